Background: an optimization exercise with open tools, aiming at small area and a short achievable clock period. Do not read the settings as production practice. The RTL was checked by simulation tests, not by an equivalence proof against the original design. The runs stand in the order in which they began. Some may have run side by side, so a run need not build on the results above it, and the first need not be the original design. Not every run is shown, and edits may drop behaviour that the tests do not exercise. Power figures rest on the tool's default switching activity, not on a simulated workload.

===== flow/flow/run.sh =====
#!/bin/bash
# Standard layout, with plain buffers (buf_1) on the ports instead of the
# delay-cell buffers buffer_ports picks by default, and timing repair aimed
# at a 5.5 ns setup margin.
set -euo pipefail
bash standard.sh BUFFER_PORTS_ARGS="-buffer_cell sky130_fd_sc_hd__buf_1" SETUP_SLACK_MARGIN=5.5 finish > flow_make.log 2>&1

===== flow/standard.sh =====
#!/bin/bash
# synth_recipe.tcl (not shown) runs the flow's synth.tcl, then flattens the netlist and writes it again
# the make line also repeats each setting of config.mk as NAME=value (left out here)
make -C /OpenROAD-flow-scripts/flow DESIGN_CONFIG=/design/flow/config.mk WORK_HOME=/design/flow/orfs CLKGATE_MAP_FILE= SYNTH_SCRIPT=/design/flow/synth_recipe.tcl "${@:-finish}"

===== flow/config.mk =====
export PLATFORM = sky130hd
export DESIGN_NAME = MIPS_CPU
export DESIGN_NICKNAME = MIPS_CPU
export VERILOG_FILES = /design/flow/design.v
export SDC_FILE = /design/flow/constraint.sdc
export NUM_CORES = 4
export LEC_CHECK = 0
export CAP_MARGIN = 20
export CELL_PAD_IN_SITES_DETAIL_PLACEMENT = 1
export CORE_MARGIN = 2
export CORE_UTILIZATION = 50
export CTS_CLUSTER_DIAMETER = 100
export CTS_CLUSTER_SIZE = 20
export PLACE_DENSITY = 0.65
export SETUP_SLACK_MARGIN = 5
export SLEW_MARGIN = 20
export SYNTH_HIERARCHICAL = 1

===== flow/constraint.sdc =====
create_clock -name core_clock -period 14.0 [get_ports {clk}]
set_input_delay 2.8000 -clock core_clock [delete_from_list [all_inputs] [get_ports {clk}]]
set_output_delay 2.8000 -clock core_clock [all_outputs]
set_load 0.01 [all_outputs]

===== flow/design.v =====
`timescale 1ns / 1ps
module AddrAdd(input [11:0] a, input [11:0] b, output [11:0] s);
    wire g1, t2, p3, g7, t8, p9, g13, t14, p15, g19, t20, p21, g25, t26, p27, g31, t32, p33, g37, t38, p39, g43, t44, p45, g49, t50, p51, g55, t56, p57, g61, t62, p63, g67, t68, p69, G73, G75, T77, G79, T81, G83, T85, G87, T89, G91, T93, n95, n97, G99, G101, n103, n105, G107, T109, G111, T113, n115, n117, G119, T121, G123, T125, G127, n129, n131, G133, G135, G137, n139, n141, G143, G145, n147, n149, G151, n153, n155, G157;
    g_nand2 u4 (.a(a[0]), .b(b[0]), .y(g1));
    g_nor2 u5 (.a(a[0]), .b(b[0]), .y(t2));
    g_xor2 u6 (.a(a[0]), .b(b[0]), .y(p3));
    g_nand2 u10 (.a(a[1]), .b(b[1]), .y(g7));
    g_nor2 u11 (.a(a[1]), .b(b[1]), .y(t8));
    g_xor2 u12 (.a(a[1]), .b(b[1]), .y(p9));
    g_nand2 u16 (.a(a[2]), .b(b[2]), .y(g13));
    g_nor2 u17 (.a(a[2]), .b(b[2]), .y(t14));
    g_xor2 u18 (.a(a[2]), .b(b[2]), .y(p15));
    g_nand2 u22 (.a(a[3]), .b(b[3]), .y(g19));
    g_nor2 u23 (.a(a[3]), .b(b[3]), .y(t20));
    g_xor2 u24 (.a(a[3]), .b(b[3]), .y(p21));
    g_nand2 u28 (.a(a[4]), .b(b[4]), .y(g25));
    g_nor2 u29 (.a(a[4]), .b(b[4]), .y(t26));
    g_xor2 u30 (.a(a[4]), .b(b[4]), .y(p27));
    g_nand2 u34 (.a(a[5]), .b(b[5]), .y(g31));
    g_nor2 u35 (.a(a[5]), .b(b[5]), .y(t32));
    g_xor2 u36 (.a(a[5]), .b(b[5]), .y(p33));
    g_nand2 u40 (.a(a[6]), .b(b[6]), .y(g37));
    g_nor2 u41 (.a(a[6]), .b(b[6]), .y(t38));
    g_xor2 u42 (.a(a[6]), .b(b[6]), .y(p39));
    g_nand2 u46 (.a(a[7]), .b(b[7]), .y(g43));
    g_nor2 u47 (.a(a[7]), .b(b[7]), .y(t44));
    g_xor2 u48 (.a(a[7]), .b(b[7]), .y(p45));
    g_nand2 u52 (.a(a[8]), .b(b[8]), .y(g49));
    g_nor2 u53 (.a(a[8]), .b(b[8]), .y(t50));
    g_xor2 u54 (.a(a[8]), .b(b[8]), .y(p51));
    g_nand2 u58 (.a(a[9]), .b(b[9]), .y(g55));
    g_nor2 u59 (.a(a[9]), .b(b[9]), .y(t56));
    g_xor2 u60 (.a(a[9]), .b(b[9]), .y(p57));
    g_nand2 u64 (.a(a[10]), .b(b[10]), .y(g61));
    g_nor2 u65 (.a(a[10]), .b(b[10]), .y(t62));
    g_xor2 u66 (.a(a[10]), .b(b[10]), .y(p63));
    g_nand2 u70 (.a(a[11]), .b(b[11]), .y(g67));
    g_nor2 u71 (.a(a[11]), .b(b[11]), .y(t68));
    g_xor2 u72 (.a(a[11]), .b(b[11]), .y(p69));
    g_oai21 u74 (.a1(t8), .a2(g1), .b1(g7), .y(G73));
    g_oai21 u76 (.a1(t20), .a2(g13), .b1(g19), .y(G75));
    g_nor2 u78 (.a(t20), .b(t14), .y(T77));
    g_oai21 u80 (.a1(t32), .a2(g25), .b1(g31), .y(G79));
    g_nor2 u82 (.a(t32), .b(t26), .y(T81));
    g_oai21 u84 (.a1(t44), .a2(g37), .b1(g43), .y(G83));
    g_nor2 u86 (.a(t44), .b(t38), .y(T85));
    g_oai21 u88 (.a1(t56), .a2(g49), .b1(g55), .y(G87));
    g_nor2 u90 (.a(t56), .b(t50), .y(T89));
    g_oai21 u92 (.a1(t68), .a2(g61), .b1(g67), .y(G91));
    g_nor2 u94 (.a(t68), .b(t62), .y(T93));
    g_inv u96 (.a(g13), .y(n95));
    g_inv u98 (.a(t14), .y(n97));
    g_aoi21 u100 (.a1(n97), .a2(G73), .b1(n95), .y(G99));
    g_aoi21 u102 (.a1(T77), .a2(G73), .b1(G75), .y(G101));
    g_inv u104 (.a(g37), .y(n103));
    g_inv u106 (.a(t38), .y(n105));
    g_aoi21 u108 (.a1(n105), .a2(G79), .b1(n103), .y(G107));
    g_nand2 u110 (.a(n105), .b(T81), .y(T109));
    g_aoi21 u112 (.a1(T85), .a2(G79), .b1(G83), .y(G111));
    g_nand2 u114 (.a(T85), .b(T81), .y(T113));
    g_inv u116 (.a(g61), .y(n115));
    g_inv u118 (.a(t62), .y(n117));
    g_aoi21 u120 (.a1(n117), .a2(G87), .b1(n115), .y(G119));
    g_nand2 u122 (.a(n117), .b(T89), .y(T121));
    g_aoi21 u124 (.a1(T93), .a2(G87), .b1(G91), .y(G123));
    g_nand2 u126 (.a(T93), .b(T89), .y(T125));
    g_oai21 u128 (.a1(t26), .a2(G101), .b1(g25), .y(G127));
    g_inv u130 (.a(G79), .y(n129));
    g_inv u132 (.a(T81), .y(n131));
    g_oai21 u134 (.a1(n131), .a2(G101), .b1(n129), .y(G133));
    g_oai21 u136 (.a1(T109), .a2(G101), .b1(G107), .y(G135));
    g_oai21 u138 (.a1(T113), .a2(G101), .b1(G111), .y(G137));
    g_inv u140 (.a(g49), .y(n139));
    g_inv u142 (.a(t50), .y(n141));
    g_aoi21 u144 (.a1(n141), .a2(G137), .b1(n139), .y(G143));
    g_aoi21 u146 (.a1(T89), .a2(G137), .b1(G87), .y(G145));
    g_inv u148 (.a(G119), .y(n147));
    g_inv u150 (.a(T121), .y(n149));
    g_aoi21 u152 (.a1(n149), .a2(G137), .b1(n147), .y(G151));
    g_inv u154 (.a(G123), .y(n153));
    g_inv u156 (.a(T125), .y(n155));
    g_aoi21 u158 (.a1(n155), .a2(G137), .b1(n153), .y(G157));
    g_xnor2 u159 (.a(p9), .b(g1), .y(s[1]));
    g_xor2 u160 (.a(p15), .b(G73), .y(s[2]));
    g_xnor2 u161 (.a(p21), .b(G99), .y(s[3]));
    g_xnor2 u162 (.a(p27), .b(G101), .y(s[4]));
    g_xor2 u163 (.a(p33), .b(G127), .y(s[5]));
    g_xor2 u164 (.a(p39), .b(G133), .y(s[6]));
    g_xor2 u165 (.a(p45), .b(G135), .y(s[7]));
    g_xor2 u166 (.a(p51), .b(G137), .y(s[8]));
    g_xnor2 u167 (.a(p57), .b(G143), .y(s[9]));
    g_xnor2 u168 (.a(p63), .b(G145), .y(s[10]));
    g_xnor2 u169 (.a(p69), .b(G151), .y(s[11]));
    assign s[0] = p3;
endmodule
module AluAdd(input [31:0] a, input [31:0] b, input cin, output [31:0] s, output co, output [31:0] pp, output [31:0] gn, output [31:0] tn);
    wire n1, g3, t4, p5, g9, t10, p11, g15, t16, p17, g21, t22, p23, g27, t28, p29, g33, t34, p35, g39, t40, p41, g45, t46, p47, g51, t52, p53, g57, t58, p59, g63, t64, p65, g69, t70, p71, g75, t76, p77, g81, t82, p83, g87, t88, p89, g93, t94, p95, g99, t100, p101, g105, t106, p107, g111, t112, p113, g117, t118, p119, g123, t124, p125, g129, t130, p131, g135, t136, p137, g141, t142, p143, g147, t148, p149, g153, t154, p155, g159, t160, p161, g165, t166, p167, g171, t172, p173, g177, t178, p179, g183, t184, p185, g189, t190, p191, G195, G197, T199, G201, T203, G205, T207, G209, T211, G213, T215, G217, T219, G221, T223, G225, T227, G229, T231, G233, T235, G237, T239, G241, T243, G245, T247, G249, T251, G253, T255, n257, n259, G261, G263, n265, n267, G269, T271, G273, T275, n277, n279, G281, T283, G285, T287, n289, n291, G293, T295, G297, T299, n301, n303, G305, T307, G309, T311, n313, n315, G317, T319, G321, T323, n325, n327, G329, T331, G333, T335, n337, n339, G341, T343, G345, T347, G349, n351, n353, G355, G357, G359, G361, T363, n365, n367, G369, T371, G373, T375, G377, T379, G381, T383, n385, n387, G389, T391, G393, T395, G397, T399, G401, T403, n405, n407, G409, T411, G413, T415, G417, T419, n421, n423, G425, G427, n429, n431, G433, n435, n437, G439, G441, G443, G445, G447, n449, n451, G453, T455, G457, T459, n461, n463, G465, T467, n469, n471, G473, T475, G477, T479, G481, T483, G485, T487, G489, T491, G493, n495, n497, G499, G501, G503, n505, n507, G509, n511, n513, G515, n517, n519, G521, n523, n525, G527, G529, G531, G533, G535, G537, G539, G541, G543, n545, n547, G549;
    g_inv u2 (.a(cin), .y(n1));
    g_nand2 u6 (.a(a[0]), .b(b[0]), .y(g3));
    g_nor2 u7 (.a(a[0]), .b(b[0]), .y(t4));
    g_xor2 u8 (.a(a[0]), .b(b[0]), .y(p5));
    assign pp[0] = p5; assign gn[0] = g3; assign tn[0] = t4;
    g_nand2 u12 (.a(a[1]), .b(b[1]), .y(g9));
    g_nor2 u13 (.a(a[1]), .b(b[1]), .y(t10));
    g_xor2 u14 (.a(a[1]), .b(b[1]), .y(p11));
    assign pp[1] = p11; assign gn[1] = g9; assign tn[1] = t10;
    g_nand2 u18 (.a(a[2]), .b(b[2]), .y(g15));
    g_nor2 u19 (.a(a[2]), .b(b[2]), .y(t16));
    g_xor2 u20 (.a(a[2]), .b(b[2]), .y(p17));
    assign pp[2] = p17; assign gn[2] = g15; assign tn[2] = t16;
    g_nand2 u24 (.a(a[3]), .b(b[3]), .y(g21));
    g_nor2 u25 (.a(a[3]), .b(b[3]), .y(t22));
    g_xor2 u26 (.a(a[3]), .b(b[3]), .y(p23));
    assign pp[3] = p23; assign gn[3] = g21; assign tn[3] = t22;
    g_nand2 u30 (.a(a[4]), .b(b[4]), .y(g27));
    g_nor2 u31 (.a(a[4]), .b(b[4]), .y(t28));
    g_xor2 u32 (.a(a[4]), .b(b[4]), .y(p29));
    assign pp[4] = p29; assign gn[4] = g27; assign tn[4] = t28;
    g_nand2 u36 (.a(a[5]), .b(b[5]), .y(g33));
    g_nor2 u37 (.a(a[5]), .b(b[5]), .y(t34));
    g_xor2 u38 (.a(a[5]), .b(b[5]), .y(p35));
    assign pp[5] = p35; assign gn[5] = g33; assign tn[5] = t34;
    g_nand2 u42 (.a(a[6]), .b(b[6]), .y(g39));
    g_nor2 u43 (.a(a[6]), .b(b[6]), .y(t40));
    g_xor2 u44 (.a(a[6]), .b(b[6]), .y(p41));
    assign pp[6] = p41; assign gn[6] = g39; assign tn[6] = t40;
    g_nand2 u48 (.a(a[7]), .b(b[7]), .y(g45));
    g_nor2 u49 (.a(a[7]), .b(b[7]), .y(t46));
    g_xor2 u50 (.a(a[7]), .b(b[7]), .y(p47));
    assign pp[7] = p47; assign gn[7] = g45; assign tn[7] = t46;
    g_nand2 u54 (.a(a[8]), .b(b[8]), .y(g51));
    g_nor2 u55 (.a(a[8]), .b(b[8]), .y(t52));
    g_xor2 u56 (.a(a[8]), .b(b[8]), .y(p53));
    assign pp[8] = p53; assign gn[8] = g51; assign tn[8] = t52;
    g_nand2 u60 (.a(a[9]), .b(b[9]), .y(g57));
    g_nor2 u61 (.a(a[9]), .b(b[9]), .y(t58));
    g_xor2 u62 (.a(a[9]), .b(b[9]), .y(p59));
    assign pp[9] = p59; assign gn[9] = g57; assign tn[9] = t58;
    g_nand2 u66 (.a(a[10]), .b(b[10]), .y(g63));
    g_nor2 u67 (.a(a[10]), .b(b[10]), .y(t64));
    g_xor2 u68 (.a(a[10]), .b(b[10]), .y(p65));
    assign pp[10] = p65; assign gn[10] = g63; assign tn[10] = t64;
    g_nand2 u72 (.a(a[11]), .b(b[11]), .y(g69));
    g_nor2 u73 (.a(a[11]), .b(b[11]), .y(t70));
    g_xor2 u74 (.a(a[11]), .b(b[11]), .y(p71));
    assign pp[11] = p71; assign gn[11] = g69; assign tn[11] = t70;
    g_nand2 u78 (.a(a[12]), .b(b[12]), .y(g75));
    g_nor2 u79 (.a(a[12]), .b(b[12]), .y(t76));
    g_xor2 u80 (.a(a[12]), .b(b[12]), .y(p77));
    assign pp[12] = p77; assign gn[12] = g75; assign tn[12] = t76;
    g_nand2 u84 (.a(a[13]), .b(b[13]), .y(g81));
    g_nor2 u85 (.a(a[13]), .b(b[13]), .y(t82));
    g_xor2 u86 (.a(a[13]), .b(b[13]), .y(p83));
    assign pp[13] = p83; assign gn[13] = g81; assign tn[13] = t82;
    g_nand2 u90 (.a(a[14]), .b(b[14]), .y(g87));
    g_nor2 u91 (.a(a[14]), .b(b[14]), .y(t88));
    g_xor2 u92 (.a(a[14]), .b(b[14]), .y(p89));
    assign pp[14] = p89; assign gn[14] = g87; assign tn[14] = t88;
    g_nand2 u96 (.a(a[15]), .b(b[15]), .y(g93));
    g_nor2 u97 (.a(a[15]), .b(b[15]), .y(t94));
    g_xor2 u98 (.a(a[15]), .b(b[15]), .y(p95));
    assign pp[15] = p95; assign gn[15] = g93; assign tn[15] = t94;
    g_nand2 u102 (.a(a[16]), .b(b[16]), .y(g99));
    g_nor2 u103 (.a(a[16]), .b(b[16]), .y(t100));
    g_xor2 u104 (.a(a[16]), .b(b[16]), .y(p101));
    assign pp[16] = p101; assign gn[16] = g99; assign tn[16] = t100;
    g_nand2 u108 (.a(a[17]), .b(b[17]), .y(g105));
    g_nor2 u109 (.a(a[17]), .b(b[17]), .y(t106));
    g_xor2 u110 (.a(a[17]), .b(b[17]), .y(p107));
    assign pp[17] = p107; assign gn[17] = g105; assign tn[17] = t106;
    g_nand2 u114 (.a(a[18]), .b(b[18]), .y(g111));
    g_nor2 u115 (.a(a[18]), .b(b[18]), .y(t112));
    g_xor2 u116 (.a(a[18]), .b(b[18]), .y(p113));
    assign pp[18] = p113; assign gn[18] = g111; assign tn[18] = t112;
    g_nand2 u120 (.a(a[19]), .b(b[19]), .y(g117));
    g_nor2 u121 (.a(a[19]), .b(b[19]), .y(t118));
    g_xor2 u122 (.a(a[19]), .b(b[19]), .y(p119));
    assign pp[19] = p119; assign gn[19] = g117; assign tn[19] = t118;
    g_nand2 u126 (.a(a[20]), .b(b[20]), .y(g123));
    g_nor2 u127 (.a(a[20]), .b(b[20]), .y(t124));
    g_xor2 u128 (.a(a[20]), .b(b[20]), .y(p125));
    assign pp[20] = p125; assign gn[20] = g123; assign tn[20] = t124;
    g_nand2 u132 (.a(a[21]), .b(b[21]), .y(g129));
    g_nor2 u133 (.a(a[21]), .b(b[21]), .y(t130));
    g_xor2 u134 (.a(a[21]), .b(b[21]), .y(p131));
    assign pp[21] = p131; assign gn[21] = g129; assign tn[21] = t130;
    g_nand2 u138 (.a(a[22]), .b(b[22]), .y(g135));
    g_nor2 u139 (.a(a[22]), .b(b[22]), .y(t136));
    g_xor2 u140 (.a(a[22]), .b(b[22]), .y(p137));
    assign pp[22] = p137; assign gn[22] = g135; assign tn[22] = t136;
    g_nand2 u144 (.a(a[23]), .b(b[23]), .y(g141));
    g_nor2 u145 (.a(a[23]), .b(b[23]), .y(t142));
    g_xor2 u146 (.a(a[23]), .b(b[23]), .y(p143));
    assign pp[23] = p143; assign gn[23] = g141; assign tn[23] = t142;
    g_nand2 u150 (.a(a[24]), .b(b[24]), .y(g147));
    g_nor2 u151 (.a(a[24]), .b(b[24]), .y(t148));
    g_xor2 u152 (.a(a[24]), .b(b[24]), .y(p149));
    assign pp[24] = p149; assign gn[24] = g147; assign tn[24] = t148;
    g_nand2 u156 (.a(a[25]), .b(b[25]), .y(g153));
    g_nor2 u157 (.a(a[25]), .b(b[25]), .y(t154));
    g_xor2 u158 (.a(a[25]), .b(b[25]), .y(p155));
    assign pp[25] = p155; assign gn[25] = g153; assign tn[25] = t154;
    g_nand2 u162 (.a(a[26]), .b(b[26]), .y(g159));
    g_nor2 u163 (.a(a[26]), .b(b[26]), .y(t160));
    g_xor2 u164 (.a(a[26]), .b(b[26]), .y(p161));
    assign pp[26] = p161; assign gn[26] = g159; assign tn[26] = t160;
    g_nand2 u168 (.a(a[27]), .b(b[27]), .y(g165));
    g_nor2 u169 (.a(a[27]), .b(b[27]), .y(t166));
    g_xor2 u170 (.a(a[27]), .b(b[27]), .y(p167));
    assign pp[27] = p167; assign gn[27] = g165; assign tn[27] = t166;
    g_nand2 u174 (.a(a[28]), .b(b[28]), .y(g171));
    g_nor2 u175 (.a(a[28]), .b(b[28]), .y(t172));
    g_xor2 u176 (.a(a[28]), .b(b[28]), .y(p173));
    assign pp[28] = p173; assign gn[28] = g171; assign tn[28] = t172;
    g_nand2 u180 (.a(a[29]), .b(b[29]), .y(g177));
    g_nor2 u181 (.a(a[29]), .b(b[29]), .y(t178));
    g_xor2 u182 (.a(a[29]), .b(b[29]), .y(p179));
    assign pp[29] = p179; assign gn[29] = g177; assign tn[29] = t178;
    g_nand2 u186 (.a(a[30]), .b(b[30]), .y(g183));
    g_nor2 u187 (.a(a[30]), .b(b[30]), .y(t184));
    g_xor2 u188 (.a(a[30]), .b(b[30]), .y(p185));
    assign pp[30] = p185; assign gn[30] = g183; assign tn[30] = t184;
    g_nand2 u192 (.a(a[31]), .b(b[31]), .y(g189));
    g_nor2 u193 (.a(a[31]), .b(b[31]), .y(t190));
    g_xor2 u194 (.a(a[31]), .b(b[31]), .y(p191));
    assign pp[31] = p191; assign gn[31] = g189; assign tn[31] = t190;
    g_oai21 u196 (.a1(t4), .a2(n1), .b1(g3), .y(G195));
    g_oai21 u198 (.a1(t16), .a2(g9), .b1(g15), .y(G197));
    g_nor2 u200 (.a(t16), .b(t10), .y(T199));
    g_oai21 u202 (.a1(t28), .a2(g21), .b1(g27), .y(G201));
    g_nor2 u204 (.a(t28), .b(t22), .y(T203));
    g_oai21 u206 (.a1(t40), .a2(g33), .b1(g39), .y(G205));
    g_nor2 u208 (.a(t40), .b(t34), .y(T207));
    g_oai21 u210 (.a1(t52), .a2(g45), .b1(g51), .y(G209));
    g_nor2 u212 (.a(t52), .b(t46), .y(T211));
    g_oai21 u214 (.a1(t64), .a2(g57), .b1(g63), .y(G213));
    g_nor2 u216 (.a(t64), .b(t58), .y(T215));
    g_oai21 u218 (.a1(t76), .a2(g69), .b1(g75), .y(G217));
    g_nor2 u220 (.a(t76), .b(t70), .y(T219));
    g_oai21 u222 (.a1(t88), .a2(g81), .b1(g87), .y(G221));
    g_nor2 u224 (.a(t88), .b(t82), .y(T223));
    g_oai21 u226 (.a1(t100), .a2(g93), .b1(g99), .y(G225));
    g_nor2 u228 (.a(t100), .b(t94), .y(T227));
    g_oai21 u230 (.a1(t112), .a2(g105), .b1(g111), .y(G229));
    g_nor2 u232 (.a(t112), .b(t106), .y(T231));
    g_oai21 u234 (.a1(t124), .a2(g117), .b1(g123), .y(G233));
    g_nor2 u236 (.a(t124), .b(t118), .y(T235));
    g_oai21 u238 (.a1(t136), .a2(g129), .b1(g135), .y(G237));
    g_nor2 u240 (.a(t136), .b(t130), .y(T239));
    g_oai21 u242 (.a1(t148), .a2(g141), .b1(g147), .y(G241));
    g_nor2 u244 (.a(t148), .b(t142), .y(T243));
    g_oai21 u246 (.a1(t160), .a2(g153), .b1(g159), .y(G245));
    g_nor2 u248 (.a(t160), .b(t154), .y(T247));
    g_oai21 u250 (.a1(t172), .a2(g165), .b1(g171), .y(G249));
    g_nor2 u252 (.a(t172), .b(t166), .y(T251));
    g_oai21 u254 (.a1(t184), .a2(g177), .b1(g183), .y(G253));
    g_nor2 u256 (.a(t184), .b(t178), .y(T255));
    g_inv u258 (.a(g9), .y(n257));
    g_inv u260 (.a(t10), .y(n259));
    g_aoi21 u262 (.a1(n259), .a2(G195), .b1(n257), .y(G261));
    g_aoi21 u264 (.a1(T199), .a2(G195), .b1(G197), .y(G263));
    g_inv u266 (.a(g33), .y(n265));
    g_inv u268 (.a(t34), .y(n267));
    g_aoi21 u270 (.a1(n267), .a2(G201), .b1(n265), .y(G269));
    g_nand2 u272 (.a(n267), .b(T203), .y(T271));
    g_aoi21 u274 (.a1(T207), .a2(G201), .b1(G205), .y(G273));
    g_nand2 u276 (.a(T207), .b(T203), .y(T275));
    g_inv u278 (.a(g57), .y(n277));
    g_inv u280 (.a(t58), .y(n279));
    g_aoi21 u282 (.a1(n279), .a2(G209), .b1(n277), .y(G281));
    g_nand2 u284 (.a(n279), .b(T211), .y(T283));
    g_aoi21 u286 (.a1(T215), .a2(G209), .b1(G213), .y(G285));
    g_nand2 u288 (.a(T215), .b(T211), .y(T287));
    g_inv u290 (.a(g81), .y(n289));
    g_inv u292 (.a(t82), .y(n291));
    g_aoi21 u294 (.a1(n291), .a2(G217), .b1(n289), .y(G293));
    g_nand2 u296 (.a(n291), .b(T219), .y(T295));
    g_aoi21 u298 (.a1(T223), .a2(G217), .b1(G221), .y(G297));
    g_nand2 u300 (.a(T223), .b(T219), .y(T299));
    g_inv u302 (.a(g105), .y(n301));
    g_inv u304 (.a(t106), .y(n303));
    g_aoi21 u306 (.a1(n303), .a2(G225), .b1(n301), .y(G305));
    g_nand2 u308 (.a(n303), .b(T227), .y(T307));
    g_aoi21 u310 (.a1(T231), .a2(G225), .b1(G229), .y(G309));
    g_nand2 u312 (.a(T231), .b(T227), .y(T311));
    g_inv u314 (.a(g129), .y(n313));
    g_inv u316 (.a(t130), .y(n315));
    g_aoi21 u318 (.a1(n315), .a2(G233), .b1(n313), .y(G317));
    g_nand2 u320 (.a(n315), .b(T235), .y(T319));
    g_aoi21 u322 (.a1(T239), .a2(G233), .b1(G237), .y(G321));
    g_nand2 u324 (.a(T239), .b(T235), .y(T323));
    g_inv u326 (.a(g153), .y(n325));
    g_inv u328 (.a(t154), .y(n327));
    g_aoi21 u330 (.a1(n327), .a2(G241), .b1(n325), .y(G329));
    g_nand2 u332 (.a(n327), .b(T243), .y(T331));
    g_aoi21 u334 (.a1(T247), .a2(G241), .b1(G245), .y(G333));
    g_nand2 u336 (.a(T247), .b(T243), .y(T335));
    g_inv u338 (.a(g177), .y(n337));
    g_inv u340 (.a(t178), .y(n339));
    g_aoi21 u342 (.a1(n339), .a2(G249), .b1(n337), .y(G341));
    g_nand2 u344 (.a(n339), .b(T251), .y(T343));
    g_aoi21 u346 (.a1(T255), .a2(G249), .b1(G253), .y(G345));
    g_nand2 u348 (.a(T255), .b(T251), .y(T347));
    g_oai21 u350 (.a1(t22), .a2(G263), .b1(g21), .y(G349));
    g_inv u352 (.a(G201), .y(n351));
    g_inv u354 (.a(T203), .y(n353));
    g_oai21 u356 (.a1(n353), .a2(G263), .b1(n351), .y(G355));
    g_oai21 u358 (.a1(T271), .a2(G263), .b1(G269), .y(G357));
    g_oai21 u360 (.a1(T275), .a2(G263), .b1(G273), .y(G359));
    g_oai21 u362 (.a1(t70), .a2(G285), .b1(g69), .y(G361));
    g_nor2 u364 (.a(t70), .b(T287), .y(T363));
    g_inv u366 (.a(G217), .y(n365));
    g_inv u368 (.a(T219), .y(n367));
    g_oai21 u370 (.a1(n367), .a2(G285), .b1(n365), .y(G369));
    g_nor2 u372 (.a(n367), .b(T287), .y(T371));
    g_oai21 u374 (.a1(T295), .a2(G285), .b1(G293), .y(G373));
    g_nor2 u376 (.a(T295), .b(T287), .y(T375));
    g_oai21 u378 (.a1(T299), .a2(G285), .b1(G297), .y(G377));
    g_nor2 u380 (.a(T299), .b(T287), .y(T379));
    g_oai21 u382 (.a1(t118), .a2(G309), .b1(g117), .y(G381));
    g_nor2 u384 (.a(t118), .b(T311), .y(T383));
    g_inv u386 (.a(G233), .y(n385));
    g_inv u388 (.a(T235), .y(n387));
    g_oai21 u390 (.a1(n387), .a2(G309), .b1(n385), .y(G389));
    g_nor2 u392 (.a(n387), .b(T311), .y(T391));
    g_oai21 u394 (.a1(T319), .a2(G309), .b1(G317), .y(G393));
    g_nor2 u396 (.a(T319), .b(T311), .y(T395));
    g_oai21 u398 (.a1(T323), .a2(G309), .b1(G321), .y(G397));
    g_nor2 u400 (.a(T323), .b(T311), .y(T399));
    g_oai21 u402 (.a1(t166), .a2(G333), .b1(g165), .y(G401));
    g_nor2 u404 (.a(t166), .b(T335), .y(T403));
    g_inv u406 (.a(G249), .y(n405));
    g_inv u408 (.a(T251), .y(n407));
    g_oai21 u410 (.a1(n407), .a2(G333), .b1(n405), .y(G409));
    g_nor2 u412 (.a(n407), .b(T335), .y(T411));
    g_oai21 u414 (.a1(T343), .a2(G333), .b1(G341), .y(G413));
    g_nor2 u416 (.a(T343), .b(T335), .y(T415));
    g_oai21 u418 (.a1(T347), .a2(G333), .b1(G345), .y(G417));
    g_nor2 u420 (.a(T347), .b(T335), .y(T419));
    g_inv u422 (.a(g45), .y(n421));
    g_inv u424 (.a(t46), .y(n423));
    g_aoi21 u426 (.a1(n423), .a2(G359), .b1(n421), .y(G425));
    g_aoi21 u428 (.a1(T211), .a2(G359), .b1(G209), .y(G427));
    g_inv u430 (.a(G281), .y(n429));
    g_inv u432 (.a(T283), .y(n431));
    g_aoi21 u434 (.a1(n431), .a2(G359), .b1(n429), .y(G433));
    g_inv u436 (.a(G285), .y(n435));
    g_inv u438 (.a(T287), .y(n437));
    g_aoi21 u440 (.a1(n437), .a2(G359), .b1(n435), .y(G439));
    g_aoi21 u442 (.a1(T363), .a2(G359), .b1(G361), .y(G441));
    g_aoi21 u444 (.a1(T371), .a2(G359), .b1(G369), .y(G443));
    g_aoi21 u446 (.a1(T375), .a2(G359), .b1(G373), .y(G445));
    g_aoi21 u448 (.a1(T379), .a2(G359), .b1(G377), .y(G447));
    g_inv u450 (.a(g141), .y(n449));
    g_inv u452 (.a(t142), .y(n451));
    g_aoi21 u454 (.a1(n451), .a2(G397), .b1(n449), .y(G453));
    g_nand2 u456 (.a(n451), .b(T399), .y(T455));
    g_aoi21 u458 (.a1(T243), .a2(G397), .b1(G241), .y(G457));
    g_nand2 u460 (.a(T243), .b(T399), .y(T459));
    g_inv u462 (.a(G329), .y(n461));
    g_inv u464 (.a(T331), .y(n463));
    g_aoi21 u466 (.a1(n463), .a2(G397), .b1(n461), .y(G465));
    g_nand2 u468 (.a(n463), .b(T399), .y(T467));
    g_inv u470 (.a(G333), .y(n469));
    g_inv u472 (.a(T335), .y(n471));
    g_aoi21 u474 (.a1(n471), .a2(G397), .b1(n469), .y(G473));
    g_nand2 u476 (.a(n471), .b(T399), .y(T475));
    g_aoi21 u478 (.a1(T403), .a2(G397), .b1(G401), .y(G477));
    g_nand2 u480 (.a(T403), .b(T399), .y(T479));
    g_aoi21 u482 (.a1(T411), .a2(G397), .b1(G409), .y(G481));
    g_nand2 u484 (.a(T411), .b(T399), .y(T483));
    g_aoi21 u486 (.a1(T415), .a2(G397), .b1(G413), .y(G485));
    g_nand2 u488 (.a(T415), .b(T399), .y(T487));
    g_aoi21 u490 (.a1(T419), .a2(G397), .b1(G417), .y(G489));
    g_nand2 u492 (.a(T419), .b(T399), .y(T491));
    g_oai21 u494 (.a1(t94), .a2(G447), .b1(g93), .y(G493));
    g_inv u496 (.a(G225), .y(n495));
    g_inv u498 (.a(T227), .y(n497));
    g_oai21 u500 (.a1(n497), .a2(G447), .b1(n495), .y(G499));
    g_oai21 u502 (.a1(T307), .a2(G447), .b1(G305), .y(G501));
    g_oai21 u504 (.a1(T311), .a2(G447), .b1(G309), .y(G503));
    g_inv u506 (.a(G381), .y(n505));
    g_inv u508 (.a(T383), .y(n507));
    g_oai21 u510 (.a1(n507), .a2(G447), .b1(n505), .y(G509));
    g_inv u512 (.a(G389), .y(n511));
    g_inv u514 (.a(T391), .y(n513));
    g_oai21 u516 (.a1(n513), .a2(G447), .b1(n511), .y(G515));
    g_inv u518 (.a(G393), .y(n517));
    g_inv u520 (.a(T395), .y(n519));
    g_oai21 u522 (.a1(n519), .a2(G447), .b1(n517), .y(G521));
    g_inv u524 (.a(G397), .y(n523));
    g_inv u526 (.a(T399), .y(n525));
    g_oai21 u528 (.a1(n525), .a2(G447), .b1(n523), .y(G527));
    g_oai21 u530 (.a1(T455), .a2(G447), .b1(G453), .y(G529));
    g_oai21 u532 (.a1(T459), .a2(G447), .b1(G457), .y(G531));
    g_oai21 u534 (.a1(T467), .a2(G447), .b1(G465), .y(G533));
    g_oai21 u536 (.a1(T475), .a2(G447), .b1(G473), .y(G535));
    g_oai21 u538 (.a1(T479), .a2(G447), .b1(G477), .y(G537));
    g_oai21 u540 (.a1(T483), .a2(G447), .b1(G481), .y(G539));
    g_oai21 u542 (.a1(T487), .a2(G447), .b1(G485), .y(G541));
    g_oai21 u544 (.a1(T491), .a2(G447), .b1(G489), .y(G543));
    g_inv u546 (.a(g189), .y(n545));
    g_inv u548 (.a(t190), .y(n547));
    g_aoi21 u550 (.a1(n547), .a2(G543), .b1(n545), .y(G549));
    g_xnor2 u551 (.a(p5), .b(n1), .y(s[0]));
    g_xor2 u552 (.a(p11), .b(G195), .y(s[1]));
    g_xnor2 u553 (.a(p17), .b(G261), .y(s[2]));
    g_xnor2 u554 (.a(p23), .b(G263), .y(s[3]));
    g_xor2 u555 (.a(p29), .b(G349), .y(s[4]));
    g_xor2 u556 (.a(p35), .b(G355), .y(s[5]));
    g_xor2 u557 (.a(p41), .b(G357), .y(s[6]));
    g_xor2 u558 (.a(p47), .b(G359), .y(s[7]));
    g_xnor2 u559 (.a(p53), .b(G425), .y(s[8]));
    g_xnor2 u560 (.a(p59), .b(G427), .y(s[9]));
    g_xnor2 u561 (.a(p65), .b(G433), .y(s[10]));
    g_xnor2 u562 (.a(p71), .b(G439), .y(s[11]));
    g_xnor2 u563 (.a(p77), .b(G441), .y(s[12]));
    g_xnor2 u564 (.a(p83), .b(G443), .y(s[13]));
    g_xnor2 u565 (.a(p89), .b(G445), .y(s[14]));
    g_xnor2 u566 (.a(p95), .b(G447), .y(s[15]));
    g_xor2 u567 (.a(p101), .b(G493), .y(s[16]));
    g_xor2 u568 (.a(p107), .b(G499), .y(s[17]));
    g_xor2 u569 (.a(p113), .b(G501), .y(s[18]));
    g_xor2 u570 (.a(p119), .b(G503), .y(s[19]));
    g_xor2 u571 (.a(p125), .b(G509), .y(s[20]));
    g_xor2 u572 (.a(p131), .b(G515), .y(s[21]));
    g_xor2 u573 (.a(p137), .b(G521), .y(s[22]));
    g_xor2 u574 (.a(p143), .b(G527), .y(s[23]));
    g_xor2 u575 (.a(p149), .b(G529), .y(s[24]));
    g_xor2 u576 (.a(p155), .b(G531), .y(s[25]));
    g_xor2 u577 (.a(p161), .b(G533), .y(s[26]));
    g_xor2 u578 (.a(p167), .b(G535), .y(s[27]));
    g_xor2 u579 (.a(p173), .b(G537), .y(s[28]));
    g_xor2 u580 (.a(p179), .b(G539), .y(s[29]));
    g_xor2 u581 (.a(p185), .b(G541), .y(s[30]));
    g_xor2 u582 (.a(p191), .b(G543), .y(s[31]));
    g_inv u583 (.a(G549), .y(co));
endmodule
module g_inv(input a, output y);  assign y = ~a; endmodule
module g_nand2(input a, b, output y);  assign y = ~(a & b); endmodule
module g_nor2(input a, b, output y);  assign y = ~(a | b); endmodule
module g_xor2(input a, b, output y);  assign y = a ^ b; endmodule
module g_xnor2(input a, b, output y);  assign y = ~(a ^ b); endmodule
module g_aoi21(input a1, a2, b1, output y);  assign y = ~((a1 & a2) | b1); endmodule
module g_oai21(input a1, a2, b1, output y);  assign y = ~((a1 | a2) & b1); endmodule
`timescale 1ns / 1ps
module RegRead(
    input  [31:0]   sel,
    input  [1023:0] q,
    output [31:0]   r
    );
    genvar b, k;
    generate
        for (b = 0; b < 32; b = b + 1) begin : bt
            wire [10:0] p;
            for (k = 0; k < 10; k = k + 1) begin : t
                aoi222 u (.a1(sel[3*k]),   .a2(q[(3*k)*32 + b]),
                          .b1(sel[3*k+1]), .b2(q[(3*k+1)*32 + b]),
                          .c1(sel[3*k+2]), .c2(q[(3*k+2)*32 + b]),
                          .y(p[k]));
            end
            aoi222 u10 (.a1(sel[30]), .a2(q[30*32 + b]),
                        .b1(sel[31]), .b2(q[31*32 + b]),
                        .c1(sel[31]), .c2(q[31*32 + b]), .y(p[10]));
            nand11 un (.p(p), .y(r[b]));
        end
    endgenerate
endmodule
module aoi222(input a1, a2, b1, b2, c1, c2, output y);
    assign y = ~((a1 & a2) | (b1 & b2) | (c1 & c2));
endmodule
module aoi22(input a1, a2, b1, b2, output y);
    assign y = ~((a1 & a2) | (b1 & b2));
endmodule
module nand11(input [10:0] p, output y);
    wire [2:0] a;
    and4g u0 (.a(p[0]), .b(p[1]), .c(p[2]), .d(p[3]), .y(a[0]));
    and4g u1 (.a(p[4]), .b(p[5]), .c(p[6]), .d(p[7]), .y(a[1]));
    and3g u2 (.a(p[8]), .b(p[9]), .c(p[10]), .y(a[2]));
    nand3g u3 (.a(a[0]), .b(a[1]), .c(a[2]), .y(y));
endmodule
module and4g(input a, b, c, d, output y);
    assign y = a & b & c & d;
endmodule
module and3g(input a, b, c, output y);
    assign y = a & b & c;
endmodule
module nand3g(input a, b, c, output y);
    assign y = ~(a & b & c);
endmodule
`timescale 1ns / 1ps
module CountNext(
    input  [31:0] q,
    input  inc,
    output [31:0] d
    );
    wire [31:0] all1;
    assign all1[0] = 1'b1;
    genvar i;
    generate
        for (i = 1; i < 32; i = i + 1) begin : c
            assign all1[i] = all1[i-1] & q[i-1];
        end
    endgenerate
    assign d = q ^ ({32{inc}} & all1);
endmodule
`timescale 1ns / 1ps
module MIPS_CPU(clr, Go, clk, Leddata, Count_cycle, Count_branch, Count_jmp,
    imem_addr, imem_data, dmem_addr, dmem_we, dmem_be, dmem_wdata, dmem_rdata);
    input clr, clk, Go;
    output reg [31:0] Leddata;
    output reg [31:0] Count_cycle, Count_branch, Count_jmp;
    output [31:0] imem_addr;
    input  [31:0] imem_data;
    output [9:0]  dmem_addr;
    output        dmem_we;
    output [3:0]  dmem_be;
    output [31:0] dmem_wdata;
    input  [31:0] dmem_rdata;
    reg [31:0] PC;
    wire [31:0] instr = imem_data;
    wire [5:0] op = instr[31:26];
    wire [5:0] fn = instr[5:0];
    wire [4:0] rs = instr[25:21];
    wire [4:0] rt = instr[20:16];
    wire [4:0] rd = instr[15:11];
    wire [4:0] sa = instr[10:6];
    wire [15:0] imm16 = instr[15:0];
    wire opR    = (op == 6'd0);
    wire SYSCALL = opR & (fn == 6'd12);
    wire R_type = opR & ~(fn == 6'd12);
    wire JR     = opR & (fn == 6'd8);
    wire J      = (op == 6'd2);
    wire JAL    = (op == 6'd3);
    wire BEQ    = (op == 6'd4);
    wire BNE    = (op == 6'd5);
    wire BGTZ   = (op == 6'd7);
    wire ADDI   = (op == 6'd8);
    wire ADDIU  = (op == 6'd9);
    wire SLTI   = (op == 6'd10);
    wire SLTIU  = (op == 6'd11);
    wire ANDI   = (op == 6'd12);
    wire ORI    = (op == 6'd13);
    wire LW     = (op == 6'd35);
    wire SH     = (op == 6'd41);
    wire SW     = (op == 6'd43);
    wire sel_add  = opR & (fn == 6'd32 | fn == 6'd33) | ADDI | ADDIU;
    wire sel_sub  = opR & (fn == 6'd34);
    wire sel_and  = opR & (fn == 6'd36) | ANDI;
    wire sel_or   = opR & (fn == 6'd37) | ORI;
    wire sel_nor  = opR & (fn == 6'd39);
    wire sel_slt  = opR & (fn == 6'd42) | SLTI;
    wire sel_sltu = opR & (fn == 6'd43) | SLTIU;
    wire sel_sll  = opR & (fn == 6'd0 | fn == 6'd4);
    wire sel_srl  = opR & (fn == 6'd2);
    wire sel_sra  = opR & (fn == 6'd3);
    wire SLLV     = opR & (fn == 6'd4);
    wire alu_imm  = op[3];                       
    wire imm_zext = ANDI | ORI | SLTIU;
    wire [31:0] immx = {{16{imm16[15] & ~imm_zext}}, imm16};
    wire regwrite = R_type | JAL | ADDI | ADDIU | SLTI | SLTIU | ANDI | ORI | LW;
    wire [4:0] W = R_type ? rd : (JAL ? 5'd31 : rt);
    reg  [1023:0] q;
    wire [31:0]   dec_rs = 32'd1 << rs;
    wire [31:0]   dec_rt = 32'd1 << rt;
    wire [31:0]   dec_w  = {32{clr}} | ({32{regwrite}} & (32'd1 << W));
    wire [31:0]   r1, r2;
    integer i;
    RegRead rd1 (.sel(dec_rs), .q(q), .r(r1));
    RegRead rd2 (.sel(dec_rt), .q(q), .r(r2));
    wire [31:0] din;
    genvar g;
    generate
        for (g = 0; g < 32; g = g + 1) begin : rf
            always @(posedge clk)
                if (dec_w[g]) q[g*32 +: 32] <= din;
        end
    endgenerate
    wire [31:0] v2 = q[2*32 +: 32];
    wire [31:0] v4 = q[4*32 +: 32];
    wire is34 = (v2 == 32'd34);
    wire show = SYSCALL & is34;
    wire run  = ~SYSCALL | is34;
    wire [31:0] X = r1;
    wire [31:0] Y = alu_imm ? immx : r2;
    wire subop = sel_sub | sel_slt | sel_sltu;
    wire [32:0] sum;
    wire [31:0] pp, gn, tn;
    AluAdd add (.a(X), .b(Y ^ {32{subop}}), .cin(subop), .s(sum[31:0]), .co(sum[32]),
        .pp(pp), .gn(gn), .tn(tn));
    wire lt_u = ~sum[32];
    wire lt_s = (X[31] ^ Y[31]) ? X[31] : sum[31];
    wire [4:0] shamt = SLLV ? X[4:0] : sa;
    reg  [31:0] y_rev, sh_rev;
    always @(*)
        for (i = 0; i < 32; i = i + 1) y_rev[i] = r2[31 - i];
    wire [31:0] sh_in = sel_sll ? y_rev : r2;
    wire fill = sel_sra & r2[31];
    wire [63:0] sh_wide = {{32{fill}}, sh_in} >> shamt;
    wire [31:0] sh_out = sh_wide[31:0];
    always @(*)
        for (i = 0; i < 32; i = i + 1) sh_rev[i] = sh_out[31 - i];
    wire [31:0] alu =
          ({32{sel_add | sel_sub}} & sum[31:0])
        | ({32{sel_and}} & ~gn)
        | ({32{sel_or}}  & ~tn)
        | ({32{sel_nor}} & tn)
        | {31'd0, (sel_slt & lt_s) | (sel_sltu & lt_u)}
        | ({32{sel_sll}} & sh_rev)
        | ({32{sel_srl | sel_sra}} & sh_out);
    wire [29:0] pc4_hi = PC[31:2] + 30'd1;
    wire [31:0] pc4 = {pc4_hi, PC[1:0]};
    wire [29:0] br_hi = pc4_hi + {{14{imm16[15]}}, imm16};
    wire eq = ~|pp;
    wire taken = (BEQ & eq) | (BNE & ~eq) | (BGTZ & ~r1[31] & (r1 != 32'd0));
    wire jump = J | JAL | JR;
    wire [31:0] pc_next = JR ? r1 :
                          (J | JAL) ? {PC[31:28], instr[25:0], 2'b00} :
                          taken ? {br_hi, PC[1:0]} : pc4;
    always @(posedge clk or posedge clr)
        if (clr) PC <= 32'd0;
        else if (run | Go) PC <= pc_next;
    wire din_lw  = LW & ~clr;
    wire din_jal = JAL & ~clr;
    wire din_alu = ~LW & ~JAL & ~clr;
    assign din = ({32{din_lw}} & dmem_rdata) | ({32{din_jal}} & pc4) | ({32{din_alu}} & alu);
    wire [11:0] maddr;
    AddrAdd aadd (.a(r1[11:0]), .b(imm16[11:0]), .s(maddr));
    assign dmem_addr = maddr[11:2];
    assign dmem_we = SW | SH;
    assign dmem_be = {SW | maddr[1], SW | maddr[1], SW | ~maddr[1], SW | ~maddr[1]};
    assign dmem_wdata = {SH ? r2[15:0] : r2[31:16], r2[15:0]};
    assign imem_addr = PC;
    always @(posedge clk or posedge clr)
        if (clr) Leddata <= 32'd0;
        else if (show) Leddata <= v4;
    wire [31:0] cc_next, cb_next, cj_next;
    CountNext c_cyc (.q(Count_cycle),  .inc(run),   .d(cc_next));
    CountNext c_br  (.q(Count_branch), .inc(taken), .d(cb_next));
    CountNext c_jmp (.q(Count_jmp),    .inc(jump),  .d(cj_next));
    always @(posedge clk or posedge clr)
        if (clr) begin
            Count_cycle <= 32'd0;
            Count_branch <= 32'd0;
            Count_jmp <= 32'd0;
        end else begin
            Count_cycle <= cc_next;
            Count_branch <= cb_next;
            Count_jmp <= cj_next;
        end
endmodule

==> results by group, run 1 <==
Status
  – Status: no timing/DRC/antenna violations

Setup path
  – Worst Path Arrival: ~6000 ps
  – Crit end category: primary output
  – Crit-path cells: buf_6 -> clkinvlp_4 -> nand2_2 -> nor2_2 -> buf_4 -> a222oi_1 -> and4_1 -> nand3_2 -> mux2_2 -> buf_1
  – Crit path buf inv count: 4
  – CP top delay family: simple AND/OR/NAND/NOR gates
  – Worst setup SP type: primary input
  – Crit Path Category: in -> out
  – Crit-path max FO: 32
  – CP Data Required Time: ~11000 ps
  – Worst path slowest cell: a222oi_1
  – CP peak stage delay: 510 ps

Drt
  – DRC: 0
  – DR iter-0 viols: ~13000
  – Routed Antenna Nets: 0
  – Via/cell ratio: about 8
  – DR pass1 iterations: 15
  – Post-DR wirelength/cell: around 43 um
  – Via count: 51400
  – Total wire length: 278000 um

Global route
  – First-pass GRT wire length: between 300000 and 400000 um
  – Largest net degree at the start of global routing: between 60 and 70
  – Initial antenna violation count: 15
  – Global-route usage over all layers: between 40% and 50%
  – Vias in the first global route: between 40000 and 50000
  – GRT overflow: 0

Synth
  – Syn. warnings: 7
  – Syn Nets: roughly 4500
  – Synth Cell Area: 58300 um2
  – Gate Count Post-Synth: around 4400
  – Mean Syn Cell Area: ~13 um2

Placed design
  – Worst Setup Slack post-DPL: ~3500 ps
  – Placed Cells: roughly 6200
  – Placer Congestion: roughly 1.0
  – Detail Placement HPWL: around 180000 um
  – PortBufs: roughly 270

Clocking
  – Clk root buf: clkbuf_16
  – Clock slew at reported path FFs: ~90 ps
  – CTS sink cnt: about 1200
  – Total CTS buffers: a little over 70
  – CTS max path bufs: 3
  – # hold bufs at CTS: 0
  – Htree depth: 3
  – Clk latency of the worst-skew pair: about 700 ps
  – CTS tree: yes

Floorplan
  – Die Ht: roughly 350 um
  – I/O pin count: 274
  – Area of the die: ~120000 um2
  – Placeable Area: approximately 120000 um2
  – Die W: around 350 um
  – Initial Util: 50.3%
  – Std cell rows: between 100 and 150

Finish
  – Most frequent cells in the layout: edfxtp_1, a222oi_1, nand2_1
  – Most common cell after layout, fill and taps aside: edfxtp_1
  – Syn-to-layout area delta: 15.0%
  – Final nets: ~5000
  – Final core occ: between 50 and 60%
  – Fillers: roughly 11000
  – Non-Filler Instances: ~6400
  – Layout cell share with drive strength beyond 1: 17.1%

Min path
  – Hold WC Path Type: reg -> reg

Power
  – Leakage power: between 20 and 25 nW
  – PD cells: between 100 and 150 nW/um2
  – Max IR drop VDD: approximately 120 uV

STA
  – Final Slew Violations: 0
  – Fin. Hold Viols: 0
  – Slew @ Worst Pin: roughly 1300 ps
  – WHS: 483 ps
  – Worst relative slew slack: 15.6%
  – Fmax: 115 MHz
  – Final min period: 8670 ps
  – Final worst slack: about 5300 ps
  – Worst Skew: 60.2 ps
  – Final setup viols: 0
  – Final setup TNS: 0 ps
  – Period utilization: 61.9%
  – RSZ-0062 raised after global routing: yes

Flow run
  – Max Cap Viol: 0
routing by layer:
layer	vias up	global-route usage (%)	part of all wire [%]
met3	1184	14.4	15
met5	-	0	0.083
met4	10	34.0	9.9
met2	5008	66.5	43
li1	19800	-	-
met1	25400	53.9	32
registers in the layout, summed over array words and instances, names as in the netlist:
signal        flops
Count_cycle      32
PC               32
Leddata          32
Count_jmp        32
Count_branch     32
q              1024
power breakdown:
| part | internal [mW] | switching (mW) |
|---|---|---|
| Sequential | 4.35 | 0.331 |
| Clock | 0.993 | 1.22 |
| Combinational | 0.753 | 1.75 |
metrics by stage:
stage | cell area, um2 | power (mW)
after global routing | 67000 | 9.60
after CTS | 66000 | 9.18
final | 67100 | 9.39
after global placement | 62300 | 6.89
after floorplan | 58600 | 6.01
after detailed placement | 62300 | 6.97
final cells by class:
class                      instances  area [um2]  area share (%)
clock buffer                     103        1920            2.86
tap                             1524        1910            2.84
multi-input combinational       2933       23600            35.2
timing repair buffer             581        4290            6.40
antenna                            9        22.5          0.0336
clock inverter                    12         173           0.257
sequential                      1184       34800            51.8
inverter                          98         379           0.565
final timing paths:
check                         startpoint                to  slack [ps]  cells past startpoint
max reg2reg                       q[129]            q[605]        7960                     14
min reg2reg                Count_jmp[31]     Count_jmp[31]         480                      1
min                        Count_jmp[31]     Count_jmp[31]         480                      1
max                        imem_data[16]    dmem_wdata[28]        5330                     10
min in group asynchronous            clr  Count_branch[31]        2530                      3
max in group asynchronous            clr        Leddata[4]       10030                      4
timing repair:
item,4_1_cts,5_1_grt
pin swaps,53,62
cloned,16,7
endpoints found under the setup margin,932,341
endpoints found under the hold margin,0,0
setup buffers,64,43
gates resized for setup,223,132
==> run 2: changes to the inputs <==
--- a/flow/config.mk
+++ b/flow/config.mk
@@ -15,3 +15,4 @@
 export SETUP_SLACK_MARGIN = 5
 export SLEW_MARGIN = 20
 export SYNTH_HIERARCHICAL = 1
+export TNS_END_PERCENT = 5
==> run 2 against run 1 <==
Setup slack worse by 160 ps. Highest routed layer unchanged. Design area down 1.4%. Via count is 2.6% lower. Wire length is 5.8% lower. First-iteration DRC count is 10% lower. Clock-buffer cell count is the same. Maximum frequency fell by 1.8%. Largest cell class unchanged. Final cell count decreased by 0.73%. Still clean on timing, DRC and antenna. Hold slack worse by 9.9 ps. Clock power about the same.
==> results by group, run 2 <==
Floorplan
  – Die W: approximately 350 um
  – Die Ht: ~350 um
  – Initial Util: ~50%
  – Area of the die: about 120000 um2
  – Placeable Area: 116000 um2
  – I/O pin count: around 270
  – Std cell rows: approximately 130

Finish
  – Max FFs per register: just over 1000
  – Most frequent cells in the layout: edfxtp_1, a222oi_1, nand2_1
  – Reg with most FFs: q
  – Fillers: 11500
  – Final core occ: between 50% and 60%
  – Syn-to-layout area delta: 13.3%
  – Layout cell share with drive strength beyond 1: between 10% and 20%
  – Most common cell after layout, fill and taps aside: edfxtp_1
  – Multi-input gate area: ~23000 um2
  – Final nets: 4932
  – Fin area: 66100 um2
  – FF/Latch Area: about 35000 um2

STA
  – Worst Skew: roughly 42 ps
  – Final setup TNS: 0 ps
  – Worst relative slew slack: 17.7%
  – Final min period: 8830 ps
  – Fin. Hold Viols: 0
  – Final setup viols: 0
  – Slew @ Worst Pin: 1240 ps
  – RSZ-0062 raised after global routing: yes
  – Period utilization: 63.1%
  – Final Slew Violations: 0
  – Fmax: 113 MHz

Drt
  – Via count: 50100
  – Via/cell ratio: ~7.8
  – Post-DR wirelength/cell: ~41 um
  – Total wire length: between 200000 and 300000 um
  – DR pass1 iterations: 13
  – Routed Antenna Nets: 0
  – DR iter-0 viols: roughly 11000
  – DRC: 0

Global route
  – Global-route usage over all layers: a little over two fifths
  – GRT overflow: 0
  – Vias in the first global route: between 40000 and 50000
  – Initial antenna violation count: 13
  – First-pass GRT wire length: roughly 370000 um
  – Largest net degree at the start of global routing: 76

Power
  – Power Total: just over 9 mW
  – Max IR drop VDD: ~110 uV
  – Leakage power: roughly 23 nW
  – PD cells: around 140 nW/um2

Setup path
  – CP peak stage delay: around 770 ps
  – Crit-path cells: buf_2 -> nor2b_1 -> nand2_2 -> nor2_4 -> buf_4 -> a222oi_1 -> and4_4 -> nand3_2 -> mux2_2 -> buf_1
  – Worst Path Arrival: approximately 6000 ps
  – Crit-path max FO: 32
  – Worst setup SP type: primary input
  – CP top delay family: simple AND/OR/NAND/NOR gates
  – Crit path buf inv count: 3
  – Worst path slowest cell: a222oi_1
  – Crit Path Category: in -> out
  – CP Data Required Time: ~11000 ps
  – Crit end category: primary output

Clocking
  – Total CTS buffers: slightly above 70
  – CTS max path bufs: 3
  – CTS tree: yes
  – # hold bufs at CTS: 0
  – Clock slew at reported path FFs: about 80 ps
  – Clk root buf: clkbuf_16
  – Clk latency of the worst-skew pair: about 700 ps
  – Htree depth: 3
  – CTS sink cnt: approximately 1200

Status
  – Status: no timing/DRC/antenna violations

Flow run
  – Max Cap Viol: 0

Synth
  – Gate Count Post-Synth: approximately 4400
  – Synth Cell Area: between 50000 and 60000 um2
  – Syn Nets: 4537
  – Mean Syn Cell Area: 13.2 um2
  – Syn. warnings: 7

Placed design
  – Detail Placement HPWL: 169000 um
  – Placer Congestion: approximately 1.1
  – PortBufs: 273
  – DP Area: 62300 um2

Min path
  – Hold WC Path Type: reg -> reg
==> run 2: what timing repair did <==
action	CTS	global route
gates cloned	9	1
pin swaps	38	32
gates resized for setup	212	40
endpoints found under the setup margin	1032	548
setup buffers	70	8
==> run 2: final timing paths <==
| path | from | endpoint | slack, ps | cells past startpoint |
|---|---|---|---|---|
| setup / recovery | imem_data[18] | dmem_wdata[29] | 5170 | 10 |
| hold / removal | Count_jmp[31] | Count_jmp[31] | 470 | 1 |
| setup reg to reg | q[289] | q[797] | 8050 | 13 |
| hold reg to reg | Count_jmp[31] | Count_jmp[31] | 470 | 1 |
| max in group asynchronous | clr | Leddata[14] | 10040 | 4 |
| min in group asynchronous | clr | PC[28] | 2510 | 3 |
==> run 2: cell type report <==
class / count / share of cell area (%)
antenna: 8 / 0.0303
clock buffer: 103 / 2.92
clock inverter: 11 / 0.299
inverter: 98 / 0.568
multi-input combinational: 2932 / 35.5
sequential: 1184 / 52.6
tap: 1524 / 2.89
timing repair buffer: 537 / 5.25
==> run 2: stage by stage <==
step | cells | worst slack, ps | hold slack, ps
after floorplan | 4429 | 5460 | 507
after global placement | 6186 | 3660 | 460
after detailed placement | 6187 | 3530 | 462
after CTS | 6380 | 5440 | 477
after global routing | 6390 | 5250 | 491
final | 6397 | 5170 | 474
==> run 2: per-layer routing <==
metal	share of wire, %	wire length (um)	GRT usage [%]
met5	0.017	44	0
met4	8.9	23300	29.9
met3	14	37000	11.9
met2	43	113000	63.7
met1	34	88100	53.2
==> run 2: power breakdown <==
part | internal [mW] | switching [mW]
clock network | 1.02 | 1.19
registers | 4.35 | 0.318
logic | 0.728 | 1.70
total | 6.09 | 3.22
==> run 3: changes to the inputs <==
==> flow/design.v (replaced) <==
`timescale 1ns / 1ps
module AddrAdd(input [11:0] a, input [11:0] b, output [11:0] s);
    wire g1, t2, g6, t7, p8, g12, t13, p14, g18, t19, p20, g24, t25, p26, g30, t31, p32, g36, t37, p38, g42, t43, p44, g48, t49, p50, g54, t55, p56, g60, t61, p62, g66, t67, p68, G72, G74, T76, G78, T80, G82, T84, G86, T88, G90, T92, n94, n96, G98, G100, n102, n104, G106, T108, G110, T112, n114, n116, G118, T120, G122, T124, G126, n128, n130, G132, G134, G136, n138, n140, G142, G144, n146, n148, G150, n152, n154, G156;
    g_nand2 u3 (.a(a[0]), .b(b[0]), .y(g1));
    g_nor2 u4 (.a(a[0]), .b(b[0]), .y(t2));
    g_xor2 u5 (.a(a[0]), .b(b[0]), .y(s[0]));
    g_nand2 u9 (.a(a[1]), .b(b[1]), .y(g6));
    g_nor2 u10 (.a(a[1]), .b(b[1]), .y(t7));
    g_xor2 u11 (.a(a[1]), .b(b[1]), .y(p8));
    g_nand2 u15 (.a(a[2]), .b(b[2]), .y(g12));
    g_nor2 u16 (.a(a[2]), .b(b[2]), .y(t13));
    g_xor2 u17 (.a(a[2]), .b(b[2]), .y(p14));
    g_nand2 u21 (.a(a[3]), .b(b[3]), .y(g18));
    g_nor2 u22 (.a(a[3]), .b(b[3]), .y(t19));
    g_xor2 u23 (.a(a[3]), .b(b[3]), .y(p20));
    g_nand2 u27 (.a(a[4]), .b(b[4]), .y(g24));
    g_nor2 u28 (.a(a[4]), .b(b[4]), .y(t25));
    g_xor2 u29 (.a(a[4]), .b(b[4]), .y(p26));
    g_nand2 u33 (.a(a[5]), .b(b[5]), .y(g30));
    g_nor2 u34 (.a(a[5]), .b(b[5]), .y(t31));
    g_xor2 u35 (.a(a[5]), .b(b[5]), .y(p32));
    g_nand2 u39 (.a(a[6]), .b(b[6]), .y(g36));
    g_nor2 u40 (.a(a[6]), .b(b[6]), .y(t37));
    g_xor2 u41 (.a(a[6]), .b(b[6]), .y(p38));
    g_nand2 u45 (.a(a[7]), .b(b[7]), .y(g42));
    g_nor2 u46 (.a(a[7]), .b(b[7]), .y(t43));
    g_xor2 u47 (.a(a[7]), .b(b[7]), .y(p44));
    g_nand2 u51 (.a(a[8]), .b(b[8]), .y(g48));
    g_nor2 u52 (.a(a[8]), .b(b[8]), .y(t49));
    g_xor2 u53 (.a(a[8]), .b(b[8]), .y(p50));
    g_nand2 u57 (.a(a[9]), .b(b[9]), .y(g54));
    g_nor2 u58 (.a(a[9]), .b(b[9]), .y(t55));
    g_xor2 u59 (.a(a[9]), .b(b[9]), .y(p56));
    g_nand2 u63 (.a(a[10]), .b(b[10]), .y(g60));
    g_nor2 u64 (.a(a[10]), .b(b[10]), .y(t61));
    g_xor2 u65 (.a(a[10]), .b(b[10]), .y(p62));
    g_nand2 u69 (.a(a[11]), .b(b[11]), .y(g66));
    g_nor2 u70 (.a(a[11]), .b(b[11]), .y(t67));
    g_xor2 u71 (.a(a[11]), .b(b[11]), .y(p68));
    g_oai21 u73 (.a1(t7), .a2(g1), .b1(g6), .y(G72));
    g_oai21 u75 (.a1(t19), .a2(g12), .b1(g18), .y(G74));
    g_nor2 u77 (.a(t19), .b(t13), .y(T76));
    g_oai21 u79 (.a1(t31), .a2(g24), .b1(g30), .y(G78));
    g_nor2 u81 (.a(t31), .b(t25), .y(T80));
    g_oai21 u83 (.a1(t43), .a2(g36), .b1(g42), .y(G82));
    g_nor2 u85 (.a(t43), .b(t37), .y(T84));
    g_oai21 u87 (.a1(t55), .a2(g48), .b1(g54), .y(G86));
    g_nor2 u89 (.a(t55), .b(t49), .y(T88));
    g_oai21 u91 (.a1(t67), .a2(g60), .b1(g66), .y(G90));
    g_nor2 u93 (.a(t67), .b(t61), .y(T92));
    g_inv u95 (.a(g12), .y(n94));
    g_inv u97 (.a(t13), .y(n96));
    g_aoi21 u99 (.a1(n96), .a2(G72), .b1(n94), .y(G98));
    g_aoi21 u101 (.a1(T76), .a2(G72), .b1(G74), .y(G100));
    g_inv u103 (.a(g36), .y(n102));
    g_inv u105 (.a(t37), .y(n104));
    g_aoi21 u107 (.a1(n104), .a2(G78), .b1(n102), .y(G106));
    g_nand2 u109 (.a(n104), .b(T80), .y(T108));
    g_aoi21 u111 (.a1(T84), .a2(G78), .b1(G82), .y(G110));
    g_nand2 u113 (.a(T84), .b(T80), .y(T112));
    g_inv u115 (.a(g60), .y(n114));
    g_inv u117 (.a(t61), .y(n116));
    g_aoi21 u119 (.a1(n116), .a2(G86), .b1(n114), .y(G118));
    g_nand2 u121 (.a(n116), .b(T88), .y(T120));
    g_aoi21 u123 (.a1(T92), .a2(G86), .b1(G90), .y(G122));
    g_nand2 u125 (.a(T92), .b(T88), .y(T124));
    g_oai21 u127 (.a1(t25), .a2(G100), .b1(g24), .y(G126));
    g_inv u129 (.a(G78), .y(n128));
    g_inv u131 (.a(T80), .y(n130));
    g_oai21 u133 (.a1(n130), .a2(G100), .b1(n128), .y(G132));
    g_oai21 u135 (.a1(T108), .a2(G100), .b1(G106), .y(G134));
    g_oai21 u137 (.a1(T112), .a2(G100), .b1(G110), .y(G136));
    g_inv u139 (.a(g48), .y(n138));
    g_inv u141 (.a(t49), .y(n140));
    g_aoi21 u143 (.a1(n140), .a2(G136), .b1(n138), .y(G142));
    g_aoi21 u145 (.a1(T88), .a2(G136), .b1(G86), .y(G144));
    g_inv u147 (.a(G118), .y(n146));
    g_inv u149 (.a(T120), .y(n148));
    g_aoi21 u151 (.a1(n148), .a2(G136), .b1(n146), .y(G150));
    g_inv u153 (.a(G122), .y(n152));
    g_inv u155 (.a(T124), .y(n154));
    g_aoi21 u157 (.a1(n154), .a2(G136), .b1(n152), .y(G156));
    g_xnor2 u158 (.a(p8), .b(g1), .y(s[1]));
    g_xor2 u159 (.a(p14), .b(G72), .y(s[2]));
    g_xnor2 u160 (.a(p20), .b(G98), .y(s[3]));
    g_xnor2 u161 (.a(p26), .b(G100), .y(s[4]));
    g_xor2 u162 (.a(p32), .b(G126), .y(s[5]));
    g_xor2 u163 (.a(p38), .b(G132), .y(s[6]));
    g_xor2 u164 (.a(p44), .b(G134), .y(s[7]));
    g_xor2 u165 (.a(p50), .b(G136), .y(s[8]));
    g_xnor2 u166 (.a(p56), .b(G142), .y(s[9]));
    g_xnor2 u167 (.a(p62), .b(G144), .y(s[10]));
    g_xnor2 u168 (.a(p68), .b(G150), .y(s[11]));
endmodule
module AluAdd(input [31:0] a, input [31:0] b, input cin, output [31:0] s, output co, output [31:0] pp, output [31:0] gn, output [31:0] tn);
    wire n1, G99, G101, T103, G105, T107, G109, T111, G113, T115, G117, T119, G121, T123, G125, T127, G129, T131, G133, T135, G137, T139, G141, T143, G145, T147, G149, T151, G153, T155, G157, T159, n161, n163, G165, G167, n169, n171, G173, T175, G177, T179, n181, n183, G185, T187, G189, T191, n193, n195, G197, T199, G201, T203, n205, n207, G209, T211, G213, T215, n217, n219, G221, T223, G225, T227, n229, n231, G233, T235, G237, T239, n241, n243, G245, T247, G249, T251, G253, n255, n257, G259, G261, G263, G265, T267, n269, n271, G273, T275, G277, T279, G281, T283, G285, T287, n289, n291, G293, T295, G297, T299, G301, T303, G305, T307, n309, n311, G313, T315, G317, T319, G321, T323, n325, n327, G329, G331, n333, n335, G337, n339, n341, G343, G345, G347, G349, G351, n353, n355, G357, T359, G361, T363, n365, n367, G369, T371, n373, n375, G377, T379, G381, T383, G385, T387, G389, T391, G393, T395, G397, n399, n401, G403, G405, G407, n409, n411, G413, n415, n417, G419, n421, n423, G425, n427, n429, G431, G433, G435, G437, G439, G441, G443, G445, G447, n449, n451, G453;
    g_inv u2 (.a(cin), .y(n1));
    g_nand2 u3 (.a(a[0]), .b(b[0]), .y(gn[0]));
    g_nor2 u4 (.a(a[0]), .b(b[0]), .y(tn[0]));
    g_xor2 u5 (.a(a[0]), .b(b[0]), .y(pp[0]));
    g_nand2 u6 (.a(a[1]), .b(b[1]), .y(gn[1]));
    g_nor2 u7 (.a(a[1]), .b(b[1]), .y(tn[1]));
    g_xor2 u8 (.a(a[1]), .b(b[1]), .y(pp[1]));
    g_nand2 u9 (.a(a[2]), .b(b[2]), .y(gn[2]));
    g_nor2 u10 (.a(a[2]), .b(b[2]), .y(tn[2]));
    g_xor2 u11 (.a(a[2]), .b(b[2]), .y(pp[2]));
    g_nand2 u12 (.a(a[3]), .b(b[3]), .y(gn[3]));
    g_nor2 u13 (.a(a[3]), .b(b[3]), .y(tn[3]));
    g_xor2 u14 (.a(a[3]), .b(b[3]), .y(pp[3]));
    g_nand2 u15 (.a(a[4]), .b(b[4]), .y(gn[4]));
    g_nor2 u16 (.a(a[4]), .b(b[4]), .y(tn[4]));
    g_xor2 u17 (.a(a[4]), .b(b[4]), .y(pp[4]));
    g_nand2 u18 (.a(a[5]), .b(b[5]), .y(gn[5]));
    g_nor2 u19 (.a(a[5]), .b(b[5]), .y(tn[5]));
    g_xor2 u20 (.a(a[5]), .b(b[5]), .y(pp[5]));
    g_nand2 u21 (.a(a[6]), .b(b[6]), .y(gn[6]));
    g_nor2 u22 (.a(a[6]), .b(b[6]), .y(tn[6]));
    g_xor2 u23 (.a(a[6]), .b(b[6]), .y(pp[6]));
    g_nand2 u24 (.a(a[7]), .b(b[7]), .y(gn[7]));
    g_nor2 u25 (.a(a[7]), .b(b[7]), .y(tn[7]));
    g_xor2 u26 (.a(a[7]), .b(b[7]), .y(pp[7]));
    g_nand2 u27 (.a(a[8]), .b(b[8]), .y(gn[8]));
    g_nor2 u28 (.a(a[8]), .b(b[8]), .y(tn[8]));
    g_xor2 u29 (.a(a[8]), .b(b[8]), .y(pp[8]));
    g_nand2 u30 (.a(a[9]), .b(b[9]), .y(gn[9]));
    g_nor2 u31 (.a(a[9]), .b(b[9]), .y(tn[9]));
    g_xor2 u32 (.a(a[9]), .b(b[9]), .y(pp[9]));
    g_nand2 u33 (.a(a[10]), .b(b[10]), .y(gn[10]));
    g_nor2 u34 (.a(a[10]), .b(b[10]), .y(tn[10]));
    g_xor2 u35 (.a(a[10]), .b(b[10]), .y(pp[10]));
    g_nand2 u36 (.a(a[11]), .b(b[11]), .y(gn[11]));
    g_nor2 u37 (.a(a[11]), .b(b[11]), .y(tn[11]));
    g_xor2 u38 (.a(a[11]), .b(b[11]), .y(pp[11]));
    g_nand2 u39 (.a(a[12]), .b(b[12]), .y(gn[12]));
    g_nor2 u40 (.a(a[12]), .b(b[12]), .y(tn[12]));
    g_xor2 u41 (.a(a[12]), .b(b[12]), .y(pp[12]));
    g_nand2 u42 (.a(a[13]), .b(b[13]), .y(gn[13]));
    g_nor2 u43 (.a(a[13]), .b(b[13]), .y(tn[13]));
    g_xor2 u44 (.a(a[13]), .b(b[13]), .y(pp[13]));
    g_nand2 u45 (.a(a[14]), .b(b[14]), .y(gn[14]));
    g_nor2 u46 (.a(a[14]), .b(b[14]), .y(tn[14]));
    g_xor2 u47 (.a(a[14]), .b(b[14]), .y(pp[14]));
    g_nand2 u48 (.a(a[15]), .b(b[15]), .y(gn[15]));
    g_nor2 u49 (.a(a[15]), .b(b[15]), .y(tn[15]));
    g_xor2 u50 (.a(a[15]), .b(b[15]), .y(pp[15]));
    g_nand2 u51 (.a(a[16]), .b(b[16]), .y(gn[16]));
    g_nor2 u52 (.a(a[16]), .b(b[16]), .y(tn[16]));
    g_xor2 u53 (.a(a[16]), .b(b[16]), .y(pp[16]));
    g_nand2 u54 (.a(a[17]), .b(b[17]), .y(gn[17]));
    g_nor2 u55 (.a(a[17]), .b(b[17]), .y(tn[17]));
    g_xor2 u56 (.a(a[17]), .b(b[17]), .y(pp[17]));
    g_nand2 u57 (.a(a[18]), .b(b[18]), .y(gn[18]));
    g_nor2 u58 (.a(a[18]), .b(b[18]), .y(tn[18]));
    g_xor2 u59 (.a(a[18]), .b(b[18]), .y(pp[18]));
    g_nand2 u60 (.a(a[19]), .b(b[19]), .y(gn[19]));
    g_nor2 u61 (.a(a[19]), .b(b[19]), .y(tn[19]));
    g_xor2 u62 (.a(a[19]), .b(b[19]), .y(pp[19]));
    g_nand2 u63 (.a(a[20]), .b(b[20]), .y(gn[20]));
    g_nor2 u64 (.a(a[20]), .b(b[20]), .y(tn[20]));
    g_xor2 u65 (.a(a[20]), .b(b[20]), .y(pp[20]));
    g_nand2 u66 (.a(a[21]), .b(b[21]), .y(gn[21]));
    g_nor2 u67 (.a(a[21]), .b(b[21]), .y(tn[21]));
    g_xor2 u68 (.a(a[21]), .b(b[21]), .y(pp[21]));
    g_nand2 u69 (.a(a[22]), .b(b[22]), .y(gn[22]));
    g_nor2 u70 (.a(a[22]), .b(b[22]), .y(tn[22]));
    g_xor2 u71 (.a(a[22]), .b(b[22]), .y(pp[22]));
    g_nand2 u72 (.a(a[23]), .b(b[23]), .y(gn[23]));
    g_nor2 u73 (.a(a[23]), .b(b[23]), .y(tn[23]));
    g_xor2 u74 (.a(a[23]), .b(b[23]), .y(pp[23]));
    g_nand2 u75 (.a(a[24]), .b(b[24]), .y(gn[24]));
    g_nor2 u76 (.a(a[24]), .b(b[24]), .y(tn[24]));
    g_xor2 u77 (.a(a[24]), .b(b[24]), .y(pp[24]));
    g_nand2 u78 (.a(a[25]), .b(b[25]), .y(gn[25]));
    g_nor2 u79 (.a(a[25]), .b(b[25]), .y(tn[25]));
    g_xor2 u80 (.a(a[25]), .b(b[25]), .y(pp[25]));
    g_nand2 u81 (.a(a[26]), .b(b[26]), .y(gn[26]));
    g_nor2 u82 (.a(a[26]), .b(b[26]), .y(tn[26]));
    g_xor2 u83 (.a(a[26]), .b(b[26]), .y(pp[26]));
    g_nand2 u84 (.a(a[27]), .b(b[27]), .y(gn[27]));
    g_nor2 u85 (.a(a[27]), .b(b[27]), .y(tn[27]));
    g_xor2 u86 (.a(a[27]), .b(b[27]), .y(pp[27]));
    g_nand2 u87 (.a(a[28]), .b(b[28]), .y(gn[28]));
    g_nor2 u88 (.a(a[28]), .b(b[28]), .y(tn[28]));
    g_xor2 u89 (.a(a[28]), .b(b[28]), .y(pp[28]));
    g_nand2 u90 (.a(a[29]), .b(b[29]), .y(gn[29]));
    g_nor2 u91 (.a(a[29]), .b(b[29]), .y(tn[29]));
    g_xor2 u92 (.a(a[29]), .b(b[29]), .y(pp[29]));
    g_nand2 u93 (.a(a[30]), .b(b[30]), .y(gn[30]));
    g_nor2 u94 (.a(a[30]), .b(b[30]), .y(tn[30]));
    g_xor2 u95 (.a(a[30]), .b(b[30]), .y(pp[30]));
    g_nand2 u96 (.a(a[31]), .b(b[31]), .y(gn[31]));
    g_nor2 u97 (.a(a[31]), .b(b[31]), .y(tn[31]));
    g_xor2 u98 (.a(a[31]), .b(b[31]), .y(pp[31]));
    g_oai21 u100 (.a1(tn[0]), .a2(n1), .b1(gn[0]), .y(G99));
    g_oai21 u102 (.a1(tn[2]), .a2(gn[1]), .b1(gn[2]), .y(G101));
    g_nor2 u104 (.a(tn[2]), .b(tn[1]), .y(T103));
    g_oai21 u106 (.a1(tn[4]), .a2(gn[3]), .b1(gn[4]), .y(G105));
    g_nor2 u108 (.a(tn[4]), .b(tn[3]), .y(T107));
    g_oai21 u110 (.a1(tn[6]), .a2(gn[5]), .b1(gn[6]), .y(G109));
    g_nor2 u112 (.a(tn[6]), .b(tn[5]), .y(T111));
    g_oai21 u114 (.a1(tn[8]), .a2(gn[7]), .b1(gn[8]), .y(G113));
    g_nor2 u116 (.a(tn[8]), .b(tn[7]), .y(T115));
    g_oai21 u118 (.a1(tn[10]), .a2(gn[9]), .b1(gn[10]), .y(G117));
    g_nor2 u120 (.a(tn[10]), .b(tn[9]), .y(T119));
    g_oai21 u122 (.a1(tn[12]), .a2(gn[11]), .b1(gn[12]), .y(G121));
    g_nor2 u124 (.a(tn[12]), .b(tn[11]), .y(T123));
    g_oai21 u126 (.a1(tn[14]), .a2(gn[13]), .b1(gn[14]), .y(G125));
    g_nor2 u128 (.a(tn[14]), .b(tn[13]), .y(T127));
    g_oai21 u130 (.a1(tn[16]), .a2(gn[15]), .b1(gn[16]), .y(G129));
    g_nor2 u132 (.a(tn[16]), .b(tn[15]), .y(T131));
    g_oai21 u134 (.a1(tn[18]), .a2(gn[17]), .b1(gn[18]), .y(G133));
    g_nor2 u136 (.a(tn[18]), .b(tn[17]), .y(T135));
    g_oai21 u138 (.a1(tn[20]), .a2(gn[19]), .b1(gn[20]), .y(G137));
    g_nor2 u140 (.a(tn[20]), .b(tn[19]), .y(T139));
    g_oai21 u142 (.a1(tn[22]), .a2(gn[21]), .b1(gn[22]), .y(G141));
    g_nor2 u144 (.a(tn[22]), .b(tn[21]), .y(T143));
    g_oai21 u146 (.a1(tn[24]), .a2(gn[23]), .b1(gn[24]), .y(G145));
    g_nor2 u148 (.a(tn[24]), .b(tn[23]), .y(T147));
    g_oai21 u150 (.a1(tn[26]), .a2(gn[25]), .b1(gn[26]), .y(G149));
    g_nor2 u152 (.a(tn[26]), .b(tn[25]), .y(T151));
    g_oai21 u154 (.a1(tn[28]), .a2(gn[27]), .b1(gn[28]), .y(G153));
    g_nor2 u156 (.a(tn[28]), .b(tn[27]), .y(T155));
    g_oai21 u158 (.a1(tn[30]), .a2(gn[29]), .b1(gn[30]), .y(G157));
    g_nor2 u160 (.a(tn[30]), .b(tn[29]), .y(T159));
    g_inv u162 (.a(gn[1]), .y(n161));
    g_inv u164 (.a(tn[1]), .y(n163));
    g_aoi21 u166 (.a1(n163), .a2(G99), .b1(n161), .y(G165));
    g_aoi21 u168 (.a1(T103), .a2(G99), .b1(G101), .y(G167));
    g_inv u170 (.a(gn[5]), .y(n169));
    g_inv u172 (.a(tn[5]), .y(n171));
    g_aoi21 u174 (.a1(n171), .a2(G105), .b1(n169), .y(G173));
    g_nand2 u176 (.a(n171), .b(T107), .y(T175));
    g_aoi21 u178 (.a1(T111), .a2(G105), .b1(G109), .y(G177));
    g_nand2 u180 (.a(T111), .b(T107), .y(T179));
    g_inv u182 (.a(gn[9]), .y(n181));
    g_inv u184 (.a(tn[9]), .y(n183));
    g_aoi21 u186 (.a1(n183), .a2(G113), .b1(n181), .y(G185));
    g_nand2 u188 (.a(n183), .b(T115), .y(T187));
    g_aoi21 u190 (.a1(T119), .a2(G113), .b1(G117), .y(G189));
    g_nand2 u192 (.a(T119), .b(T115), .y(T191));
    g_inv u194 (.a(gn[13]), .y(n193));
    g_inv u196 (.a(tn[13]), .y(n195));
    g_aoi21 u198 (.a1(n195), .a2(G121), .b1(n193), .y(G197));
    g_nand2 u200 (.a(n195), .b(T123), .y(T199));
    g_aoi21 u202 (.a1(T127), .a2(G121), .b1(G125), .y(G201));
    g_nand2 u204 (.a(T127), .b(T123), .y(T203));
    g_inv u206 (.a(gn[17]), .y(n205));
    g_inv u208 (.a(tn[17]), .y(n207));
    g_aoi21 u210 (.a1(n207), .a2(G129), .b1(n205), .y(G209));
    g_nand2 u212 (.a(n207), .b(T131), .y(T211));
    g_aoi21 u214 (.a1(T135), .a2(G129), .b1(G133), .y(G213));
    g_nand2 u216 (.a(T135), .b(T131), .y(T215));
    g_inv u218 (.a(gn[21]), .y(n217));
    g_inv u220 (.a(tn[21]), .y(n219));
    g_aoi21 u222 (.a1(n219), .a2(G137), .b1(n217), .y(G221));
    g_nand2 u224 (.a(n219), .b(T139), .y(T223));
    g_aoi21 u226 (.a1(T143), .a2(G137), .b1(G141), .y(G225));
    g_nand2 u228 (.a(T143), .b(T139), .y(T227));
    g_inv u230 (.a(gn[25]), .y(n229));
    g_inv u232 (.a(tn[25]), .y(n231));
    g_aoi21 u234 (.a1(n231), .a2(G145), .b1(n229), .y(G233));
    g_nand2 u236 (.a(n231), .b(T147), .y(T235));
    g_aoi21 u238 (.a1(T151), .a2(G145), .b1(G149), .y(G237));
    g_nand2 u240 (.a(T151), .b(T147), .y(T239));
    g_inv u242 (.a(gn[29]), .y(n241));
    g_inv u244 (.a(tn[29]), .y(n243));
    g_aoi21 u246 (.a1(n243), .a2(G153), .b1(n241), .y(G245));
    g_nand2 u248 (.a(n243), .b(T155), .y(T247));
    g_aoi21 u250 (.a1(T159), .a2(G153), .b1(G157), .y(G249));
    g_nand2 u252 (.a(T159), .b(T155), .y(T251));
    g_oai21 u254 (.a1(tn[3]), .a2(G167), .b1(gn[3]), .y(G253));
    g_inv u256 (.a(G105), .y(n255));
    g_inv u258 (.a(T107), .y(n257));
    g_oai21 u260 (.a1(n257), .a2(G167), .b1(n255), .y(G259));
    g_oai21 u262 (.a1(T175), .a2(G167), .b1(G173), .y(G261));
    g_oai21 u264 (.a1(T179), .a2(G167), .b1(G177), .y(G263));
    g_oai21 u266 (.a1(tn[11]), .a2(G189), .b1(gn[11]), .y(G265));
    g_nor2 u268 (.a(tn[11]), .b(T191), .y(T267));
    g_inv u270 (.a(G121), .y(n269));
    g_inv u272 (.a(T123), .y(n271));
    g_oai21 u274 (.a1(n271), .a2(G189), .b1(n269), .y(G273));
    g_nor2 u276 (.a(n271), .b(T191), .y(T275));
    g_oai21 u278 (.a1(T199), .a2(G189), .b1(G197), .y(G277));
    g_nor2 u280 (.a(T199), .b(T191), .y(T279));
    g_oai21 u282 (.a1(T203), .a2(G189), .b1(G201), .y(G281));
    g_nor2 u284 (.a(T203), .b(T191), .y(T283));
    g_oai21 u286 (.a1(tn[19]), .a2(G213), .b1(gn[19]), .y(G285));
    g_nor2 u288 (.a(tn[19]), .b(T215), .y(T287));
    g_inv u290 (.a(G137), .y(n289));
    g_inv u292 (.a(T139), .y(n291));
    g_oai21 u294 (.a1(n291), .a2(G213), .b1(n289), .y(G293));
    g_nor2 u296 (.a(n291), .b(T215), .y(T295));
    g_oai21 u298 (.a1(T223), .a2(G213), .b1(G221), .y(G297));
    g_nor2 u300 (.a(T223), .b(T215), .y(T299));
    g_oai21 u302 (.a1(T227), .a2(G213), .b1(G225), .y(G301));
    g_nor2 u304 (.a(T227), .b(T215), .y(T303));
    g_oai21 u306 (.a1(tn[27]), .a2(G237), .b1(gn[27]), .y(G305));
    g_nor2 u308 (.a(tn[27]), .b(T239), .y(T307));
    g_inv u310 (.a(G153), .y(n309));
    g_inv u312 (.a(T155), .y(n311));
    g_oai21 u314 (.a1(n311), .a2(G237), .b1(n309), .y(G313));
    g_nor2 u316 (.a(n311), .b(T239), .y(T315));
    g_oai21 u318 (.a1(T247), .a2(G237), .b1(G245), .y(G317));
    g_nor2 u320 (.a(T247), .b(T239), .y(T319));
    g_oai21 u322 (.a1(T251), .a2(G237), .b1(G249), .y(G321));
    g_nor2 u324 (.a(T251), .b(T239), .y(T323));
    g_inv u326 (.a(gn[7]), .y(n325));
    g_inv u328 (.a(tn[7]), .y(n327));
    g_aoi21 u330 (.a1(n327), .a2(G263), .b1(n325), .y(G329));
    g_aoi21 u332 (.a1(T115), .a2(G263), .b1(G113), .y(G331));
    g_inv u334 (.a(G185), .y(n333));
    g_inv u336 (.a(T187), .y(n335));
    g_aoi21 u338 (.a1(n335), .a2(G263), .b1(n333), .y(G337));
    g_inv u340 (.a(G189), .y(n339));
    g_inv u342 (.a(T191), .y(n341));
    g_aoi21 u344 (.a1(n341), .a2(G263), .b1(n339), .y(G343));
    g_aoi21 u346 (.a1(T267), .a2(G263), .b1(G265), .y(G345));
    g_aoi21 u348 (.a1(T275), .a2(G263), .b1(G273), .y(G347));
    g_aoi21 u350 (.a1(T279), .a2(G263), .b1(G277), .y(G349));
    g_aoi21 u352 (.a1(T283), .a2(G263), .b1(G281), .y(G351));
    g_inv u354 (.a(gn[23]), .y(n353));
    g_inv u356 (.a(tn[23]), .y(n355));
    g_aoi21 u358 (.a1(n355), .a2(G301), .b1(n353), .y(G357));
    g_nand2 u360 (.a(n355), .b(T303), .y(T359));
    g_aoi21 u362 (.a1(T147), .a2(G301), .b1(G145), .y(G361));
    g_nand2 u364 (.a(T147), .b(T303), .y(T363));
    g_inv u366 (.a(G233), .y(n365));
    g_inv u368 (.a(T235), .y(n367));
    g_aoi21 u370 (.a1(n367), .a2(G301), .b1(n365), .y(G369));
    g_nand2 u372 (.a(n367), .b(T303), .y(T371));
    g_inv u374 (.a(G237), .y(n373));
    g_inv u376 (.a(T239), .y(n375));
    g_aoi21 u378 (.a1(n375), .a2(G301), .b1(n373), .y(G377));
    g_nand2 u380 (.a(n375), .b(T303), .y(T379));
    g_aoi21 u382 (.a1(T307), .a2(G301), .b1(G305), .y(G381));
    g_nand2 u384 (.a(T307), .b(T303), .y(T383));
    g_aoi21 u386 (.a1(T315), .a2(G301), .b1(G313), .y(G385));
    g_nand2 u388 (.a(T315), .b(T303), .y(T387));
    g_aoi21 u390 (.a1(T319), .a2(G301), .b1(G317), .y(G389));
    g_nand2 u392 (.a(T319), .b(T303), .y(T391));
    g_aoi21 u394 (.a1(T323), .a2(G301), .b1(G321), .y(G393));
    g_nand2 u396 (.a(T323), .b(T303), .y(T395));
    g_oai21 u398 (.a1(tn[15]), .a2(G351), .b1(gn[15]), .y(G397));
    g_inv u400 (.a(G129), .y(n399));
    g_inv u402 (.a(T131), .y(n401));
    g_oai21 u404 (.a1(n401), .a2(G351), .b1(n399), .y(G403));
    g_oai21 u406 (.a1(T211), .a2(G351), .b1(G209), .y(G405));
    g_oai21 u408 (.a1(T215), .a2(G351), .b1(G213), .y(G407));
    g_inv u410 (.a(G285), .y(n409));
    g_inv u412 (.a(T287), .y(n411));
    g_oai21 u414 (.a1(n411), .a2(G351), .b1(n409), .y(G413));
    g_inv u416 (.a(G293), .y(n415));
    g_inv u418 (.a(T295), .y(n417));
    g_oai21 u420 (.a1(n417), .a2(G351), .b1(n415), .y(G419));
    g_inv u422 (.a(G297), .y(n421));
    g_inv u424 (.a(T299), .y(n423));
    g_oai21 u426 (.a1(n423), .a2(G351), .b1(n421), .y(G425));
    g_inv u428 (.a(G301), .y(n427));
    g_inv u430 (.a(T303), .y(n429));
    g_oai21 u432 (.a1(n429), .a2(G351), .b1(n427), .y(G431));
    g_oai21 u434 (.a1(T359), .a2(G351), .b1(G357), .y(G433));
    g_oai21 u436 (.a1(T363), .a2(G351), .b1(G361), .y(G435));
    g_oai21 u438 (.a1(T371), .a2(G351), .b1(G369), .y(G437));
    g_oai21 u440 (.a1(T379), .a2(G351), .b1(G377), .y(G439));
    g_oai21 u442 (.a1(T383), .a2(G351), .b1(G381), .y(G441));
    g_oai21 u444 (.a1(T387), .a2(G351), .b1(G385), .y(G443));
    g_oai21 u446 (.a1(T391), .a2(G351), .b1(G389), .y(G445));
    g_oai21 u448 (.a1(T395), .a2(G351), .b1(G393), .y(G447));
    g_inv u450 (.a(gn[31]), .y(n449));
    g_inv u452 (.a(tn[31]), .y(n451));
    g_aoi21 u454 (.a1(n451), .a2(G447), .b1(n449), .y(G453));
    g_xnor2 u455 (.a(pp[0]), .b(n1), .y(s[0]));
    g_xor2 u456 (.a(pp[1]), .b(G99), .y(s[1]));
    g_xnor2 u457 (.a(pp[2]), .b(G165), .y(s[2]));
    g_xnor2 u458 (.a(pp[3]), .b(G167), .y(s[3]));
    g_xor2 u459 (.a(pp[4]), .b(G253), .y(s[4]));
    g_xor2 u460 (.a(pp[5]), .b(G259), .y(s[5]));
    g_xor2 u461 (.a(pp[6]), .b(G261), .y(s[6]));
    g_xor2 u462 (.a(pp[7]), .b(G263), .y(s[7]));
    g_xnor2 u463 (.a(pp[8]), .b(G329), .y(s[8]));
    g_xnor2 u464 (.a(pp[9]), .b(G331), .y(s[9]));
    g_xnor2 u465 (.a(pp[10]), .b(G337), .y(s[10]));
    g_xnor2 u466 (.a(pp[11]), .b(G343), .y(s[11]));
    g_xnor2 u467 (.a(pp[12]), .b(G345), .y(s[12]));
    g_xnor2 u468 (.a(pp[13]), .b(G347), .y(s[13]));
    g_xnor2 u469 (.a(pp[14]), .b(G349), .y(s[14]));
    g_xnor2 u470 (.a(pp[15]), .b(G351), .y(s[15]));
    g_xor2 u471 (.a(pp[16]), .b(G397), .y(s[16]));
    g_xor2 u472 (.a(pp[17]), .b(G403), .y(s[17]));
    g_xor2 u473 (.a(pp[18]), .b(G405), .y(s[18]));
    g_xor2 u474 (.a(pp[19]), .b(G407), .y(s[19]));
    g_xor2 u475 (.a(pp[20]), .b(G413), .y(s[20]));
    g_xor2 u476 (.a(pp[21]), .b(G419), .y(s[21]));
    g_xor2 u477 (.a(pp[22]), .b(G425), .y(s[22]));
    g_xor2 u478 (.a(pp[23]), .b(G431), .y(s[23]));
    g_xor2 u479 (.a(pp[24]), .b(G433), .y(s[24]));
    g_xor2 u480 (.a(pp[25]), .b(G435), .y(s[25]));
    g_xor2 u481 (.a(pp[26]), .b(G437), .y(s[26]));
    g_xor2 u482 (.a(pp[27]), .b(G439), .y(s[27]));
    g_xor2 u483 (.a(pp[28]), .b(G441), .y(s[28]));
    g_xor2 u484 (.a(pp[29]), .b(G443), .y(s[29]));
    g_xor2 u485 (.a(pp[30]), .b(G445), .y(s[30]));
    g_xor2 u486 (.a(pp[31]), .b(G447), .y(s[31]));
    g_inv u487 (.a(G453), .y(co));
endmodule
module g_inv(input a, output y);  assign y = ~a; endmodule
module g_nand2(input a, b, output y);  assign y = ~(a & b); endmodule
module g_nor2(input a, b, output y);  assign y = ~(a | b); endmodule
module g_xor2(input a, b, output y);  assign y = a ^ b; endmodule
module g_xnor2(input a, b, output y);  assign y = ~(a ^ b); endmodule
module g_aoi21(input a1, a2, b1, output y);  assign y = ~((a1 & a2) | b1); endmodule
module g_oai21(input a1, a2, b1, output y);  assign y = ~((a1 | a2) & b1); endmodule
`timescale 1ns / 1ps
module RegRead(
    input  [31:0]   sel,
    input  [1023:0] q,
    output [31:0]   r
    );
    genvar b, k;
    generate
        for (b = 0; b < 32; b = b + 1) begin : bt
            wire [10:0] p;
            for (k = 0; k < 10; k = k + 1) begin : t
                aoi222 u (.a1(sel[3*k]),   .a2(q[(3*k)*32 + b]),
                          .b1(sel[3*k+1]), .b2(q[(3*k+1)*32 + b]),
                          .c1(sel[3*k+2]), .c2(q[(3*k+2)*32 + b]),
                          .y(p[k]));
            end
            aoi222 u10 (.a1(sel[30]), .a2(q[30*32 + b]),
                        .b1(sel[31]), .b2(q[31*32 + b]),
                        .c1(sel[31]), .c2(q[31*32 + b]), .y(p[10]));
            nand11 un (.p(p), .y(r[b]));
        end
    endgenerate
endmodule
module aoi222(input a1, a2, b1, b2, c1, c2, output y);
    assign y = ~((a1 & a2) | (b1 & b2) | (c1 & c2));
endmodule
module nand11(input [10:0] p, output y);
    wire [2:0] a;
    and4g u0 (.a(p[0]), .b(p[1]), .c(p[2]), .d(p[3]), .y(a[0]));
    and4g u1 (.a(p[4]), .b(p[5]), .c(p[6]), .d(p[7]), .y(a[1]));
    and3g u2 (.a(p[8]), .b(p[9]), .c(p[10]), .y(a[2]));
    nand3g u3 (.a(a[0]), .b(a[1]), .c(a[2]), .y(y));
endmodule
module and4g(input a, b, c, d, output y);
    assign y = a & b & c & d;
endmodule
module and3g(input a, b, c, output y);
    assign y = a & b & c;
endmodule
module nand3g(input a, b, c, output y);
    assign y = ~(a & b & c);
endmodule
`timescale 1ns / 1ps
module CountNext(
    input  [31:0] q,
    input  inc,
    output [31:0] d
    );
    wire [31:0] all1;
    assign all1[0] = 1'b1;
    genvar i;
    generate
        for (i = 1; i < 32; i = i + 1) begin : c
            assign all1[i] = all1[i-1] & q[i-1];
        end
    endgenerate
    assign d = q ^ ({32{inc}} & all1);
endmodule
`timescale 1ns / 1ps
module MIPS_CPU(clr, Go, clk, Leddata, Count_cycle, Count_branch, Count_jmp,
    imem_addr, imem_data, dmem_addr, dmem_we, dmem_be, dmem_wdata, dmem_rdata);
    input clr, clk, Go;
    output reg [31:0] Leddata;
    output reg [31:0] Count_cycle, Count_branch, Count_jmp;
    output [31:0] imem_addr;
    input  [31:0] imem_data;
    output [9:0]  dmem_addr;
    output        dmem_we;
    output [3:0]  dmem_be;
    output [31:0] dmem_wdata;
    input  [31:0] dmem_rdata;
    reg [31:0] PC;
    wire [31:0] instr = imem_data;
    wire [5:0] op = instr[31:26];
    wire [5:0] fn = instr[5:0];
    wire [4:0] rs = instr[25:21];
    wire [4:0] rt = instr[20:16];
    wire [4:0] rd = instr[15:11];
    wire [4:0] sa = instr[10:6];
    wire [15:0] imm16 = instr[15:0];
    wire opR    = (op == 6'd0);
    wire SYSCALL = opR & (fn == 6'd12);
    wire R_type = opR & ~(fn == 6'd12);
    wire JR     = opR & (fn == 6'd8);
    wire J      = (op == 6'd2);
    wire JAL    = (op == 6'd3);
    wire BEQ    = (op == 6'd4);
    wire BNE    = (op == 6'd5);
    wire BGTZ   = (op == 6'd7);
    wire ADDI   = (op == 6'd8);
    wire ADDIU  = (op == 6'd9);
    wire SLTI   = (op == 6'd10);
    wire SLTIU  = (op == 6'd11);
    wire ANDI   = (op == 6'd12);
    wire ORI    = (op == 6'd13);
    wire LW     = (op == 6'd35);
    wire SH     = (op == 6'd41);
    wire SW     = (op == 6'd43);
    wire sel_add  = opR & (fn == 6'd32 | fn == 6'd33) | ADDI | ADDIU;
    wire sel_sub  = opR & (fn == 6'd34);
    wire sel_and  = opR & (fn == 6'd36) | ANDI;
    wire sel_or   = opR & (fn == 6'd37) | ORI;
    wire sel_nor  = opR & (fn == 6'd39);
    wire sel_slt  = opR & (fn == 6'd42) | SLTI;
    wire sel_sltu = opR & (fn == 6'd43) | SLTIU;
    wire sel_sll  = opR & (fn == 6'd0 | fn == 6'd4);
    wire sel_srl  = opR & (fn == 6'd2);
    wire sel_sra  = opR & (fn == 6'd3);
    wire SLLV     = opR & (fn == 6'd4);
    wire alu_imm  = op[3];                       
    wire imm_zext = ANDI | ORI | SLTIU;
    wire [31:0] immx = {{16{imm16[15] & ~imm_zext}}, imm16};
    wire regwrite = R_type | JAL | ADDI | ADDIU | SLTI | SLTIU | ANDI | ORI | LW;
    wire [4:0] W = R_type ? rd : (JAL ? 5'd31 : rt);
    reg  [1023:0] q;
    wire [31:0]   dec_rs = 32'd1 << rs;
    wire [31:0]   dec_rt = 32'd1 << rt;
    wire [31:0]   dec_w  = {32{clr}} | ({32{regwrite}} & (32'd1 << W));
    wire [31:0]   r1, r2;
    integer i;
    RegRead rd1 (.sel(dec_rs), .q(q), .r(r1));
    RegRead rd2 (.sel(dec_rt), .q(q), .r(r2));
    wire [31:0] din;
    genvar g;
    generate
        for (g = 0; g < 32; g = g + 1) begin : rf
            always @(posedge clk)
                if (dec_w[g]) q[g*32 +: 32] <= din;
        end
    endgenerate
    wire [31:0] v2 = q[2*32 +: 32];
    wire [31:0] v4 = q[4*32 +: 32];
    wire is34 = (v2 == 32'd34);
    wire show = SYSCALL & is34;
    wire run  = ~SYSCALL | is34;
    wire [31:0] X = r1;
    wire [31:0] Y = alu_imm ? immx : r2;
    wire subop = sel_sub | sel_slt | sel_sltu;
    wire [32:0] sum;
    wire [31:0] pp, gn, tn;
    AluAdd add (.a(X), .b(Y ^ {32{subop}}), .cin(subop), .s(sum[31:0]), .co(sum[32]),
        .pp(pp), .gn(gn), .tn(tn));
    wire lt_u = ~sum[32];
    wire lt_s = (X[31] ^ Y[31]) ? X[31] : sum[31];
    wire [4:0] shamt = SLLV ? X[4:0] : sa;
    reg  [31:0] y_rev, sh_rev;
    always @(*)
        for (i = 0; i < 32; i = i + 1) y_rev[i] = r2[31 - i];
    wire [31:0] sh_in = sel_sll ? y_rev : r2;
    wire fill = sel_sra & r2[31];
    wire [63:0] sh_wide = {{32{fill}}, sh_in} >> shamt;
    wire [31:0] sh_out = sh_wide[31:0];
    always @(*)
        for (i = 0; i < 32; i = i + 1) sh_rev[i] = sh_out[31 - i];
    wire [31:0] alu =
          ({32{sel_add | sel_sub}} & sum[31:0])
        | ({32{sel_and}} & ~gn)
        | ({32{sel_or}}  & ~tn)
        | ({32{sel_nor}} & tn)
        | {31'd0, (sel_slt & lt_s) | (sel_sltu & lt_u)}
        | ({32{sel_sll}} & sh_rev)
        | ({32{sel_srl | sel_sra}} & sh_out);
    wire [29:0] pc4_hi = PC[31:2] + 30'd1;
    wire [31:0] pc4 = {pc4_hi, PC[1:0]};
    wire [29:0] br_hi = pc4_hi + {{14{imm16[15]}}, imm16};
    wire eq = ~|pp;
    wire taken = (BEQ & eq) | (BNE & ~eq) | (BGTZ & ~r1[31] & (r1 != 32'd0));
    wire jump = J | JAL | JR;
    wire [31:0] pc_next = JR ? r1 :
                          (J | JAL) ? {PC[31:28], instr[25:0], 2'b00} :
                          taken ? {br_hi, PC[1:0]} : pc4;
    always @(posedge clk or posedge clr)
        if (clr) PC <= 32'd0;
        else if (run | Go) PC <= pc_next;
    wire din_lw  = LW & ~clr;
    wire din_jal = JAL & ~clr;
    wire din_alu = ~LW & ~JAL & ~clr;
    assign din = ({32{din_lw}} & dmem_rdata) | ({32{din_jal}} & pc4) | ({32{din_alu}} & alu);
    wire [11:0] maddr;
    AddrAdd aadd (.a(r1[11:0]), .b(imm16[11:0]), .s(maddr));
    assign dmem_addr = maddr[11:2];
    assign dmem_we = SW | SH;
    assign dmem_be = {SW | maddr[1], SW | maddr[1], SW | ~maddr[1], SW | ~maddr[1]};
    assign dmem_wdata = {SH ? r2[15:0] : r2[31:16], r2[15:0]};
    assign imem_addr = PC;
    always @(posedge clk or posedge clr)
        if (clr) Leddata <= 32'd0;
        else if (show) Leddata <= v4;
    wire [31:0] cc_next, cb_next, cj_next;
    CountNext c_cyc (.q(Count_cycle),  .inc(run),   .d(cc_next));
    CountNext c_br  (.q(Count_branch), .inc(taken), .d(cb_next));
    CountNext c_jmp (.q(Count_jmp),    .inc(jump),  .d(cj_next));
    always @(posedge clk or posedge clr)
        if (clr) begin
            Count_cycle <= 32'd0;
            Count_branch <= 32'd0;
            Count_jmp <= 32'd0;
        end else begin
            Count_cycle <= cc_next;
            Count_branch <= cb_next;
            Count_jmp <= cj_next;
        end
endmodule
==> flow/config.mk (replaced) <==
export PLATFORM = sky130hd
export DESIGN_NAME = MIPS_CPU
export DESIGN_NICKNAME = MIPS_CPU
export VERILOG_FILES = /design/flow/design.v
export SDC_FILE = /design/flow/constraint.sdc
export NUM_CORES = 4
export LEC_CHECK = 0
export CAP_MARGIN = 20
export CORE_MARGIN = 2
export CORE_UTILIZATION = 55
export CTS_CLUSTER_DIAMETER = 100
export CTS_CLUSTER_SIZE = 20
export PLACE_DENSITY = 0.7
export SETUP_SLACK_MARGIN = 5
export SLEW_MARGIN = 20
export SYNTH_HIERARCHICAL = 1
==> run 3 against run 2 <==
First-iteration DRC count increased by 19%. Final cell count decreased by 2.5%. Die area decreased by 10%. Register-to-register slack got worse by 70 ps. Sequential power about the same. Clock-buffer cell count unchanged. Hold slack got worse by 0.95 ps. Clock skew decreased by 3.1 ps. Non-clock buffer count decreased by 8. Combinational power decreased by 5%. Synthesized cell count decreased by 2.2%. Power decreased by 2.2%. Critical endpoint unchanged.
==> results by group, run 3 <==
STA
  – Worst Skew: approximately 39 ps
  – Final setup viols: 0
  – Final worst slack: ~5400 ps
  – Fin. Hold Viols: 0
  – Worst relative slew slack: roughly 16%
  – Period utilization: about 62%
  – Final min period: roughly 8600 ps
  – Slew @ Worst Pin: 1260 ps
  – WHS: 473 ps
  – RSZ-0062 raised after global routing: no
  – Final setup TNS: 0 ps
  – Fmax: approximately 120 MHz
  – Final Slew Violations: 0

Clocking
  – Htree depth: 3
  – Clock slew at reported path FFs: approximately 90 ps
  – CTS max path bufs: 3
  – CTS sink cnt: ~1200
  – Total CTS buffers: 70
  – Clk latency of the worst-skew pair: between 700 and 800 ps
  – Clk root buf: clkbuf_16
  – CTS tree: yes

Power
  – Max IR drop VDD: between 100 and 150 uV
  – Leakage power: about 23 nW
  – PD cells: between 100 and 150 nW/um2
  – Power Total: roughly 9 mW

Floorplan
  – Std cell rows: around 120
  – Die W: 328 um
  – Placeable Area: 104000 um2
  – I/O pin count: about 270
  – Initial Util: 55.6%
  – Area of the die: roughly 110000 um2
  – Die Ht: ~330 um

Status
  – Status: no timing/DRC/antenna violations

Drt
  – Via count: about 50000
  – Total wire length: roughly 240000 um
  – Via/cell ratio: 7.96
  – DR pass1 iterations: 14
  – DRC: 0
  – Routed Antenna Nets: 0
  – DR iter-0 viols: 13600
  – Post-DR wirelength/cell: approximately 40 um

Placed design
  – Placer Congestion: ~1.1
  – DP Area: about 62000 um2
  – PortBufs: roughly 270
  – Detail Placement HPWL: roughly 160000 um
  – Placed Cells: roughly 6000
  – Worst Setup Slack post-DPL: between 3000 and 4000 ps

Finish
  – Most frequent cells in the layout: edfxtp_1, a222oi_1, nand2_1
  – Most common cell after layout, fill and taps aside: edfxtp_1
  – Reg with most FFs: q
  – Fillers: about 8000
  – Max FFs per register: 1024
  – Layout cell share with drive strength beyond 1: ~15%
  – Non-Filler Instances: 6240
  – Syn-to-layout area delta: 14.2%
  – Final nets: between 4000 and 5000
  – Final core occ: between 60% and 70%
  – Fin area: about 66000 um2

Global route
  – GRT overflow: 0
  – Largest net degree at the start of global routing: 74
  – First-pass GRT wire length: 334000 um
  – Vias in the first global route: between 40000 and 50000
  – Global-route usage over all layers: a little over two fifths
  – Initial antenna violation count: 9

Synth
  – Gate Count Post-Synth: 4333
  – Syn. warnings: 7
  – Mean Syn Cell Area: around 13 um2
  – Synth Cell Area: approximately 58000 um2
  – Syn Nets: between 4000 and 5000

Setup path
  – CP Data Required Time: roughly 11000 ps
  – Worst setup SP type: primary input
  – Crit Path Category: in -> out
  – Worst Path Arrival: approximately 6000 ps
  – Crit-path max FO: 32
  – Crit end category: primary output

Min path
  – Hold WC Path Type: reg -> reg

Flow run
  – Max Cap Viol: 0
run 3: report_power, final:
part           total (mW)  switching [mW]  internal, mW
clock network        2.14            1.18         0.959
logic                2.32            1.60         0.723
registers            4.64           0.295          4.35
run 3: timing repair:
item / 4_1_cts / 5_1_grt
pin swaps: 23 / 51
endpoints found under the hold margin: 0 / 0
cloned: 7 / 5
hold buffers: 0 / 0
gates resized for setup: 150 / 110
setup endpoints to repair: 981 / 185
setup buffers: 49 / 25
run 3: routing by layer:
layer	up-vias	routed length [um]	global-route usage, %
li1	19700	-	-
met1	24200	83600	58.6
met2	4848	102000	62.9
met3	867	41800	14.6
met4	12	17200	23.6
met5	-	72	0
run 3: cell type report:
cell class,instances,area [um2],area share [%]
flip-flops and latches,1184,34800,52.8
clock buffers,103,1900,2.88
well taps,1380,1730,2.62
multi-input cells,2930,23400,35.6
diodes,5,12.5,0.0190
clock inverters,11,140,0.213
repair buffers,529,3480,5.30
inverters,98,375,0.571
run 3: critical path, stage by stage:
cell and delay, ps:
buf_2 210, inv_1 150, nand3_1 330, nor2_4 60, buf_4 320, a222oi_1 500, and4_1 490, nand3_4 320
mux2_2 450, buf_1 160
run 3: worst paths after layout:
kind / from / endpoint / slack [ps] / cells past startpoint
worst min register to register: Count_cycle[31] / Count_cycle[31] / 470 / 1
max in group asynchronous: clr / PC[16] / 9760 / 3
worst min-delay path: Count_cycle[31] / Count_cycle[31] / 470 / 1
worst max register to register: q[289] / q[311] / 7980 / 12
worst max-delay path: imem_data[16] / dmem_wdata[29] / 5360 / 10
min in group asynchronous: clr / Count_cycle[29] / 2790 / 2
==> run 4: changes to the inputs <==
--- a/flow/config.mk
+++ b/flow/config.mk
@@ -14,3 +14,4 @@
 export SETUP_SLACK_MARGIN = 5
 export SLEW_MARGIN = 20
 export SYNTH_HIERARCHICAL = 1
+export TNS_END_PERCENT = 5
==> run 4 against run 3 <==
Non-clock buffer count grew 5. Global-route usage grew 2.1 points. Die area is the same. Final cell count grew 0.14%. Core utilization grew 0.27 points. Critical endpoint is now dmem_wdata[21].
==> results by group, run 4 <==
Status
  – Status: no timing/DRC/antenna violations

Setup path
  – Crit Path Category: in -> out
  – Worst R2R Start: q[492]
  – Worst Path Arrival: around 5900 ps
  – Most frequent CP cell: buf_4
  – Crit-path max FO: 32
  – R2R cell count: 16
  – CP Data Required Time: roughly 11000 ps
  – Crit end category: primary output
  – Worst reg2reg endpoint: q[375]
  – Worst path slowest cell: a222oi_1
  – FF-to-FF setup slack: roughly 8100 ps
  – Worst setup SP type: primary input
  – CP peak stage delay: around 620 ps
  – Crit-path cells: buf_4 -> inv_1 -> nand2_2 -> nor2_4 -> buf_4 -> a222oi_1 -> and4_4 -> nand3_2 -> mux2_2 -> buf_1

Floorplan
  – Std cell rows: approximately 120
  – Placeable Area: slightly above 100000 um2
  – Area of the die: approximately 110000 um2
  – Initial Util: 55.6%
  – I/O pin count: about 270
  – Die W: 328 um
  – Die Ht: ~330 um

STA
  – Fin. Hold Viols: 0
  – Final setup TNS: 0 ps
  – Slew @ Worst Pin: about 1200 ps
  – Final setup viols: 0
  – Worst relative slew slack: 18.6%
  – Final worst slack: 5300 ps
  – Worst Skew: 35.2 ps
  – Final min period: about 8700 ps
  – Fmax: 115 MHz
  – Final Slew Violations: 0
  – Period utilization: 62.2%
  – RSZ-0062 raised after global routing: yes

Min path
  – Worst hold start: Count_cycle[31]
  – Min-Delay Path Depth: 1
  – Hold WC Path Type: reg -> reg
  – Endpoint, Worst Hold: Count_cycle[31]

Drt
  – Total wire length: between 200000 and 300000 um
  – Post-DR wirelength/cell: 40.3 um
  – Via/cell ratio: around 7.9
  – DR iter-0 viols: 12500
  – DRC: 0
  – Via count: ~50000
  – DR pass1 iterations: 14
  – Routed Antenna Nets: 0

Placed design
  – Worst Setup Slack post-DPL: approximately 3300 ps
  – Placer Congestion: between 1 and 1.5
  – Detail Placement HPWL: ~160000 um
  – PortBufs: roughly 270

Finish
  – Max FFs per register: about 1000
  – Most common cell after layout, fill and taps aside: edfxtp_1
  – Multi-input gate area: around 23000 um2
  – FF/Latch Area: about 35000 um2
  – Reg with most FFs: q
  – Final core occ: 63.7%
  – Syn-to-layout area delta: 14.7%
  – Layout cell share with drive strength beyond 1: between 10% and 20%
  – Most frequent cells in the layout: edfxtp_1, a222oi_1, nand2_1
  – Final nets: roughly 5000
  – Fillers: slightly below 8000

Clocking
  – CTS sink cnt: between 1000 and 1500
  – Clock slew at reported path FFs: ~90 ps
  – CTS tree: yes
  – CTS max path bufs: 3
  – Clk root buf: clkbuf_16
  – # hold bufs at CTS: 0
  – Clk latency of the worst-skew pair: around 710 ps
  – Total CTS buffers: a little over 70
  – Htree depth: 3

Global route
  – First-pass GRT wire length: 346000 um
  – Vias in the first global route: about 46000
  – Global-route usage over all layers: between 40% and 50%
  – GRT overflow: 0
  – Largest net degree at the start of global routing: around 110
  – Initial antenna violation count: 14

Synth
  – Mean Syn Cell Area: between 10 and 15 um2
  – Synth Cell Area: 57600 um2
  – Syn. warnings: 7
  – Syn Nets: 4441
  – Gate Count Post-Synth: about 4300

Flow run
  – Max Cap Viol: 0

Power
  – PD cells: between 100 and 150 nW/um2
  – Leakage power: around 23 nW
  – Max IR drop VDD: approximately 120 uV
## run 4: where the power goes
part           leakage [nW]  total [mW]  switching (mW)  internal, mW
Combinational          9.08        2.33            1.61         0.722
Clock                  1.01        2.20            1.21         0.986
Sequential             12.7        4.64           0.292          4.35
## run 4: worst max-delay path by stage
stage	slack [ps]	end	depth (start not counted)	start
4_1_cts	5460	dmem_wdata[17]	10	imem_data[20]
3_3_place_gp	3320	q[128]	26	imem_data[18]
5_1_grt	5360	dmem_addr[8]	17	imem_data[21]
6_report	5300	dmem_wdata[21]	10	imem_data[16]
3_5_place_dp	3280	q[608]	26	imem_data[18]
2_1_floorplan	5450	q[1015]	20	imem_data[19]
## run 4: what timing repair did
action | CTS | global route
pin swaps | 57 | 26
endpoints found under the hold margin | 0 | 0
endpoints found under the setup margin | 1126 | 312
cloned | 18 | 0
buffers inserted | 68 | 12
resized for setup | 232 | 40
## run 4: metal layers
layer	global-route usage, %	up-vias	wire length, um
li1	-	19700	-
met4	29.1	14	20700
met3	15.8	848	40900
met1	59.4	24300	85100
met5	0	-	89
met2	65.8	4687	105000
## run 4: through the flow
step | hold slack (ps) | cells | power (mW) | instance area (um2)
after floorplan | 507 | 4333 | 5.92 | 57900
after global placement | 458 | 6031 | 6.80 | 61900
after detailed placement | 475 | 6031 | 6.83 | 61900
after CTS | 486 | 6228 | 9.04 | 65800
after global routing | 509 | 6241 | 9.42 | 66000
final | 487 | 6249 | 9.17 | 66100
## run 4: critical path, delay by kind of cell
family / cells / cell delay, ps
and+or+nand+nor: 4 / 1100
buffers and inverters: 4 / 880
AOI/OAI and AO/OA: 1 / 620
muxes: 1 / 430
## run 4: area by class of cell
class | instances | area share, %
Tap cell | 1380 | 2.61
Inverter | 98 | 0.568
Sequential cell | 1184 | 52.6
Clock buffer | 100 | 2.92
Antenna cell | 8 | 0.0303
Timing Repair Buffer | 534 | 5.42
Clock inverter | 11 | 0.284
Multi-Input combinational cell | 2934 | 35.6
==> run 5: changes to the inputs <==
--- a/flow/config.mk
+++ b/flow/config.mk
@@ -8,10 +8,9 @@
 export CAP_MARGIN = 20
 export CORE_MARGIN = 2
 export CORE_UTILIZATION = 55
-export CTS_CLUSTER_DIAMETER = 100
-export CTS_CLUSTER_SIZE = 20
+export CTS_CLUSTER_DIAMETER = 110
+export CTS_CLUSTER_SIZE = 24
 export PLACE_DENSITY = 0.7
 export SETUP_SLACK_MARGIN = 5
 export SLEW_MARGIN = 20
 export SYNTH_HIERARCHICAL = 1
-export TNS_END_PERCENT = 5
==> run 5 against run 4 <==
Still clean. Design area decreased by 0.75%. Non-clock buffer count increased by 13. Hold slack got worse by 15 ps. Sequential share of layout area increased by 0.40 points. Global-route usage decreased by 2.1 points. Final cell count about the same. Power decreased by 3.0%. Clock skew increased by 30 ps. Synthesized cell count unchanged. Setup slack got worse by 54 ps. Core utilization decreased by 0.48 points. Largest power group unchanged.
==> results by group, run 5 <==
Drt
  – DRC: 0
  – Via/cell ratio: slightly below 8
  – Routed Antenna Nets: 0
  – DR iter-0 viols: between 10000 and 15000
  – Via count: between 40000 and 50000
  – Total wire length: around 250000 um
  – DR pass1 iterations: 17
  – Post-DR wirelength/cell: slightly below 40 um

STA
  – Slew @ Worst Pin: 1220 ps
  – Fin. Hold Viols: 0
  – Fmax: 114 MHz
  – Final Slew Violations: 0
  – Period utilization: a little over three fifths
  – RSZ-0062 raised after global routing: yes
  – Worst relative slew slack: a little under a fifth
  – Worst Skew: between 60 and 70 ps
  – Final min period: 8760 ps
  – Final setup viols: 0
  – Final worst slack: roughly 5200 ps
  – Final setup TNS: 0 ps
  – WHS: 473 ps

Global route
  – Vias in the first global route: approximately 44000
  – Global-route usage over all layers: between 40% and 50%
  – Initial antenna violation count: 14
  – First-pass GRT wire length: about 330000 um
  – GRT overflow: 0
  – Largest net degree at the start of global routing: 74

Clocking
  – Clock slew at reported path FFs: ~90 ps
  – Clk root buf: clkbuf_16
  – CTS max path bufs: 3
  – CTS sink cnt: approximately 1200
  – Htree depth: 2
  – Total CTS buffers: 56
  – # hold bufs at CTS: 0
  – CTS tree: yes
  – Clk latency of the worst-skew pair: between 700 and 800 ps

Floorplan
  – Placeable Area: between 100000 and 150000 um2
  – I/O pin count: approximately 270
  – Initial Util: 55.6%
  – Die Ht: ~330 um
  – Area of the die: approximately 110000 um2
  – Die W: approximately 330 um
  – Std cell rows: 118

Setup path
  – CP Data Required Time: roughly 11000 ps
  – Crit end category: primary output
  – Crit-path max FO: 32
  – Crit-path cells: buf_2 -> nor2_1 -> nand2_1 -> nor2_2 -> buf_4 -> a222oi_1 -> and4_1 -> nand3_2 -> mux2_2 -> buf_1
  – CP peak stage delay: 570 ps
  – Worst Path Arrival: ~6000 ps
  – Worst setup path startpoint: imem_data[17]
  – Worst R2R Start: q[289]
  – Crit Path Category: in -> out
  – Worst setup SP type: primary input
  – FF-to-FF setup slack: 8070 ps
  – Worst path slowest cell: a222oi_1

Power
  – PD cells: 136 nW/um2
  – Power Total: a little under 9 mW
  – Max IR drop VDD: roughly 120 uV
  – Leakage power: 22.6 nW

Finish
  – Syn-to-layout area delta: 13.8%
  – Reg with most FFs: q
  – Max FFs per register: 1024
  – Layout cell share with drive strength beyond 1: roughly 15%
  – Final nets: 4925
  – Most common cell after layout, fill and taps aside: edfxtp_1
  – Fin area: 65600 um2
  – Most frequent cells in the layout: edfxtp_1, a222oi_1, nand2_1
  – Non-Filler Instances: between 6000 and 7000
  – Final core occ: 63.3%

Placed design
  – DP Area: around 62000 um2
  – PortBufs: 273
  – Placer Congestion: approximately 1.1
  – Detail Placement HPWL: 158000 um
  – Worst Setup Slack post-DPL: between 3000 and 4000 ps
  – Placed Cells: ~6000

Synth
  – Syn Nets: roughly 4400
  – Gate Count Post-Synth: 4333
  – Synth Cell Area: approximately 58000 um2
  – Syn. warnings: 7
  – Mean Syn Cell Area: about 13 um2

Status
  – Status: no timing/DRC/antenna violations

Flow run
  – Max Cap Viol: 0

Min path
  – Worst hold start: Count_jmp[31]
  – Hold WC Path Type: reg -> reg
==> run 5: changes by cell type in the layout (fill, tap and decap cells not counted), sizes merged, moves of 2 or more <==
| cell | delta |
|---|---|
| clkbuf | +2 |
| clkinv | -3 |
| diode | -2 |
| bufbuf | -5 |
| nor2 | -4 |
| inv | -4 |
| buf | +15 |
==> run 5: layer usage <==
metal / up-vias / wire [um] / global-route usage [%]
met5: - / 120 / 0
met4: 12 / 17500 / 21.7
met3: 890 / 42500 / 15.0
met2: 4861 / 102000 / 63.3
met1: 24200 / 83100 / 58.8
li1: 19700 / - / -
==> run 5: layout make-up <==
class	instances	area [um2]
Timing Repair Buffer	547	3570
Fill cell	7893	38100
Clock inverter	4	72.6
Tap cell	1380	1730
Clock buffer	99	1580
Multi-Input combinational cell	2930	23500
Antenna cell	6	15.0
Inverter	98	375
Sequential cell	1184	34800
==> run 5: worst paths after layout <==
check / to / cells past startpoint
min reg2reg: Count_jmp[31] / 1
min in group asynchronous: Count_cycle[29] / 2
max reg2reg: q[375] / 12
max in group asynchronous: PC[11] / 3
max: dmem_wdata[30] / 10
min: Count_jmp[31] / 1
==> run 5: where the power goes <==
part / switching (mW) / internal [mW] / total (mW)
sequential: 0.296 / 4.35 / 4.64
combinational: 1.61 / 0.738 / 2.35
clock: 1.12 / 0.782 / 1.90
total: 3.02 / 5.87 / 8.89
==> run 5: worst max-delay path: cells and delay by family <==
kind / cells / cell delay [ps]
compound gates: 1 / 570
buf+inv: 3 / 760
mux: 1 / 450
simple gates: 5 / 1320
==> run 5: repair_timing <==
action	4_1_cts	5_1_grt
pin swaps	26	48
gates cloned	8	5
resized for setup	149	110
buffers inserted	49	43
setup endpoints to repair	958	167

[port drivers added, routing unchanged]
The results above use ideal ports. As a check the final layouts listed here were re-extracted and re-timed, cells and wires unchanged. Step 1 assumes that a clkbuf_16 drives the clock port and a buf_2 every other input. Step 2, shift: input delay + t, output delay - t, t = (earliest + latest rising clock arrival at the registers) / 2. This alone moves slack from input paths to output paths. Slacks: ideal ports / drivers / drivers and shift; pairs: ideal ports / drivers.
run	shift t [ns]	slack for setup (ns)	hold WS [ns]	worst setup path at the end	pins driven straight from the clock port
run 1	0.764	5.329 / 5.230 / 4.728	0.483 / 0.483 / 0.483	input to register	1
run 2	0.754	5.168 / 5.024 / 4.439	0.474 / 0.474 / 0.474	input to register	1
run 3	0.768	5.362 / 5.199 / 4.683	0.473 / 0.473 / 0.473	input to register	1
run 4	0.772	5.297 / 5.194 / 4.624	0.487 / 0.487 / 0.487	input to register	1
run 5	0.790	5.243 / 5.207 / 4.551	0.473 / 0.473 / 0.473	input to register	1
After both steps every run listed still meets setup and hold. For run 2, which loses most, drivers alone change the setup slack by -0.144 ns; drivers and shift together by -0.729 ns.
